What follows belongs to an exercise in optimizing a design on an open flow for small area, a short achievable clock period and few clock cycles per item; a production flow would make more cautious choices. At most, simulation tests tie the RTL to the original design; equivalence was not proved. Runs are listed by start time; runs that overlapped did not see each other's results, and the first one shown may already differ from the original design. Some runs may be left out. An edit can pass the tests and still lose a function that they never use. The RTL of runs 1 to 9 was laid out without a check of its function. Power figures rest on the tool's default switching activity, not on a simulated workload.

`flow/config.mk`:
```
export PLATFORM = sky130hd
export DESIGN_NAME = rc5_encryption
export DESIGN_NICKNAME = rc5_encryption
export VERILOG_FILES = /design/flow/design.v
export SDC_FILE = /design/flow/constraint.sdc
export NUM_CORES = 4
export LEC_CHECK = 0
export CAP_MARGIN = 20
export CORE_MARGIN = 2
export CORE_UTILIZATION = 40
export SLEW_MARGIN = 20
```
`flow/constraint.sdc`:
```
create_clock -name core_clock -period 10.0 [get_ports {clk}]
set_input_delay 2.0000 -clock core_clock [delete_from_list [all_inputs] [get_ports {clk}]]
set_output_delay 2.0000 -clock core_clock [all_outputs]
set_load 0.01 [all_outputs]
```
`flow/run.sh`:
```
#!/bin/bash
# synth_recipe.tcl (not shown) runs the flow's synth.tcl, then flattens the netlist and writes it again
# the make line also repeats each setting of config.mk as NAME=value (left out here)
make -C /OpenROAD-flow-scripts/flow DESIGN_CONFIG=/design/flow/config.mk WORK_HOME=/design/flow/orfs CLKGATE_MAP_FILE= SYNTH_SCRIPT=/design/flow/synth_recipe.tcl finish
```
`flow/design.v`:
```
module rc5_encryption (
    input clk,
    input rst,
    input start,
    input [63:0] d_in,
    output ready,
    output reg done,
    output reg [63:0] d_out
);
    parameter WORD_SIZE  = 32;
    parameter NUM_ROUNDS = 12;
    function [WORD_SIZE-1:0] rol;
        input [WORD_SIZE-1:0] value;
        input [4:0] shift;
        begin
            rol = (value << shift) | (value >> (WORD_SIZE-shift));
        end
    endfunction
    localparam IDLE    = 2'b00,
               INIT    = 2'b01,
               ENCRYPT = 2'b10,
               DONE    = 2'b11;
    reg [1:0] state;
    reg [31:0] A, B;
    reg [3:0] round_counter;
    reg [WORD_SIZE-1:0] key_a, key_b;
    always @(*) begin
        case (round_counter)
            4'd0: begin key_a = 32'h0; key_b = 32'h0; end
            4'd1: begin key_a = 32'h46F8E8C5; key_b = 32'h460C6085; end
            4'd2: begin key_a = 32'h70F83B8A; key_b = 32'h284B8303; end
            4'd3: begin key_a = 32'h513E1454; key_b = 32'hF621ED22; end
            4'd4: begin key_a = 32'h3125065D; key_b = 32'h11A83A5D; end
            4'd5: begin key_a = 32'hD427686B; key_b = 32'h713AD82D; end
            4'd6: begin key_a = 32'h4B792F99; key_b = 32'h2799A4DD; end
            4'd7: begin key_a = 32'hA7901C49; key_b = 32'hDEDE871A; end
            4'd8: begin key_a = 32'h36C03196; key_b = 32'hA7EFC249; end
            4'd9: begin key_a = 32'h61A78BB8; key_b = 32'h3B0A1D2B; end
            4'd10: begin key_a = 32'h4DBFCA76; key_b = 32'hAE162167; end
            4'd11: begin key_a = 32'h30D76B0A; key_b = 32'h43192304; end
            4'd12: begin key_a = 32'hF6CC1431; key_b = 32'h65046380; end
            default: begin key_a = 32'h0; key_b = 32'h0; end
        endcase
    end
    wire [31:0] nextA = rol((A ^ B), B[4:0]) + key_a;
    wire [31:0] nextB = rol((B ^ nextA), nextA[4:0]) + key_b;
    assign ready = (state == IDLE);
    always @(posedge clk) begin
        if (rst) begin
            state <= IDLE;
            done  <= 1'b0;
        end else begin
            done <= 1'b0;
            case (state)
                IDLE: begin
                    if (start) begin
                        A <= d_in[63:32];
                        B <= d_in[31:0];
                        state <= INIT;
                    end
                end
                INIT: begin
                    A <= A + 32'h0;
                    B <= B + 32'h0;
                    round_counter <= 1;
                    state <= ENCRYPT;
                end
                ENCRYPT: begin
                    if (round_counter < NUM_ROUNDS+1) begin
                        A <= nextA;
                        B <= nextB;
                        round_counter <= round_counter + 1;
                    end else begin
                        state <= DONE;
                    end
                end
                DONE: begin
                    d_out <= {A, B};
                    done  <= 1'b1;
                    state <= IDLE;
                end
                default: state <= IDLE;
            endcase
        end
    end
endmodule
```
==> metrics.yaml, run 1 <==
clocking:
  clock_path_buffers: 2
  clk_pin_slew_worst_paths_ps: 90
  cts_hold_buf: 0
  cts_buffers: 17
  clockRootBuffer: "clkbuf_16"
  insertion_delay_ps: 510
  cts_tree: "yes"
  cts_sinks: 199
  htreeDepth: 4
routing:
  drt_iter0_markers: 2143
  dr.pass1.iters: 6
  ant_nets: 0
  remaining_drc_errors: 0
  wl_per_cell_um: 28.93
  vias: 18380
  viasPerCell: 6.300
  drt_wl_total_um: 84410
timing:
  hold_slack_ps: 463.2
  hold_viol: 0
  max_slew.worst_pin.slew_ps: 1167
  min_period_ps: 9463
  clock_skew_ps: 20.45
  min_period_over_period_pct: 94.63
  layout_setup_ws_ps: 537.3
  maxSlewHeadroom_pct: 22.18
  slew_violations: 0
  setup_viol: 0
  max_freq_ghz: 0.1057
synth:
  synth_nets: 2343
  synth_enable_flop_cells: 132
  syn_avg_cell_area_um2: 8.469
  synth_warnings: 1
  synth-adder-area-share_pct: 5.813
  yosysUniqueCellTypes: 94
  synth_top_family_by_area: "compound AO/OA/AOI/OAI gates"
  netlist_area_um2: 18560
  synthFlopType: "edfxtp_1"
  synth-async-reset-ratio_pct: 0
  synthCells: 2191
  synth_commonest_cells: "nand2_1 (276), nor2_1 (214), a21oi_1 (195)"
  synth_most_common_cell: "nand2_1"
  synth.largest_area_cell: "edfxtp_1"
  synth-compound-area-share_pct: 24.54
  yosys.area_share.xor_xnor_pct: 8.780
  synth-simple-area-share_pct: 15.45
  yosysSeqAreaShare_pct: 28.59
  ys_ff_latch: 199
  synth_area_leaders: "edfxtp_1 (21%), dfxtp_1 (7.2%), ha_1 (5.6%), nand2_1 (5.6%), a21oi_1 (5.3%)"
  synthMuxAreaShare_pct: 12.87
  synth_top_area_share_pct: 21.36
finish:
  multi_input_area_um2: 12720
  final_util_pct: 47.64
  seq_area_um2: 5305
  drive_gt1_share_pct: 13.86
  fillCellCount: 4443
  final_cells: 2918
  syn2layout_area_growth_pct: 17.01
  nNetsFinal: 2455
setup_path:
  reg2reg_slack_ps: 540
  path_class: "flip-flop to flip-flop"
  slowest_delay_ps: 600
  r2r_start: "B[11]"
  cp.arrival_ps: 9710
  crit_start: "B[11]"
  crit_path_start_kind: "flip-flop"
  cp.required_ps: 10240
  timing.critical_path.mode_cell: "nand2_1"
  cp_max_fo: 8
  critical_path.slowest_cell: "xnor2_1"
  worst_setup_path_end_kind: "flip-flop"
die:
  dieHeight_um: 219.4
  boundaryPins: 133
  core_um2: 45580
  dieArea_um2: 48130
  rows: 78
  die_x_um: 219.4
  start_util_pct: 40.71
status:
  status: "finished clean"
flow_run:
  drv_cap: 0
place:
  hpwlAfterDp_um: 67250
  dp.cells: 2884
  pre_cts_slack_ps: 92.17
  io_buffers: 132
  routabilityCongestion: 0.9945
global_routing:
  grt_max_degree: 79
  grt_pass1_wl_um: 120400
  grt.total_usage_pct: 34.91
  gr-total-overflow: 0
  grt_antenna_before_repair: 2
  grt_pass1_vias: 17220
hold_path:
  hp-start: "A[26]"
  hp-class: "flip-flop to flip-flop"
layout by cell type (no fill, tap or decap), types with 10 or more instances in the layout:
master	n
nand2_1	276
nor2_1	214
a21oi_1	194
o21ai_0	189
edfxtp_1	132
clkdlybuf4s50_1	132
buf_4	108
mux2i_1	89
xnor2_1	82
ha_1	80
mux2_2	68
dfxtp_1	67
a21o_1	50
xor2_1	47
nand3_1	41
o211ai_1	40
o22ai_1	32
mux4_2	31
inv_1	29
nor3_1	24
a211oi_1	22
a31oi_1	21
clkbuf_16	17
and2_1	16
nand2b_1	16
o221ai_1	13
o21a_1	12
o21ai_1	11
and3_1	11
o21bai_1	11
xnor2_2	10
a211o_1	10
a22oi_1	10
stage by stage:
step / cell area (um2) / setup TNS, ps
floorplan: 18560 / 0
global placement: 20980 / -6.348
detailed placement: 20980 / 0
CTS: 21590 / 0
global route: 21710 / -2.176
finish: 21710 / 0
routing by layer:
layer / share of wire (%) / up-vias / GRT usage [%]
li1: - / 8323 / -
met1: 43 / 8929 / 47.52
met2: 45 / 991 / 55.53
met3: 8.6 / 141 / 6.376
met4: 3.7 / 0 / 11.98
met5: 0 / - / 0
flip-flops by register name (all words and copies together), names as in the netlist:
| name | flops |
|---|---|
| A | 32 |
| done | 1 |
| round_counter | 4 |
| state | 2 |
| B | 32 |
| key_a | 32 |
| d_out | 64 |
| key_b | 32 |
cell type report:
cell class                      instances  area share [%]
Clock buffer                           17           1.959
Timing Repair Buffer                  244           10.11
Antenna cell                            2         0.02305
Inverter                               34          0.5993
Multi-Input combinational cell       1807           58.58
Sequential cell                       199           24.43
Clock inverter                         15          0.8356
Tap cell                              600           3.458
path summary, 6_finish.rpt:
path | cells after the start | endpoint
worst max-delay path | 37 | B[25]
worst min-delay path | 0 | d_out[58]
worst max register to register | 37 | B[25]
worst min register to register | 0 | d_out[58]
critical path, delay by kind of cell, from the launching register on:
kind / cells / cell delay, ps
AO/OA/AOI/OAI: 15 / 3300
flip-flops: 1 / 510
XOR/XNOR: 4 / 1250
adder cells (fa/ha/maj): 2 / 830
AND/OR/NAND/NOR: 12 / 2150
buffers and inverters: 1 / 160
multiplexers: 3 / 970
logic make-up after synthesis:
group / count (synthesis)
AOI/OAI and AO/OA: 716
and+or+nand+nor: 656
DFF: 199
muxes: 191
buffers and inverters: 185
xor gates and xnor gates: 159
adders and majority gates: 85
timing repair:
item / CTS / global route
endpoints found under the setup margin: 0 / 14
setup buffers: 0 / 0
hold endpoints to repair: 0 / 0
resized for setup: 0 / 28
Power of run 1 is not shown: default switching activity piles up to over one toggle a cycle in this logic, so the estimate is an artifact.
==> inputs of run 2 (changes only) <==
==> flow/design.v (replaced) <==
module rc5_encryption (
    input clk,
    input rst,
    input start,
    input [63:0] d_in,
    output ready,
    output done,
    output [63:0] d_out
);
    function [31:0] key;
        input [4:0] c;
        begin
            case (c)
                5'd1:  key = 32'h46F8E8C5;
                5'd2:  key = 32'h460C6085;
                5'd3:  key = 32'h70F83B8A;
                5'd4:  key = 32'h284B8303;
                5'd5:  key = 32'h513E1454;
                5'd6:  key = 32'hF621ED22;
                5'd7:  key = 32'h3125065D;
                5'd8:  key = 32'h11A83A5D;
                5'd9:  key = 32'hD427686B;
                5'd10: key = 32'h713AD82D;
                5'd11: key = 32'h4B792F99;
                5'd12: key = 32'h2799A4DD;
                5'd13: key = 32'hA7901C49;
                5'd14: key = 32'hDEDE871A;
                5'd15: key = 32'h36C03196;
                5'd16: key = 32'hA7EFC249;
                5'd17: key = 32'h61A78BB8;
                5'd18: key = 32'h3B0A1D2B;
                5'd19: key = 32'h4DBFCA76;
                5'd20: key = 32'hAE162167;
                5'd21: key = 32'h30D76B0A;
                5'd22: key = 32'h43192304;
                5'd23: key = 32'hF6CC1431;
                5'd24: key = 32'h65046380;
                default: key = 32'h0;
            endcase
        end
    endfunction
    function [31:0] rol;
        input [31:0] v;
        input [4:0] s;
        reg [31:0] t;
        begin
            t = v;
            if (s[0]) t = {t[30:0], t[31]};
            if (s[1]) t = {t[29:0], t[31:30]};
            if (s[2]) t = {t[27:0], t[31:28]};
            if (s[3]) t = {t[23:0], t[31:24]};
            if (s[4]) t = {t[15:0], t[31:16]};
            rol = t;
        end
    endfunction
    reg [31:0] xp, yp;
    reg [4:0]  cp;
    reg        vp;
    reg [31:0] rq, yq;
    reg [4:0]  cq;
    reg        vq;
    reg        ready_r, done_r;
    wire [31:0] rot = rol(xp ^ yp, yp[4:0]);
    wire [31:0] sum = rq + key(cq);
    assign ready = ready_r;
    assign done  = done_r;
    assign d_out = {xp, yp};
    always @(posedge clk) begin
        xp <= yq;
        yp <= sum;
        cp <= cq + 5'd1;
        if (ready_r) begin
            rq <= d_in[31:0];
            yq <= d_in[63:32];
            cq <= 5'd0;
        end else begin
            rq <= rot;
            yq <= yp;
            cq <= cp;
        end
        if (rst) begin
            vp      <= 1'b0;
            vq      <= 1'b0;
            done_r  <= 1'b0;
            ready_r <= 1'b1;
        end else begin
            vp      <= vq;
            vq      <= ready_r ? start : vp;
            done_r  <= vq && (cq == 5'd24);
            ready_r <= !vq || (cq == 5'd24);
        end
    end
endmodule
==> run 2 against run 1 <==
  * Still clean on timing, DRC and antenna
  * Sequential share of layout area grew 5.8 points
  * First-iteration DRC count shrank 67%
  * Register-to-register slack gained 5600 ps
  * Routed wire length shrank 65%
  * Highest routed layer unchanged
==> metrics.yaml, run 2 <==
die:
  dieArea_um2: 24940
  rows: 56
  start_util_pct: 40.62
  boundaryPins: 133
  die_x_um: 157.9
  dieHeight_um: 157.9
  core_um2: 23330
synth:
  synth-async-reset-ratio_pct: 0
  synth_nets: 1097
  synth_enable_flop_cells: 0
  synth_top_area_share_pct: 36.76
  syn_avg_cell_area_um2: 9.601
  synth_area_leaders: "dfxtp_1 (37%), mux4_2 (6.7%), mux2_2 (6.4%), ha_1 (5.5%), xnor2_1 (4.8%)"
  synth-simple-area-share_pct: 10.51
  synth_top_family_by_area: "compound AO/OA/AOI/OAI gates"
  netlist_area_um2: 9477
  synth_most_common_cell: "dfxtp_1"
  yosysSeqAreaShare_pct: 36.76
  yosysUniqueCellTypes: 66
  synth-compound-area-share_pct: 19.98
  synthFlopType: "dfxtp_1"
  synth.largest_area_cell: "dfxtp_1"
  synthCells: 987
  synth_commonest_cells: "dfxtp_1 (174), a21oi_1 (82), nand2_1 (81)"
  ys_ff_latch: 174
  yosys.area_share.xor_xnor_pct: 5.823
  synthMuxAreaShare_pct: 17.08
  synth-adder-area-share_pct: 5.757
  synth_warnings: 1
routing:
  drt_iter0_markers: 705
  vias: 8078
  drt_wl_total_um: 29860
  ant_nets: 0
  wl_per_cell_um: 21.21
  viasPerCell: 5.737
  remaining_drc_errors: 0
  dr.pass1.iters: 5
timing:
  min_period_over_period_pct: 43.42
  maxSlewHeadroom_pct: 31.72
  max_slew.worst_pin.slew_ps: 1023
  max_freq_ghz: 0.2303
  min_period_ps: 4342
  clock_skew_ps: 14.46
  hold_viol: 0
  slew_violations: 0
  setup_viol: 0
  layout_setup_ws_ps: 5658
  rsz0062_at_grt: "no"
  fin_tns_setup_ps: 0
finish:
  antenna_cells: 0
  syn2layout_area_growth_pct: 21.80
  final_cells: 1408
  nNetsFinal: 1187
  final_util_pct: 49.47
  drive_gt1_share_pct: 14.97
  fillCellCount: 2201
  final_common_cell: "dfxtp_1"
  layout_common_cells: "dfxtp_1 (171), clkdlybuf4s50_1 (132), a21oi_1 (82), nand2_1 (81)"
setup_path:
  path_cells: "buf_4 > clkdlybuf4s50_1"
  worst_setup_path_end_kind: "output port"
  crit_path_start_kind: "flip-flop"
  cp_max_fo: 56
  critical_path.slowest_cell: "clkdlybuf4s50_1"
  cp.required_ps: 8000
  slowest_delay_ps: 660
  cp.arrival_ps: 2340
  path_class: "flip-flop to output port"
pwr:
  power_density_nw_per_um2: 193.6
  leakage_nw: 4.694
  ir_drop_uv: 97.41
place:
  pre_cts_slack_ps: 6100
  hpwlAfterDp_um: 22790
  routabilityCongestion: 0.9164
  dp.cells: 1376
  io_buffers: 132
flow_run:
  drv_cap: 0
clocking:
  clockRootBuffer: "clkbuf_16"
  htreeDepth: 4
  cts_hold_buf: 0
  cts_sinks: 174
  clk_pin_slew_worst_paths_ps: 70
  insertion_delay_ps: 440
  cts_buffers: 17
  clock_path_buffers: 2
  cts_tree: "yes"
  post_cts_resized: 0
  postCtsSetupRepairBufs: 0
global_routing:
  grt_antenna_before_repair: 0
  gr-total-overflow: 0
  grt.total_usage_pct: 24.24
  grt_max_degree: 57
  grt_pass1_vias: 7586
  grt_pass1_wl_um: 45040
hold_path:
  hp-class: "flip-flop to flip-flop"
status:
  status: "finished clean"
-- run 2: final timing paths --
kind / from / to / slack, ps / cells after the start
worst max-delay path: ready_r / ready / 5660 / 2
worst min-delay path: yq[14] / xp[14] / 320 / 0
worst max register to register: ready_r / key$func$/design/flow/design.v:64$5471.$result[26] / 6170 / 7
worst min register to register: yq[14] / xp[14] / 320 / 0
-- run 2: through the flow --
| stage | cell area [um2] | hold slack [ps] | power [W] |
|---|---|---|---|
| after detailed placement | 10970 | 312.1 | 0.001598 |
| after floorplan | 9477 | 309.6 | 0.001317 |
| after global placement | 10970 | 310.2 | 0.001602 |
| after global routing | 11540 | 327.8 | 0.002337 |
| final | 11540 | 323.3 | 0.002234 |
| after CTS | 11510 | 323.5 | 0.002233 |
-- run 2: cell type report --
cell class / instances / area, um2 / area share [%]
multi-input cells: 716 / 5605 / 48.56
clock buffers: 17 / 425.4 / 3.686
clock inverters: 14 / 120.1 / 1.041
repair buffers: 139 / 1394 / 12.08
well taps: 319 / 399.1 / 3.458
inverters: 29 / 108.9 / 0.9431
flip-flops and latches: 174 / 3490 / 30.23
-- run 2: metal layers --
layer	part of all wire, %	vias to the layer above	track usage [%]	routed length [um]
met5	0	-	0	0
met4	3.4	0	10.13	1003
met3	8.3	53	6.269	2466
met2	43	377	36.05	12970
met1	45	3872	33.28	13420
li1	-	3776	-	-
-- run 2: worst max-delay path, delay by kind of cell, from the launching register on --
kind | cells | cell delay, ps
buffers and inverters | 2 | 1260
flip-flops | 1 | 630
-- run 2: kinds of logic after synthesis --
kind of cell / count (synthesis)
compound gates: 275
simple gates: 215
flops: 174
mux: 120
buf+inv: 97
xor+xnor: 63
fa+ha+maj: 43
-- run 2: where the power goes --
group          switching (W)  leakage [nW]  internal, W
logic               0.000414          2.97     0.000366
clock network       0.000304         0.267     0.000325
registers          0.0000626          1.45     0.000763
total               0.000781          4.69      0.00145
==> inputs of run 3 (changes only) <==
--- a/flow/config.mk
+++ b/flow/config.mk
@@ -6,6 +6,9 @@
 export NUM_CORES = 4
 export LEC_CHECK = 0
+export ABC_CLOCK_PERIOD_IN_PS = 2500
 export CAP_MARGIN = 20
 export CORE_MARGIN = 2
 export CORE_UTILIZATION = 40
+export SETUP_SLACK_MARGIN = 5
 export SLEW_MARGIN = 20
+export TNS_END_PERCENT = 100
==> run 3 against run 2 <==
  * Count of clock-buffer cells in the layout is the same
  * Combinational power is essentially flat
  * Sequential share of layout area is the same
  * Design area is the same
  * Critical endpoint unchanged
  * Utilization is the same
  * Setup slack is the same
  * Largest cell class unchanged
  * Via count is the same
  * Sequential cell count is the same
  * Final cell count is the same
  * Synthesized area is the same
  * Total power is the same
  * Largest power group unchanged
  * Sequential power is essentially flat
==> metrics.yaml, run 3 <==
finish:
  final_cells: 1408
  layout_common_cells: "dfxtp_1 (171), clkdlybuf4s50_1 (132), a21oi_1 (82), nand2_1 (81)"
  antenna_cells: 0
  syn2layout_area_growth_pct: 21.80
  drive_gt1_share_pct: 14.97
  nNetsFinal: 1187
  final_common_cell: "dfxtp_1"
  fin_area_um2: 11540
routing:
  wl_per_cell_um: 21.21
  viasPerCell: 5.737
  remaining_drc_errors: 0
  dr.pass1.iters: 5
  ant_nets: 0
  vias: 8078
  drt_wl_total_um: 29860
  drt_iter0_markers: 705
synth:
  synth-async-reset-ratio_pct: 0
  synth_area_leaders: "dfxtp_1 (37%), mux4_2 (6.7%), mux2_2 (6.4%), ha_1 (5.5%), xnor2_1 (4.8%)"
  synth_top_family_by_area: "compound AO/OA/AOI/OAI gates"
  synthFlopType: "dfxtp_1"
  ys_ff_latch: 174
  yosysSeqAreaShare_pct: 36.76
  synthCells: 987
  netlist_area_um2: 9477
  synth_top_area_share_pct: 36.76
  synth_commonest_cells: "dfxtp_1 (174), a21oi_1 (82), nand2_1 (81)"
  synth_warnings: 1
  synth.largest_area_cell: "dfxtp_1"
  synth-adder-area-share_pct: 5.757
  synth_enable_flop_cells: 0
  synth-compound-area-share_pct: 19.98
  synth-simple-area-share_pct: 10.51
  synth_most_common_cell: "dfxtp_1"
  synthMuxAreaShare_pct: 17.08
  syn_avg_cell_area_um2: 9.601
  yosys.area_share.xor_xnor_pct: 5.823
  yosysUniqueCellTypes: 66
  synth_nets: 1097
clocking:
  cts_tree: "yes"
  postCtsSetupRepairBufs: 0
  htreeDepth: 4
  cts_hold_buf: 0
  clk_pin_slew_worst_paths_ps: 70
  cts_sinks: 174
  post_cts_resized: 0
  clockRootBuffer: "clkbuf_16"
  clock_path_buffers: 2
  insertion_delay_ps: 440
  cts_buffers: 17
hold_path:
  hp-class: "flip-flop to flip-flop"
die:
  boundaryPins: 133
  rows: 56
  dieArea_um2: 24940
  dieHeight_um: 157.9
  core_um2: 23330
  start_util_pct: 40.62
  die_x_um: 157.9
setup_path:
  cp_max_fo: 56
  path_cells: "buf_4 > clkdlybuf4s50_1"
  slowest_delay_ps: 660
  path_class: "flip-flop to output port"
  cp.required_ps: 8000
  critical_path.slowest_cell: "clkdlybuf4s50_1"
  worst_setup_path_end_kind: "output port"
  crit_path_start_kind: "flip-flop"
  cp.arrival_ps: 2340
pwr:
  p_total_w: 0.002234
  ir_drop_uv: 97.41
  power_density_nw_per_um2: 193.6
  leakage_nw: 4.694
global_routing:
  grt_antenna_before_repair: 0
  grt_pass1_vias: 7586
  grt.total_usage_pct: 24.24
  gr-total-overflow: 0
  grt_max_degree: 57
  grt_pass1_wl_um: 45040
flow_run:
  drv_cap: 0
timing:
  min_period_ps: 4342
  min_period_over_period_pct: 43.42
  hold_slack_ps: 323.3
  hold_viol: 0
  max_slew.worst_pin.slew_ps: 1023
  clock_skew_ps: 14.46
  max_freq_ghz: 0.2303
  fin_tns_setup_ps: 0
  maxSlewHeadroom_pct: 31.72
  setup_viol: 0
  rsz0062_at_grt: "no"
  slew_violations: 0
status:
  status: "finished clean"
place:
  hpwlAfterDp_um: 22790
  dp.cells: 1376
  routabilityCongestion: 0.9164
  postPlaceCellArea_um2: 10970
  io_buffers: 132
-- run 3: cell counts in the layout (fill, tap and decap cells not counted) --
Identical to the previous run, type by type.
-- run 3: final timing paths --
kind,cells after the start,slack [ps],to,start
setup reg to reg,7,6170,key$func$/design/flow/design.v:64$5471.$result[26],ready_r
setup / recovery,2,5660,ready,ready_r
hold / removal,0,320,xp[14],yq[14]
hold reg to reg,0,320,xp[14],yq[14]
-- run 3: cell families (layout without fill, tap and decap cells) --
family	count (synthesis)	in the layout
flops	174	174
mux	120	120
buf+inv	97	199
fa+ha+maj	43	43
xor+xnor	63	63
simple gates	215	215
compound gates	275	275
-- run 3: where the power goes --
| group | total [W] | switching (W) | internal, W | leakage (nW) |
|---|---|---|---|---|
| sequential | 0.000826 | 0.0000626 | 0.000763 | 1.45 |
| clock | 0.000629 | 0.000304 | 0.000325 | 0.267 |
| combinational | 0.000780 | 0.000414 | 0.000366 | 2.97 |
-- run 3: layout make-up --
type	count	area, um2
clock buffer	17	425.4
clock inverter	14	120.1
fill	2201	11790
inverter	29	108.9
multi-input combinational	716	5605
sequential	174	3490
tap	319	399.1
timing repair buffer	139	1394
-- run 3: through the flow --
stage	utilization, %	setup WS, ps
floorplan	-	7546
global placement	47.01	6094
CTS	49.35	5609
detailed placement	47.01	6100
global route	49.47	5489
finish	49.47	5658
-- run 3: layer usage --
layer	track usage [%]	share of wire, %	up-vias
li1	-	-	3776
met3	6.269	8.3	53
met5	0	0	-
met1	33.28	45	3872
met2	36.05	43	377
met4	10.13	3.4	0
-- run 3: critical path: cells and delay by family (launching register included) --
family | cells | cell delay [ps]
buffers and inverters | 2 | 1260
DFF | 1 | 630
==> inputs of run 4 (changes only) <==
==> flow/flow/run.sh (new file) <==
#!/bin/bash
export SETUP_SLACK_MARGIN=7.0
bash standard.sh > standard.log 2>&1
==> flow/standard.sh (new file) <==
#!/bin/bash
# synth_recipe.tcl (not shown) runs the flow's synth.tcl, then flattens the netlist and writes it again
# the make line also repeats each setting of config.mk as NAME=value (left out here)
make -C /OpenROAD-flow-scripts/flow DESIGN_CONFIG=/design/flow/config.mk WORK_HOME=/design/flow/orfs CLKGATE_MAP_FILE= SYNTH_SCRIPT=/design/flow/synth_recipe.tcl "${@:-finish}"
--- a/flow/config.mk
+++ b/flow/config.mk
@@ -10,5 +10,4 @@
 export CORE_MARGIN = 2
 export CORE_UTILIZATION = 40
-export SETUP_SLACK_MARGIN = 5
 export SLEW_MARGIN = 20
 export TNS_END_PERCENT = 100
removed: flow/run.sh
==> run 4 against run 3 <==
  * Synthesized cell count unchanged
  * Clock power about the same
  * Utilization rose by 2.2 points
  * Global-route usage up 1.9 points
  * Synthesized area is the same
  * Count of clock-buffer cells in the layout is the same
  * Largest power group is now combinational logic
  * Non-clock buffer count increased by 58
  * Critical path depth unchanged
  * Sequential power decreased by 1%
  * Hold slack about the same
  * Highest routed layer unchanged
  * Combinational power up 11%
  * Sequential share of layout area fell by 0.43 points
==> metrics.yaml, run 4 <==
routing:
  drt_wl_total_um: 32250
  dr.pass1.iters: 5
  drt_iter0_markers: 798
  remaining_drc_errors: 0
  wl_per_cell_um: 22.00
  vias: 8449
  ant_nets: 0
  viasPerCell: 5.763
synth:
  synthFlopType: "dfxtp_1"
  synth_most_common_cell: "dfxtp_1"
  synth-async-reset-ratio_pct: 0
  netlist_area_um2: 9477
  synth_nets: 1097
  synth_commonest_cells: "dfxtp_1 (174), a21oi_1 (82), nand2_1 (81)"
  synth_enable_flop_cells: 0
  ys_ff_latch: 174
  synth_area_leaders: "dfxtp_1 (37%), mux4_2 (6.7%), mux2_2 (6.4%), ha_1 (5.5%), xnor2_1 (4.8%)"
  synth.largest_area_cell: "dfxtp_1"
  synth_warnings: 1
  synth_top_area_share_pct: 36.76
  yosysSeqAreaShare_pct: 36.76
  yosysUniqueCellTypes: 66
  syn_avg_cell_area_um2: 9.601
  synthCells: 987
timing:
  setup_viol: 0
  max_freq_ghz: 0.3286
  slew_violations: 0
  min_period_ps: 3043
  hold_viol: 0
  rsz0062_at_grt: "yes"
  maxSlewHeadroom_pct: 52.34
  fin_tns_setup_ps: 0
  clock_skew_ps: 15.34
  layout_setup_ws_ps: 6957
  min_period_over_period_pct: 30.43
  max_slew.worst_pin.slew_ps: 709.7
global_routing:
  grt_pass1_wl_um: 48230
  grt_max_degree: 41
  gr-total-overflow: 0
  grt_pass1_vias: 8034
  grt_antenna_before_repair: 0
  grt.total_usage_pct: 26.16
clocking:
  insertion_delay_ps: 440
  clk_pin_slew_worst_paths_ps: 70
  cts_buffers: 17
  cts_hold_buf: 0
  cts_tree: "yes"
  clock_path_buffers: 2
  cts_sinks: 174
  clockRootBuffer: "clkbuf_16"
  htreeDepth: 4
finish:
  layout_common_cells: "dfxtp_1 (110), a21oi_1 (82), nand2_1 (79), clkdlybuf4s50_1 (66), buf_2 (62)"
  multi_input_area_um2: 5630
  syn2layout_area_growth_pct: 27.13
  nNetsFinal: 1245
  drive_gt1_share_pct: 30.86
  antenna_cells: 0
  fillCellCount: 2197
  seq_area_um2: 3591
  final_common_cell: "dfxtp_1"
place:
  pre_cts_slack_ps: 6100
  routabilityCongestion: 0.9164
  io_buffers: 132
  hpwlAfterDp_um: 22790
pwr:
  switchingPower_w: 0.0008101
  leakage_nw: 5.127
  ir_drop_uv: 97.53
  p_int_w: 0.001502
  p_sw_share_pct: 35.04
  clkPwrFrac_pct: 27.3
  p_total_w: 0.002312
  p_comb_share_pct: 37.5
  seq_power_share_pct: 35.2
  power_density_nw_per_um2: 191.9
die:
  boundaryPins: 133
  rows: 56
  start_util_pct: 40.62
  die_x_um: 157.9
  dieArea_um2: 24940
  core_um2: 23330
  dieHeight_um: 157.9
hold_path:
  hp-class: "flip-flop to flip-flop"
  whs_path_depth: 0
setup_path:
  crit_path_start_kind: "flip-flop"
  cp.arrival_ps: 1040
  cp_max_fo: 2
  worst_setup_path_end_kind: "output port"
  cp.required_ps: 8000
  path_class: "flip-flop to output port"
  reg2reg_depth: 9
flow_run:
  drv_cap: 0
status:
  status: "finished clean"
==> run 4: cell counts after synthesis <==
Identical to the previous run, type by type.
==> run 4: what timing repair did <==
item,in CTS,in global routing
cloned,7,0
pin swaps,0,0
endpoints found under the setup margin,97,37
resized for setup,332,28
setup buffers,51,0
==> run 4: layer usage <==
metal | vias to the layer above | part of all wire (%) | track usage [%]
li1 | 3899 | - | -
met1 | 4049 | 43 | 34.71
met2 | 433 | 44 | 39.34
met3 | 68 | 9.9 | 8.130
met4 | 0 | 3.7 | 10.91
met5 | - | 0 | 0
==> run 4: worst paths after layout <==
kind	end	slack (ps)	start
min reg2reg	xp[14]	320	yq[14]
max	ready	6960	ready_r
max reg2reg	key$func$/design/flow/design.v:64$5471.$result[24]	7190	ready_r
min	xp[14]	320	yq[14]
==> run 4: kinds of logic after synthesis <==
logic type	share of synthesized area [%]
buffers and inverters	4.093
XOR/XNOR	5.823
AND/OR/NAND/NOR	10.51
adder cells (fa/ha/maj)	5.757
AO/OA/AOI/OAI	19.98
flip-flops	36.76
multiplexers	17.08
==> run 4: worst max-delay path, cell delays in order (launching register included) <==
cell,delay (ps)
dfxtp_4,370
buf_16,120
buf_6,110
==> run 4: through the flow <==
step                      instances  hold slack (ps)  area, um2  utilization (%)
after CTS                      1465            322.0      12120            51.95
final                          1466            323.1      12050            51.64
after global placement         1376            310.2      10970            47.01
after global routing           1466            324.7      12050            51.64
after floorplan                 987            309.6       9477                -
after detailed placement       1376            312.1      10970            47.01
==> run 4: power groups by stage <==
stage,registers [W],clock network [W],logic [W]
CTS,0.000814,0.000643,0.000849
global placement,0.000841,0,0.000761
detailed placement,0.000842,0,0.000756
global route,0.000820,0.000675,0.000915
floorplan,0.000831,0,0.000486
finish,0.000814,0.000631,0.000867
==> run 4: final cells by class <==
class,instances,share of cell area [%]
multi-input cells,716,46.73
flip-flops and latches,174,29.81
repair buffers,197,14.71
clock buffers,17,3.531
well taps,319,3.313
clock inverters,14,0.9970
inverters,29,0.9139
==> inputs of run 5 (changes only) <==
--- a/flow/design.v
+++ b/flow/design.v
@@ -11,31 +11,28 @@
         input [4:0] c;
         begin
-            case (c)
-                5'd1:  key = 32'h46F8E8C5;
-                5'd2:  key = 32'h460C6085;
-                5'd3:  key = 32'h70F83B8A;
-                5'd4:  key = 32'h284B8303;
-                5'd5:  key = 32'h513E1454;
-                5'd6:  key = 32'hF621ED22;
-                5'd7:  key = 32'h3125065D;
-                5'd8:  key = 32'h11A83A5D;
-                5'd9:  key = 32'hD427686B;
-                5'd10: key = 32'h713AD82D;
-                5'd11: key = 32'h4B792F99;
-                5'd12: key = 32'h2799A4DD;
-                5'd13: key = 32'hA7901C49;
-                5'd14: key = 32'hDEDE871A;
-                5'd15: key = 32'h36C03196;
-                5'd16: key = 32'hA7EFC249;
-                5'd17: key = 32'h61A78BB8;
-                5'd18: key = 32'h3B0A1D2B;
-                5'd19: key = 32'h4DBFCA76;
-                5'd20: key = 32'hAE162167;
-                5'd21: key = 32'h30D76B0A;
-                5'd22: key = 32'h43192304;
-                5'd23: key = 32'hF6CC1431;
-                5'd24: key = 32'h65046380;
-                default: key = 32'h0;
-            endcase
+            key = ({32{c == 5'd1}} & 32'h46F8E8C5)
+                | ({32{c == 5'd2}} & 32'h460C6085)
+                | ({32{c == 5'd3}} & 32'h70F83B8A)
+                | ({32{c == 5'd4}} & 32'h284B8303)
+                | ({32{c == 5'd5}} & 32'h513E1454)
+                | ({32{c == 5'd6}} & 32'hF621ED22)
+                | ({32{c == 5'd7}} & 32'h3125065D)
+                | ({32{c == 5'd8}} & 32'h11A83A5D)
+                | ({32{c == 5'd9}} & 32'hD427686B)
+                | ({32{c == 5'd10}} & 32'h713AD82D)
+                | ({32{c == 5'd11}} & 32'h4B792F99)
+                | ({32{c == 5'd12}} & 32'h2799A4DD)
+                | ({32{c == 5'd13}} & 32'hA7901C49)
+                | ({32{c == 5'd14}} & 32'hDEDE871A)
+                | ({32{c == 5'd15}} & 32'h36C03196)
+                | ({32{c == 5'd16}} & 32'hA7EFC249)
+                | ({32{c == 5'd17}} & 32'h61A78BB8)
+                | ({32{c == 5'd18}} & 32'h3B0A1D2B)
+                | ({32{c == 5'd19}} & 32'h4DBFCA76)
+                | ({32{c == 5'd20}} & 32'hAE162167)
+                | ({32{c == 5'd21}} & 32'h30D76B0A)
+                | ({32{c == 5'd22}} & 32'h43192304)
+                | ({32{c == 5'd23}} & 32'hF6CC1431)
+                | ({32{c == 5'd24}} & 32'h65046380);
         end
     endfunction
==> run 5 against run 4 <==
  * Critical endpoint is now yp[24]
  * Still clean
  * Global-route usage rose by 1.6 points
  * Via count is 8.3% higher
  * Utilization rose by 6.3 points
==> metrics.yaml, run 5 <==
die:
  rows: 54
  boundaryPins: 133
  die_x_um: 152.7
  dieArea_um2: 23310
  dieHeight_um: 152.7
  core_um2: 21760
  start_util_pct: 40.64
timing:
  hold_viol: 0
  slew_violations: 0
  max_slew.worst_pin.slew_ps: 912.2
  clock_skew_ps: 16.28
  max_freq_ghz: 0.2788
  min_period_over_period_pct: 35.86
  min_period_ps: 3586
  setup_viol: 0
  fin_tns_setup_ps: 0
  maxSlewHeadroom_pct: 39.19
  rsz0062_at_grt: "yes"
routing:
  vias: 9148
  dr.pass1.iters: 6
  ant_nets: 0
  wl_per_cell_um: 21.60
  viasPerCell: 5.868
  remaining_drc_errors: 0
  drt_iter0_markers: 1053
  drt_wl_total_um: 33680
setup_path:
  rr_endpoint: "yp[24]"
  crit_path_start_kind: "flip-flop"
  r2r_start: "cq[0]"
  cp.required_ps: 10350
  cp.arrival_ps: 3940
  reg2reg_slack_ps: 6410
  reg2reg_depth: 19
  path_class: "flip-flop to flip-flop"
  cp_max_fo: 5
  worst_setup_path_end_kind: "flip-flop"
place:
  postPlaceCellArea_um2: 10390
  io_buffers: 132
  hpwlAfterDp_um: 22850
  routabilityCongestion: 0.9759
finish:
  layout_common_cells: "nand2_1 (149), buf_4 (107), nor2_1 (83), dfxtp_1 (80), clkdlybuf4s50_1 (66)"
  final_util_pct: 57.96
  fillCellCount: 1942
  syn2layout_area_growth_pct: 42.61
  drive_gt1_share_pct: 37.56
  final_common_cell: "nand2_1"
  nNetsFinal: 1369
  fin_area_um2: 12610
pwr:
  p_sw_share_pct: 36.31
  power_density_nw_per_um2: 171.2
  p_total_w: 0.002159
  seq_power_share_pct: 31.3
  p_comb_share_pct: 37.0
  ir_drop_uv: 101.4
  clkPwrFrac_pct: 31.7
  leakage_nw: 5.532
  switchingPower_w: 0.0007839
  p_int_w: 0.001375
synth:
  synth_commonest_cells: "nand2_1 (155), dfxtp_1 (142), nor2_1 (95)"
  synth_most_common_cell: "nand2_1"
  synth_area_leaders: "dfxtp_1 (32%), mux4_2 (6.6%), nand2_1 (6.6%), ha_1 (5.1%), mux2_2 (4.5%)"
  synth.largest_area_cell: "dfxtp_1"
  synth_warnings: 1
  synthCells: 1049
  syn_avg_cell_area_um2: 8.429
  netlist_area_um2: 8842
  yosysUniqueCellTypes: 75
  synthFlopType: "dfxtp_1"
  ys_ff_latch: 142
  synth_enable_flop_cells: 0
  synth_nets: 1153
  yosysSeqAreaShare_pct: 32.15
  synth_top_area_share_pct: 32.15
  synth-async-reset-ratio_pct: 0
flow_run:
  drv_cap: 0
clocking:
  clockRootBuffer: "clkbuf_16"
  clock_path_buffers: 2
  cts_buffers: 17
  cts_tree: "yes"
  htreeDepth: 4
  insertion_delay_ps: 450
  clk_pin_slew_worst_paths_ps: 80
  cts_sinks: 142
global_routing:
  grt_pass1_vias: 8638
  grt.total_usage_pct: 27.78
  grt_max_degree: 79
  grt_antenna_before_repair: 1
  gr-total-overflow: 0
  grt_pass1_wl_um: 50230
hold_path:
  hp-class: "flip-flop to flip-flop"
  whs_path_depth: 0
  hold_path_end: "xp[14]"
  hp-start: "yq[14]"
status:
  status: "finished clean"
[run 5: layout make-up]
type / count / area [um2] / area share, %
Clock buffer: 17 / 425.4 / 3.374
Multi-Input combinational cell: 814 / 6148 / 48.76
Clock inverter: 15 / 197.7 / 1.568
Tap cell: 280 / 350.3 / 2.778
Timing Repair Buffer: 268 / 2396 / 19.00
Antenna cell: 1 / 2.502 / 0.01985
Sequential cell: 142 / 2983 / 23.66
Inverter: 22 / 106.4 / 0.8434
[run 5: power by group through the flow]
stage               clock (W)  combinational (W)  sequential, W
global route         0.000717           0.000856       0.000680
floorplan                   0           0.000444       0.000685
global placement            0           0.000702       0.000689
detailed placement          0           0.000699       0.000689
CTS                  0.000693           0.000775       0.000674
finish               0.000685           0.000799       0.000675
[run 5: repair_timing]
action                     CTS  global route
hold buffers                 0             0
cloned                       7             2
buffers inserted            91            25
gates resized for setup    412            85
pin swaps                   39            30
setup endpoints to repair   93            54
[run 5: worst max-delay path, stage by stage, from the launching register on]
cell,delay [ps]
dfxtp_4,370
inv_4,50
ha_4,170
buf_12,130
and2_4,150
o21ai_2,140
a21oi_2,60
or3_4,420
ha_4,180
fa_2,350
a21oi_2,170
nand3b_1,170
a31o_1,240
nor3b_2,90
nor2_2,130
o21ai_2,90
buf_4,140
buf_4,140
a31oi_4,140
xnor2_1,150
[run 5: through the flow]
step,worst slack [ps],hold slack [ps],std cells
floorplan,6645,309.6,1049
global placement,5772,309.5,1401
detailed placement,5883,312.1,1401
CTS,6426,324.9,1531
global route,6324,329.5,1558
finish,6414,325.4,1559
[run 5: logic make-up (layout without fill, tap and decap cells)]
group / after synthesis / in the layout / share of synthesized area (%)
other: 0 / 1 / 0
AO/OA/AOI/OAI: 292 / 292 / 21.28
buffers and inverters: 93 / 322 / 4.486
flip-flops: 142 / 142 / 32.15
XOR/XNOR: 61 / 61 / 6.042
AND/OR/NAND/NOR: 334 / 334 / 16.36
multiplexers: 90 / 90 / 14.36
adder cells (fa/ha/maj): 37 / 37 / 5.320
[run 5: how the worst max path moves through the flow]
stage,end,start,slack [ps],cells after the start
final,yp[24],cq[0],6410,19
after global routing,yp[30],cq[1],6320,16
after CTS,yp[30],cq[0],6430,17
after detailed placement,yp[30],cq[4],5880,15
after global placement,yp[31],cq[4],5770,15
after floorplan,yp[31],cq[0],6650,17
[run 5: routing by layer]
metal	track usage, %	wire (um)
met5	0	91
met4	12.52	1786
met3	5.034	2435
met2	46.76	15900
met1	34.70	13460
==> inputs of run 6 (changes only) <==
==> flow/design.v: back to that of run 2 <==
==> flow/flow/run.sh (replaced) <==
#!/bin/bash
export SETUP_SLACK_MARGIN=7.0
export BUFFER_PORTS_ARGS="-buffer_cell sky130_fd_sc_hd__buf_1"
bash standard.sh > standard.log 2>&1
--- a/flow/config.mk
+++ b/flow/config.mk
@@ -9,5 +9,7 @@
 export CAP_MARGIN = 20
 export CORE_MARGIN = 2
-export CORE_UTILIZATION = 40
+export CORE_UTILIZATION = 60
+export CTS_BUF_LIST = sky130_fd_sc_hd__clkbuf_8
+export CTS_CLUSTER_SIZE = 30
 export SLEW_MARGIN = 20
 export TNS_END_PERCENT = 100
==> run 6 against run 5 <==
  * Utilization up 15 points
  * Critical path depth down 17
  * Synthesized cell count down 5.9%
  * Final cell count down 14%
  * Design area down 12%
  * Global-route usage up 5.9 points
  * Sequential share of layout area up 8.6 points
  * Critical path type is now flip-flop to output port
==> metrics.yaml, run 6 <==
status:
  status: "finished clean"
pwr:
  ir_drop_uv: 102.7
  p_total_w: 0.002113
  switchingPower_w: 0.0007611
  seq_power_share_pct: 38.7
  power_density_nw_per_um2: 189.9
  clkPwrFrac_pct: 23.3
  p_int_w: 0.001352
  p_sw_share_pct: 36.02
  leakage_nw: 4.739
  p_comb_share_pct: 37.9
routing:
  drt_iter0_markers: 950
  dr.pass1.iters: 7
  drt_wl_total_um: 29100
  viasPerCell: 6.246
  ant_nets: 0
  remaining_drc_errors: 0
  wl_per_cell_um: 21.62
  vias: 8407
synth:
  yosys.area_share.xor_xnor_pct: 5.823
  yosysSeqAreaShare_pct: 36.76
  ys_ff_latch: 174
  synthMuxAreaShare_pct: 17.08
  syn_avg_cell_area_um2: 9.601
  synth_top_family_by_area: "compound AO/OA/AOI/OAI gates"
  synthFlopType: "dfxtp_1"
  synth_enable_flop_cells: 0
  synth-simple-area-share_pct: 10.51
  synth_nets: 1097
  synth_area_leaders: "dfxtp_1 (37%), mux4_2 (6.7%), mux2_2 (6.4%), ha_1 (5.5%), xnor2_1 (4.8%)"
  synthCells: 987
  synth_top_area_share_pct: 36.76
  synth_commonest_cells: "dfxtp_1 (174), a21oi_1 (82), nand2_1 (81)"
  synth_warnings: 1
  synth-async-reset-ratio_pct: 0
  synth-compound-area-share_pct: 19.98
  yosysUniqueCellTypes: 66
  synth-adder-area-share_pct: 5.757
  synth.largest_area_cell: "dfxtp_1"
  synth_most_common_cell: "dfxtp_1"
  netlist_area_um2: 9477
timing:
  rsz0062_at_grt: "yes"
  setup_viol: 0
  clock_skew_ps: 15.52
  maxSlewHeadroom_pct: 29.68
  fin_tns_setup_ps: 0
  max_freq_ghz: 0.3269
  hold_viol: 0
  min_period_over_period_pct: 30.59
  min_period_ps: 3059
  slew_violations: 0
  max_slew.worst_pin.slew_ps: 1052
global_routing:
  grt.total_usage_pct: 33.66
  grt_max_degree: 63
  grt_pass1_wl_um: 42480
  grt_pass1_vias: 7582
  grt_antenna_before_repair: 1
  gr-total-overflow: 0
finish:
  layout_common_cells: "dfxtp_1 (109), a21oi_1 (82), nand2_1 (80), buf_1 (67), dfxtp_2 (57)"
  fillCellCount: 1146
  drive_gt1_share_pct: 29.69
  syn2layout_area_growth_pct: 17.44
  nNetsFinal: 1232
  final_common_cell: "dfxtp_1"
  final_cells: 1346
  antenna_cells: 0
setup_path:
  path_class: "flip-flop to output port"
  cp_max_fo: 2
  crit_path_start_kind: "flip-flop"
  cp.arrival_ps: 1060
  r2r_start: "rq[0]"
  cp.required_ps: 8000
  worst_setup_path_end_kind: "output port"
  crit_start: "yp[0]"
hold_path:
  hp-start: "yq[12]"
  hp-class: "flip-flop to flip-flop"
clocking:
  cts_sinks: 174
  cts_tree: "yes"
  insertion_delay_ps: 480
  clk_pin_slew_worst_paths_ps: 100
  cts_buffers: 17
  htreeDepth: 4
  clockRootBuffer: "clkbuf_8"
  clock_path_buffers: 2
die:
  start_util_pct: 61.88
  boundaryPins: 133
  die_x_um: 129.7
  rows: 45
  dieHeight_um: 129.7
  dieArea_um2: 16820
  core_um2: 15310
flow_run:
  drv_cap: 0
place:
  io_buffers: 132
  routabilityCongestion: 0.9650
  hpwlAfterDp_um: 20250
  dp.cells: 1268
==> run 6: cell count changes after synthesis, sizes merged, moves of 19 or more <==
cell    change
a21oi      +23
dfxtp      +32
mux2       +19
nand2      -74
nand2b     +29
nor2       -47
o21ai      -52
o221a      +28
xnor2      +30
xor2       -28
==> run 6: through the flow <==
stage	hold WS [ps]	utilization, %	instance area (um2)	worst slack [ps]
2_1_floorplan	309.6	-	9477	7546
3_3_place_gp	309.7	65.35	10010	6848
3_5_place_dp	312.1	65.35	10010	6838
4_1_cts	323.8	70.34	10770	6841
5_1_grt	316.3	72.67	11130	6913
6_report	318.6	72.67	11130	6941
==> run 6: worst max-delay path, stage by stage, from the launching register on <==
cell and delay [ps]:
dfxtp_4 360, buf_12 120, buf_6 110
==> run 6: area by class of cell <==
type,instances,area (um2),share of cell area (%)
Sequential cell,174,3585,32.21
Clock inverter,15,157.7,1.417
Multi-Input combinational cell,716,5610,50.41
Clock buffer,17,234.0,2.102
Tap cell,211,264.0,2.372
Timing Repair Buffer,184,1166,10.48
Inverter,29,112.6,1.012
==> run 6: power by group through the flow <==
stage | Combinational [W] | Clock (W) | Sequential, W
2_1_floorplan | 0.000486 | 0 | 0.000831
3_3_place_gp | 0.000662 | 0 | 0.000838
3_5_place_dp | 0.000665 | 0 | 0.000840
4_1_cts | 0.000724 | 0.000498 | 0.000820
5_1_grt | 0.000843 | 0.000526 | 0.000824
6_report | 0.000802 | 0.000493 | 0.000819
==> run 6: logic make-up (layout without fill, tap and decap cells) <==
kind of cell             Yosys count  in the layout
flip-flops                       174            174
adder cells (fa/ha/maj)           43             43
AO/OA/AOI/OAI                    275            275
buffers and inverters             97            245
multiplexers                     120            120
AND/OR/NAND/NOR                  215            215
XOR/XNOR                          63             63
==> run 6: timing repair <==
action	4_1_cts	5_1_grt
hold buffers	0	0
cloned	3	0
gates resized for setup	104	56
setup endpoints to repair	63	68
setup buffers	13	30
==> run 6: routing by layer <==
layer | up-vias | GRT usage, % | wire length, um
met2 | 513 | 53.03 | 13480
met1 | 3931 | 45.71 | 11790
met4 | 0 | 13.41 | 1091
met3 | 84 | 6.606 | 2745
met5 | - | 0 | 0
li1 | 3879 | - | -
==> run 6: path summary, 6_finish.rpt <==
kind | to | slack, ps | cells after the start
max | d_out[0] | 6940 | 2
min | xp[12] | 320 | 0
max reg2reg | yp[30] | 7150 | 9
min reg2reg | xp[12] | 320 | 0
==> inputs of run 7 (changes only) <==
--- a/flow/config.mk
+++ b/flow/config.mk
@@ -9,7 +9,5 @@
 export CAP_MARGIN = 20
 export CORE_MARGIN = 2
-export CORE_UTILIZATION = 60
-export CTS_BUF_LIST = sky130_fd_sc_hd__clkbuf_8
-export CTS_CLUSTER_SIZE = 30
+export CORE_UTILIZATION = 40
 export SLEW_MARGIN = 20
 export TNS_END_PERCENT = 100
==> run 7 against run 6 <==
  * Clock skew down 3.2 ps
  * Sequential power about the same
  * Via count down 2.5%
  * Synthesized area unchanged
  * Clock power up 35%
  * Utilization down 24 points
  * Highest routed layer unchanged
==> metrics.yaml, run 7 <==
status:
  status: "finished clean"
synth:
  netlist_area_um2: 9477
  yosysUniqueCellTypes: 66
  yosysSeqAreaShare_pct: 36.76
  synth_top_area_share_pct: 36.76
  synth_warnings: 1
  synth_enable_flop_cells: 0
  synth_commonest_cells: "dfxtp_1 (174), a21oi_1 (82), nand2_1 (81)"
  synth_nets: 1097
  synthFlopType: "dfxtp_1"
  syn_avg_cell_area_um2: 9.601
  synth-async-reset-ratio_pct: 0
  synth.largest_area_cell: "dfxtp_1"
  ys_ff_latch: 174
  synth_most_common_cell: "dfxtp_1"
  synthCells: 987
  synth_area_leaders: "dfxtp_1 (37%), mux4_2 (6.7%), mux2_2 (6.4%), ha_1 (5.5%), xnor2_1 (4.8%)"
global_routing:
  grt_antenna_before_repair: 0
  grt_pass1_wl_um: 45920
  grt_max_degree: 41
  grt.total_usage_pct: 25.14
  gr-total-overflow: 0
  grt_pass1_vias: 7705
timing:
  fin_tns_setup_ps: 0
  hold_slack_ps: 320.0
  min_period_ps: 3098
  layout_setup_ws_ps: 6902
  setup_viol: 0
  hold_viol: 0
  rsz0062_at_grt: "yes"
  min_period_over_period_pct: 30.98
  max_slew.worst_pin.slew_ps: 834.0
  maxSlewHeadroom_pct: 44.32
  slew_violations: 0
  max_freq_ghz: 0.3227
  clock_skew_ps: 12.30
place:
  postPlaceCellArea_um2: 10150
  routabilityCongestion: 0.9100
  pre_cts_slack_ps: 6503
  hpwlAfterDp_um: 22330
  io_buffers: 132
pwr:
  p_total_w: 0.002288
  power_density_nw_per_um2: 202.3
  ir_drop_uv: 115.2
  leakage_nw: 4.748
finish:
  nNetsFinal: 1209
  layout_common_cells: "dfxtp_1 (139), a21oi_1 (82), buf_1 (81), nand2_1 (79)"
  fin_area_um2: 11310
  syn2layout_area_growth_pct: 19.34
  final_common_cell: "dfxtp_1"
  drive_gt1_share_pct: 24.46
  antenna_cells: 0
routing:
  viasPerCell: 5.728
  wl_per_cell_um: 21.67
  remaining_drc_errors: 0
  dr.pass1.iters: 6
  ant_nets: 0
  drt_wl_total_um: 31010
  drt_iter0_markers: 966
  vias: 8197
die:
  dieArea_um2: 24940
  rows: 56
  boundaryPins: 133
  core_um2: 23330
  die_x_um: 157.9
  dieHeight_um: 157.9
  start_util_pct: 40.62
setup_path:
  worst_setup_path_end_kind: "output port"
  cp.arrival_ps: 1100
  crit_path_start_kind: "flip-flop"
  reg2reg_depth: 9
  cp.required_ps: 8000
  cp_max_fo: 3
  path_class: "flip-flop to output port"
clocking:
  htreeDepth: 4
  cts_buffers: 17
  clockRootBuffer: "clkbuf_16"
  insertion_delay_ps: 440
  cts_tree: "yes"
  clock_path_buffers: 2
  cts_sinks: 174
  cts_hold_buf: 0
  clk_pin_slew_worst_paths_ps: 70
hold_path:
  hp-class: "flip-flop to flip-flop"
  whs_path_depth: 0
flow_run:
  drv_cap: 0
==> run 7: metal layers <==
| metal | wire length, um | up-vias | GRT usage [%] |
|---|---|---|---|
| met4 | 816 | 0 | 9.481 |
| met5 | 0 | - | 0 |
| met1 | 13580 | 3927 | 32.58 |
| met3 | 2733 | 42 | 7.802 |
| li1 | - | 3833 | - |
| met2 | 13880 | 395 | 39.21 |
==> run 7: final timing paths <==
path,startpoint,endpoint,slack [ps]
min,yq[16],xp[16],320
max reg2reg,key$func$/design/flow/design.v:64$5471.$result[0],yp[30],7180
min reg2reg,yq[16],xp[16],320
max,ready_r,ready,6900
==> run 7: repair_timing <==
action	CTS	global route
pin swaps	0	0
endpoints found under the setup margin	40	59
cloned	7	0
gates resized for setup	61	52
setup buffers	14	1
==> run 7: area by class of cell <==
class,count,area (um2)
well taps,319,399.1
repair buffers,161,1050
flip-flops and latches,174,3550
clock buffers,20,456.7
fillers,2207,12020
multi-input cells,716,5618
clock inverters,12,126.4
inverters,29,110.1
==> run 7: stage by stage <==
step / utilization, % / std cells
final: 48.47 / 1431
after global routing: 48.47 / 1431
after CTS: 48.11 / 1430
after detailed placement: 43.51 / 1377
after global placement: 43.51 / 1377
after floorplan: - / 987
==> run 7: cells by family after synthesis <==
group	Yosys count	share of synthesized area (%)
AO/OA/AOI/OAI	275	19.98
XOR/XNOR	63	5.823
adder cells (fa/ha/maj)	43	5.757
buffers and inverters	97	4.093
flip-flops	174	36.76
multiplexers	120	17.08
AND/OR/NAND/NOR	215	10.51
==> run 7: worst max-delay path, cell delays in order, from the launching register on <==
cell and delay, ps:
dfxtp_4 390, buf_16 150, buf_6 110
==> run 7: where the power goes <==
| part | internal [W] | switching (W) | leakage [nW] |
|---|---|---|---|
| combinational | 0.000362 | 0.000441 | 3.01 |
| sequential | 0.000769 | 0.0000516 | 1.46 |
| clock | 0.000364 | 0.000300 | 0.286 |
| total | 0.00150 | 0.000793 | 4.75 |
==> inputs of run 8 (changes only) <==
--- a/flow/design.v
+++ b/flow/design.v
@@ -55,4 +55,5 @@
     endfunction
     reg [31:0] xp, yp;
+    reg [4:0]  ys_n;
     reg [4:0]  cp;
     reg        vp;
@@ -60,8 +61,9 @@
     reg [4:0]  cq;
     reg        vq;
-    reg        ready_r, done_r;
-    wire [31:0] rot = rol(xp ^ yp, yp[4:0]);
-    wire [31:0] sum = rq + key(cq);
-    assign ready = ready_r;
+    reg        ready_r, ready_o, done_r;   
+    wire [31:0] rot = rol(xp ^ yp, ~ys_n);
+    wire [31:0] kq  = key(cq);
+    wire [31:0] sum = rq + kq;
+    assign ready = ready_o;
     assign done  = done_r;
     assign d_out = {xp, yp};
@@ -69,4 +71,5 @@
         xp <= yq;
         yp <= sum;
+        ys_n <= ~sum[4:0];
         cp <= cq + 5'd1;
         if (ready_r) begin
@@ -84,4 +87,5 @@
             done_r  <= 1'b0;
             ready_r <= 1'b1;
+            ready_o <= 1'b1;
         end else begin
             vp      <= vq;
@@ -89,4 +93,5 @@
             done_r  <= vq && (cq == 5'd24);
             ready_r <= !vq || (cq == 5'd24);
+            ready_o <= !vq || ((cq + 5'd1) == 5'd25);
         end
     end
--- a/flow/config.mk
+++ b/flow/config.mk
@@ -9,5 +9,7 @@
 export CAP_MARGIN = 20
 export CORE_MARGIN = 2
-export CORE_UTILIZATION = 40
+export CORE_UTILIZATION = 60
+export CTS_BUF_LIST = sky130_fd_sc_hd__clkbuf_16
+export CTS_CLUSTER_SIZE = 60
 export SLEW_MARGIN = 20
 export TNS_END_PERCENT = 100
==> run 8 against run 7 <==
  * Final cell count down 13%
  * Register-to-register slack better by 40 ps
  * First-iteration DRC count down 14%
  * Critical path depth down 1
  * Combinational power up 33%
  * Maximum frequency up 3.8%
  * Design area down 1.1%
  * Sequential cell count up 6
  * Global-route usage up 7.4 points
  * Setup slack better by 110 ps
  * Clock skew about the same
==> metrics.yaml, run 8 <==
status:
  status: "finished clean"
global_routing:
  grt_pass1_wl_um: 44020
  grt_antenna_before_repair: 2
  gr-total-overflow: 0
  grt.total_usage_pct: 32.50
  grt_max_degree: 65
  grt_pass1_vias: 7741
timing:
  max_freq_ghz: 0.3351
  hold_slack_ps: 325.9
  max_slew.worst_pin.slew_ps: 935.6
  fin_tns_setup_ps: 0
  rsz0062_at_grt: "no"
  setup_viol: 0
  min_period_ps: 2984
  maxSlewHeadroom_pct: 37.63
  min_period_over_period_pct: 29.84
  layout_setup_ws_ps: 7016
  clock_skew_ps: 12.27
  hold_viol: 0
  slew_violations: 0
place:
  routabilityCongestion: 0.9279
  pre_cts_slack_ps: 6591
  io_buffers: 132
  dp.cells: 1216
  hpwlAfterDp_um: 21680
die:
  dieArea_um2: 17860
  rows: 47
  core_um2: 16520
  die_x_um: 133.6
  start_util_pct: 61.03
  dieHeight_um: 133.6
  boundaryPins: 133
hold_path:
  hp-class: "flip-flop to flip-flop"
finish:
  nNetsFinal: 1126
  syn2layout_area_growth_pct: 10.91
  final_common_cell: "dfxtp_1"
  final_cells: 1250
  drive_gt1_share_pct: 17.59
  layout_common_cells: "dfxtp_1 (164), buf_1 (98), mux2_2 (68), a21oi_1 (66), nand2_1 (60)"
pwr:
  seq_power_share_pct: 34.6
  ir_drop_uv: 142.1
  power_density_nw_per_um2: 234.2
  clkPwrFrac_pct: 24.7
  p_sw_share_pct: 37.01
  p_int_w: 0.001650
  p_total_w: 0.002620
  switchingPower_w: 0.0009695
  leakage_nw: 4.698
  p_comb_share_pct: 40.7
clocking:
  cts_hold_buf: 0
  clk_pin_slew_worst_paths_ps: 70
  cts_sinks: 180
  clock_path_buffers: 2
  htreeDepth: 4
  cts_tree: "yes"
  cts_buffers: 17
  insertion_delay_ps: 440
  clockRootBuffer: "clkbuf_16"
routing:
  dr.pass1.iters: 6
  ant_nets: 0
  drt_iter0_markers: 833
  vias: 7975
  drt_wl_total_um: 29100
  viasPerCell: 6.380
  wl_per_cell_um: 23.28
  remaining_drc_errors: 0
setup_path:
  critical_path.top_delay_family: "flip-flops"
  cp.arrival_ps: 980
  path_cells: "clkbuf_2"
  cp.required_ps: 8000
  path_class: "flip-flop to output port"
  cp_max_fo: 3
  crit_path_start_kind: "flip-flop"
  crit_buf_inv: 1
  slowest_delay_ps: 390
  critical_path.slowest_cell: "dfxtp_1"
  worst_setup_path_end_kind: "output port"
synth:
  synth_commonest_cells: "dfxtp_1 (180), mux2_2 (68), a21oi_1 (66)"
  yosysSeqAreaShare_pct: 35.73
  synth_area_leaders: "dfxtp_1 (36%), mux4_1 (15%), mux2_2 (7.6%), ha_1 (5.2%), xnor2_1 (4.5%)"
  synth-async-reset-ratio_pct: 0
  synthFlopType: "dfxtp_1"
  synth_warnings: 1
  netlist_area_um2: 10080
  yosysUniqueCellTypes: 68
  synth.largest_area_cell: "dfxtp_1"
  syn_avg_cell_area_um2: 10.87
  ys_ff_latch: 180
  synth_enable_flop_cells: 0
  synthCells: 928
  synth_nets: 1038
  synth_most_common_cell: "dfxtp_1"
  synth_top_area_share_pct: 35.73
flow_run:
  drv_cap: 0
run 8: changes by cell type in the layout (fill, tap and decap cells not counted), moves of 11 or more:
| cell | delta |
|---|---|
| mux4_1 | +56 |
| o221a_2 | -29 |
| nand2b_1 | -27 |
| dfxtp_1 | +25 |
| mux4_2 | -20 |
| nand2_1 | -19 |
| buf_1 | +17 |
| a21oi_1 | -16 |
| buf_2 | -16 |
| mux2_2 | +14 |
| dfxtp_2 | -11 |
run 8: cells by family after synthesis:
family / share of synthesized area, %
AO/OA/AOI/OAI: 13.41
flip-flops: 35.73
multiplexers: 27.74
AND/OR/NAND/NOR: 7.543
buffers and inverters: 4.777
XOR/XNOR: 5.385
adder cells (fa/ha/maj): 5.409
run 8: power groups by stage:
stage / Clock, W / Sequential, W / Combinational (W)
floorplan: 0 / 0.000895 / 0.000741
global placement: 0 / 0.000912 / 0.00101
detailed placement: 0 / 0.000917 / 0.00102
CTS: 0.000652 / 0.000902 / 0.00104
global route: 0.000677 / 0.000915 / 0.00112
finish: 0.000647 / 0.000906 / 0.00107
run 8: stage by stage:
stage                     utilization (%)  area (um2)
final                               67.68       11180
after global routing                67.67       11180
after CTS                           67.25       11110
after detailed placement            63.70       10530
after global placement              63.69       10530
after floorplan                         -       10080
run 8: metal layers:
| layer | track usage, % | share of wire, % |
|---|---|---|
| met1 | 42.42 | 42 |
| met2 | 54.21 | 48 |
| met3 | 6.773 | 6.8 |
| met4 | 10.82 | 3.4 |
| met5 | 0 | 0 |
run 8: timing repair:
action | CTS | global route
setup buffers | 0 | 1
resized for setup | 13 | 42
setup endpoints to repair | 34 | 41
run 8: area by class of cell:
cell class	instances	area, um2
antenna	1	2.502
clock buffer	17	425.4
clock inverter	15	133.9
fill	1292	5340
inverter	27	101.3
multi-input combinational	651	6010
sequential	180	3626
tap	220	275.3
timing repair buffer	139	610.6
run 8: worst paths after layout:
check | slack [ps] | cells after the start | end | start
hold / removal | 330 | 0 | xp[31] | yq[31]
setup reg to reg | 7220 | 7 | kq[12] | ready_r
hold reg to reg | 330 | 0 | xp[31] | yq[31]
setup / recovery | 7020 | 1 | d_out[19] | yp[19]
==> inputs of run 9 (changes only) <==
--- a/flow/config.mk
+++ b/flow/config.mk
@@ -10,6 +10,6 @@
 export CORE_MARGIN = 2
 export CORE_UTILIZATION = 60
-export CTS_BUF_LIST = sky130_fd_sc_hd__clkbuf_16
-export CTS_CLUSTER_SIZE = 60
+export CTS_BUF_LIST = sky130_fd_sc_hd__clkbuf_8
+export CTS_CLUSTER_SIZE = 30
 export SLEW_MARGIN = 20
 export TNS_END_PERCENT = 100
==> run 9 against run 8 <==
  * Sequential share of layout area up 0.21 points
  * Sequential cell count unchanged
  * Via count up 2.0%
  * Non-clock buffer count up 19
  * First-iteration DRC count up 5.8%
  * Routed wire length up 1.6%
  * Largest cell class unchanged
==> metrics.yaml, run 9 <==
timing:
  min_period_over_period_pct: 29.89
  setup_viol: 0
  clock_skew_ps: 21.28
  rsz0062_at_grt: "no"
  hold_viol: 0
  max_slew.worst_pin.slew_ps: 938.7
  fin_tns_setup_ps: 0
  min_period_ps: 2989
  max_freq_ghz: 0.3345
  slew_violations: 0
  maxSlewHeadroom_pct: 37.42
setup_path:
  r2r_start: "ready_r"
  crit_start: "yp[20]"
  path_class: "flip-flop to output port"
  worst_setup_path_end_kind: "output port"
  critical_path.top_delay_family: "flip-flops"
  critical_path.slowest_cell: "dfxtp_2"
  slowest_delay_ps: 350
  cp.required_ps: 8000
  crit_buf_inv: 1
  crit_path_start_kind: "flip-flop"
  cp.arrival_ps: 990
  reg2reg_depth: 7
  path_cells: "buf_2"
  cp_max_fo: 2
  rr_endpoint: "kq[12]"
  reg2reg_slack_ps: 7230
finish:
  drive_gt1_share_pct: 26.62
  layout_common_cells: "dfxtp_1 (117), mux2_2 (68), buf_1 (68), a21oi_1 (66)"
  syn2layout_area_growth_pct: 12.12
  final_cells: 1269
  fillCellCount: 1277
  final_common_cell: "dfxtp_1"
  nNetsFinal: 1145
pwr:
  leakage_nw: 4.810
  p_total_w: 0.002522
  power_density_nw_per_um2: 223.1
  ir_drop_uv: 129.0
synth:
  synth_nets: 1038
  syn_avg_cell_area_um2: 10.87
  synth_area_leaders: "dfxtp_1 (36%), mux4_1 (15%), mux2_2 (7.6%), ha_1 (5.2%), xnor2_1 (4.5%)"
  synthFlopType: "dfxtp_1"
  synth_commonest_cells: "dfxtp_1 (180), mux2_2 (68), a21oi_1 (66)"
  yosysUniqueCellTypes: 68
  netlist_area_um2: 10080
  synth_warnings: 1
  synth_most_common_cell: "dfxtp_1"
  ys_ff_latch: 180
  synthCells: 928
  yosysSeqAreaShare_pct: 35.73
  synth-async-reset-ratio_pct: 0
  synth_top_area_share_pct: 35.73
  synth.largest_area_cell: "dfxtp_1"
  synth_enable_flop_cells: 0
routing:
  ant_nets: 0
  wl_met2_um: 14280
  dr.pass1.iters: 5
  vias: 8135
  drt_iter0_markers: 881
  route.met3.wl_um: 2140
  viasPerCell: 6.411
  wl_per_cell_um: 23.29
  drt_wl_total_um: 29550
  met1Wirelength_um: 12240
  top_layer_used: "met4"
  remaining_drc_errors: 0
global_routing:
  grt_max_degree: 65
  grt.total_usage_pct: 32.37
  grt_antenna_before_repair: 1
  grt_pass1_wl_um: 43790
  gr-total-overflow: 0
  grt_pass1_vias: 7732
flow_run:
  drv_cap: 0
clocking:
  clk_pin_slew_worst_paths_ps: 110
  clock_path_buffers: 2
  cts_hold_buf: 0
  cts_sinks: 180
  cts_buffers: 17
  clockRootBuffer: "clkbuf_8"
  insertion_delay_ps: 490
  cts_tree: "yes"
  htreeDepth: 4
place:
  routabilityCongestion: 0.9279
  io_buffers: 132
  hpwlAfterDp_um: 21680
  dp.cells: 1216
hold_path:
  hp-class: "flip-flop to flip-flop"
  hold_path_end: "xp[13]"
  whs_path_depth: 0
  hp-start: "yq[13]"
die:
  start_util_pct: 61.03
  boundaryPins: 133
  die_x_um: 133.6
  dieHeight_um: 133.6
  dieArea_um2: 17860
  rows: 47
  core_um2: 16520
status:
  status: "finished clean"
run 9: cell counts after synthesis:
Identical to the previous run, type by type.
run 9: through the flow:
step           cell area, um2  setup WS, ps  hold slack (ps)  utilization [%]
2_1_floorplan           10080          7627            309.6                -
3_3_place_gp            10530          6650            310.1            63.69
3_5_place_dp            10530          6591            312.1            63.70
4_1_cts                 11050          7000            329.5            66.87
5_1_grt                 11300          6976            339.4            68.41
6_report                11310          7011            332.5            68.43
run 9: where the power goes:
group	internal, W	leakage [nW]	switching [W]	total (W)
registers	0.000822	1.51	0.0000881	0.000910
logic	0.000541	3.10	0.000572	0.00111
clock network	0.000199	0.203	0.000301	0.000499
total	0.00156	4.81	0.000961	0.00252
run 9: cells by family (layout without fill, tap and decap cells):
kind of cell / count (synthesis) / after routing / synth area share [%]
xor gates and xnor gates: 62 / 62 / 5.385
DFF: 180 / 180 / 35.73
AOI/OAI and AO/OA: 209 / 209 / 13.41
other: 0 / 1 / 0
adders and majority gates: 43 / 43 / 5.409
and+or+nand+nor: 167 / 167 / 7.543
muxes: 170 / 170 / 27.74
buffers and inverters: 97 / 217 / 4.777
run 9: worst max path at each step:
| stage | cells after the start | slack (ps) | end |
|---|---|---|---|
| floorplan | 0 | 7630 | d_out[0] |
| global placement | 6 | 6650 | kq[26] |
| detailed placement | 8 | 6590 | kq[26] |
| CTS | 1 | 7000 | d_out[46] |
| global route | 1 | 6980 | d_out[20] |
| finish | 1 | 7010 | d_out[20] |
run 9: cell type report:
| type | instances | area [um2] | share of cell area, % |
|---|---|---|---|
| Timing Repair Buffer | 158 | 840.8 | 7.436 |
| Antenna cell | 1 | 2.502 | 0.02213 |
| Tap cell | 220 | 275.3 | 2.434 |
| Clock inverter | 13 | 126.4 | 1.118 |
| Inverter | 27 | 101.3 | 0.8963 |
| Sequential cell | 180 | 3690 | 32.63 |
| Multi-Input combinational cell | 651 | 6010 | 53.15 |
| Clock buffer | 19 | 261.5 | 2.313 |
run 9: worst register-to-register path, delay by kind of cell, from the launching register on:
kind                   cells  cell delay (ps)
AOI/OAI and AO/OA          2              250
buffers and inverters      2              710
DFF                        1              530
and+or+nand+nor            3             1130
run 9: timing repair:
action,4_1_cts,5_1_grt
hold endpoints to repair,0,0
buffers inserted,0,20
pin swaps,0,0
cloned,0,0
setup endpoints to repair,86,65
gates resized for setup,96,46
run 9: per-layer routing:
| metal | track usage (%) | vias up |
|---|---|---|
| met5 | 0 | - |
| met4 | 10.70 | 0 |
| met3 | 6.355 | 63 |
| met2 | 54.12 | 403 |
| met1 | 42.42 | 3986 |
| li1 | - | 3683 |
==> inputs of run 10 (changes only) <==
--- a/flow/design.v
+++ b/flow/design.v
@@ -61,7 +61,7 @@
     reg [4:0]  cq;
     reg        vq;
+    reg [31:0] kq;       
     reg        ready_r, ready_o, done_r;   
     wire [31:0] rot = rol(xp ^ yp, ~ys_n);
-    wire [31:0] kq  = key(cq);
     wire [31:0] sum = rq + kq;
     assign ready = ready_o;
@@ -73,4 +73,5 @@
         ys_n <= ~sum[4:0];
         cp <= cq + 5'd1;
+        kq <= key(ready_r ? 5'd0 : cp);
         if (ready_r) begin
             rq <= d_in[31:0];
--- a/flow/config.mk
+++ b/flow/config.mk
@@ -10,6 +10,6 @@
 export CORE_MARGIN = 2
 export CORE_UTILIZATION = 60
-export CTS_BUF_LIST = sky130_fd_sc_hd__clkbuf_8
-export CTS_CLUSTER_SIZE = 30
+export CTS_BUF_LIST = sky130_fd_sc_hd__clkbuf_16
+export CTS_CLUSTER_SIZE = 60
 export SLEW_MARGIN = 20
 export TNS_END_PERCENT = 100
==> run 10 against run 9 <==
  * Still clean on timing, DRC and antenna
  * Setup slack improved by 16 ps
  * Clock skew fell by 11 ps
  * Sequential cell count did not move
  * Global-route usage rose by 0.76 points
  * Non-clock buffer count fell by 17
==> metrics.yaml, run 10 <==
die:
  start_util_pct: 61.75
  core_um2: 16000
  dieHeight_um: 132.3
  boundaryPins: 133
  rows: 46
  dieArea_um2: 17510
  die_x_um: 132.3
synth:
  synthFlopType: "dfxtp_1"
  ys_ff_latch: 180
  synth_most_common_cell: "dfxtp_1"
  yosysUniqueCellTypes: 63
  synth_top_area_share_pct: 36.47
  syn_avg_cell_area_um2: 10.97
  synth_area_leaders: "dfxtp_1 (36%), mux4_1 (15%), mux2_2 (7.3%), ha_1 (5.3%), xnor2_1 (4.5%)"
  synth_warnings: 1
  synth_enable_flop_cells: 0
  synth_nets: 1011
  synth_commonest_cells: "dfxtp_1 (180), a21oi_1 (75), mux2_2 (64)"
  synthCells: 901
  yosysSeqAreaShare_pct: 36.47
  netlist_area_um2: 9879
  synth.largest_area_cell: "dfxtp_1"
  synth-async-reset-ratio_pct: 0
timing:
  min_period_ps: 2974
  clock_skew_ps: 9.859
  maxSlewHeadroom_pct: 36.97
  hold_viol: 0
  setup_viol: 0
  slew_violations: 0
  min_period_over_period_pct: 29.74
  max_freq_ghz: 0.3363
  max_slew.worst_pin.slew_ps: 945.4
  rsz0062_at_grt: "no"
  fin_tns_setup_ps: 0
global_routing:
  grt_max_degree: 61
  gr-total-overflow: 0
  grt_antenna_before_repair: 1
  grt_pass1_wl_um: 44410
  grt.total_usage_pct: 33.14
  grt_pass1_vias: 7613
setup_path:
  path_cells: "buf_1"
  cp_max_fo: 2
  cp.arrival_ps: 970
  critical_path.slowest_cell: "dfxtp_1"
  reg2reg_depth: 5
  reg2reg_slack_ps: 7160
  r2r_start: "xp[28]"
  rr_endpoint: "rq[23]"
  slowest_delay_ps: 370
  crit_buf_inv: 1
  critical_path.top_delay_family: "flip-flops"
  cp.required_ps: 8000
  crit_path_start_kind: "flip-flop"
  worst_setup_path_end_kind: "output port"
  path_class: "flip-flop to output port"
hold_path:
  hold_path_end: "xp[31]"
  hp-start: "yq[31]"
  whs_path_depth: 0
  hp-class: "flip-flop to flip-flop"
pwr:
  leakage_nw: 4.619
  power_density_nw_per_um2: 228.5
  ir_drop_uv: 141.7
routing:
  dr.pass1.iters: 7
  remaining_drc_errors: 0
  drt_iter0_markers: 971
  viasPerCell: 6.501
  drt_wl_total_um: 29250
  wl_per_cell_um: 23.69
  ant_nets: 0
  vias: 8029
finish:
  drive_gt1_share_pct: 17.27
  nNetsFinal: 1116
  final_util_pct: 69.28
  fillCellCount: 1209
  final_common_cell: "dfxtp_1"
  antenna_cells: 0
  layout_common_cells: "dfxtp_1 (162), buf_1 (95), a21oi_1 (75), mux2_2 (64), mux4_1 (56)"
  syn2layout_area_growth_pct: 12.21
clocking:
  cts_sinks: 180
  cts_tree: "yes"
  clockRootBuffer: "clkbuf_16"
  insertion_delay_ps: 440
  clk_pin_slew_worst_paths_ps: 80
  htreeDepth: 4
  cts_buffers: 17
  clock_path_buffers: 2
place:
  hpwlAfterDp_um: 21260
  routabilityCongestion: 0.9958
  io_buffers: 132
status:
  status: "finished clean"
flow_run:
  drv_cap: 0
## run 10: cell types whose count changed after synthesis, moves of 5 or more
cell	before	now
o21ai_0	45	51
nand2b_1	10	3
a21oi_1	66	75
nor2_1	44	50
o22ai_1	9	4
buf_1	9	4
## run 10: logic make-up (layout without fill, tap and decap cells)
family                   Yosys count  in the layout  synth area share, %
AO/OA/AOI/OAI                    207            207                12.88
flip-flops                       180            180                36.47
multiplexers                     165            165                27.89
AND/OR/NAND/NOR                  159            159                7.244
buffers and inverters             82            200                4.230
XOR/XNOR                          65             65                5.762
adder cells (fa/ha/maj)           43             43                5.522
## run 10: metrics by stage
step	instances	area, um2	hold slack (ps)	power (W)	worst slack [ps]
floorplan	901	9879	309.6	0.001525	7627
global placement	1203	10400	309.9	0.001781	7172
detailed placement	1203	10400	312.8	0.001798	7047
CTS	1235	11020	330.0	0.002498	6992
global route	1235	11090	332.1	0.002612	6992
finish	1235	11090	329.1	0.002533	7026
## run 10: repair_timing
item                       CTS  global route
setup endpoints to repair   10            43
buffers inserted             0             0
gates resized for setup     12            46
hold buffers                 0             0
## run 10: power breakdown
| group | leakage (nW) | internal [W] | switching [W] |
|---|---|---|---|
| logic | 2.82 | 0.000446 | 0.000527 |
| clock network | 0.294 | 0.000340 | 0.000340 |
| registers | 1.50 | 0.000810 | 0.0000700 |
## run 10: how the worst max path moves through the flow
stage / startpoint / end / cells after the start
2_1_floorplan: yp[0] / d_out[0] / 0
3_3_place_gp: ready_r / kq[2] / 9
3_5_place_dp: ready_r / kq[2] / 9
4_1_cts: yp[30] / d_out[30] / 1
5_1_grt: xp[8] / d_out[40] / 1
6_report: xp[12] / d_out[44] / 1
## run 10: area by class of cell
type | count | area (um2) | area share (%)
well taps | 216 | 270.3 | 2.438
multi-input cells | 639 | 5863 | 52.89
repair buffers | 141 | 609.3 | 5.497
clock inverters | 15 | 181.4 | 1.637
inverters | 27 | 105.1 | 0.9481
flip-flops and latches | 180 | 3631 | 32.75
clock buffers | 17 | 425.4 | 3.837
## run 10: routing by layer
layer  share of wire [%]  GRT usage (%)  vias to the layer above  wire [um]
met4                 3.4          10.39                        0        999
met1                  40          43.34                     3881      11610
met3                 9.5          8.651                       73       2786
met5                   0              0                        -          0
li1                    -              -                     3601          -
met2                  47          54.03                      474      13850
Testbench counts for the RTL of run 10, summed over its fixed seeds: cycles 19,206, blocks 768.
==> inputs of run 11 (changes only) <==
--- a/flow/config.mk
+++ b/flow/config.mk
@@ -6,5 +6,5 @@
 export NUM_CORES = 4
 export LEC_CHECK = 0
-export ABC_CLOCK_PERIOD_IN_PS = 2500
+export ABC_AREA = 1
 export CAP_MARGIN = 20
 export CORE_MARGIN = 2
==> run 11 against run 10 <==
  * Sequential power fell by 5.0%
  * Total power fell by 19%
  * Synthesized cell count grew 58%
  * Critical path depth unchanged
  * Via count increased by 32%
  * Largest power group is now sequential cells
  * Maximum frequency decreased by 0.83%
  * Still clean on timing, DRC and antenna
  * Final cell count rose by 41%
  * Routed wire length grew 17%
==> metrics.yaml, run 11 <==
clocking:
  clock_path_buffers: 2
  postCtsSetupRepairBufs: 0
  cts_tree: "yes"
  insertion_delay_ps: 450
  cts_buffers: 17
  cts_sinks: 180
  clockRootBuffer: "clkbuf_16"
  clk_pin_slew_worst_paths_ps: 70
  htreeDepth: 4
die:
  die_x_um: 131.4
  dieHeight_um: 131.4
  boundaryPins: 133
  core_um2: 15890
  dieArea_um2: 17250
  start_util_pct: 61.26
  rows: 46
global_routing:
  gr-total-overflow: 0
  grt_pass1_wl_um: 52780
  grt_pass1_vias: 9820
  grt.total_usage_pct: 39.10
  grt_max_degree: 95
  grt_antenna_before_repair: 1
finish:
  fillCellCount: 1347
  nNetsFinal: 1627
  syn2layout_area_growth_pct: 11.90
  final_cells: 1746
  multi_input_area_um2: 5310
  layout_common_cells: "nand3_1 (390), nand2_1 (305), dfxtp_1 (160), inv_1 (137), buf_1 (102)"
  antenna_cells: 0
  seq_area_um2: 3631
  drive_gt1_share_pct: 6.863
  final_common_cell: "nand3_1"
synth:
  synth-simple-area-share_pct: 36.72
  yosys.area_share.xor_xnor_pct: 2.250
  synth_top_area_share_pct: 37.03
  ys_ff_latch: 180
  synth_most_common_cell: "nand3_1"
  synth_warnings: 1
  synth-async-reset-ratio_pct: 0
  synth_top_family_by_area: "simple AND/OR/NAND/NOR gates"
  netlist_area_um2: 9732
  synth_enable_flop_cells: 0
  synth-compound-area-share_pct: 9.990
  synth-adder-area-share_pct: 5.606
  synthMuxAreaShare_pct: 0
  yosysUniqueCellTypes: 38
  yosysSeqAreaShare_pct: 37.03
  synth_area_leaders: "dfxtp_1 (37%), nand3_1 (20%), nand2_1 (12%), ha_1 (5.4%), inv_1 (5.2%)"
  syn_avg_cell_area_um2: 6.853
  synth_commonest_cells: "nand3_1 (390), nand2_1 (305), dfxtp_1 (180)"
  synthCells: 1420
  synth_nets: 1530
  synthFlopType: "dfxtp_1"
  synth.largest_area_cell: "dfxtp_1"
pwr:
  leakage_nw: 5.211
  ir_drop_uv: 144.3
  power_density_nw_per_um2: 187.7
timing:
  slew_violations: 0
  hold_slack_ps: 317.6
  min_period_over_period_pct: 29.99
  fin_tns_setup_ps: 0
  hold_viol: 0
  max_freq_ghz: 0.3335
  clock_skew_ps: 15.59
  min_period_ps: 2999
  rsz0062_at_grt: "no"
  max_slew.worst_pin.slew_ps: 1047
  setup_viol: 0
  maxSlewHeadroom_pct: 30.12
setup_path:
  crit_start: "yp[7]"
  path_class: "flip-flop to output port"
  crit_end: "d_out[7]"
  cp_max_fo: 3
  crit_path_start_kind: "flip-flop"
  rr_endpoint: "kq[0]"
  path_cells: "buf_2"
  critical_path.slowest_cell: "dfxtp_1"
  cp.arrival_ps: 1000
  critical_path.top_delay_family: "flip-flops"
  cp.required_ps: 8000
  r2r_start: "ready_r"
  crit_buf_inv: 1
  reg2reg_depth: 5
  reg2reg_slack_ps: 7110
  path_depth: 1
  slowest_delay_ps: 390
  worst_setup_path_end_kind: "output port"
routing:
  drt_wl_total_um: 34260
  viasPerCell: 6.050
  ant_nets: 0
  drt_iter0_markers: 1449
  vias: 10560
  wl_per_cell_um: 19.62
  remaining_drc_errors: 0
  dr.pass1.iters: 7
hold_path:
  hp-class: "flip-flop to flip-flop"
  hp-start: "yq[18]"
status:
  status: "finished clean"
place:
  dp.cells: 1714
  io_buffers: 132
  hpwlAfterDp_um: 26680
  routabilityCongestion: 1.056
flow_run:
  drv_cap: 0
==> run 11: logic make-up after synthesis <==
family / after synthesis
buf+inv: 200
flops: 180
xor+xnor: 25
simple gates: 794
compound gates: 178
fa+ha+maj: 43
==> run 11: repair_timing <==
item	CTS	global route
hold buffers	0	0
endpoints found under the setup margin	14	32
resized for setup	10	39
==> run 11: metrics by stage <==
step | worst slack (ps) | instance area [um2] | utilization (%) | power, W
4_1_cts | 7000 | 10840 | 68.25 | 0.002017
6_report | 7001 | 10890 | 68.56 | 0.002045
3_3_place_gp | 6952 | 10250 | 64.55 | 0.001360
5_1_grt | 6995 | 10890 | 68.56 | 0.002125
3_5_place_dp | 6923 | 10250 | 64.55 | 0.001366
2_1_floorplan | 7638 | 9732 | - | 0.001202
==> run 11: layout make-up <==
| cell class | instances | share of cell area, % |
|---|---|---|
| inverters | 140 | 4.825 |
| repair buffers | 138 | 5.308 |
| clock buffers | 17 | 3.906 |
| flip-flops and latches | 180 | 33.34 |
| well taps | 216 | 2.482 |
| clock inverters | 15 | 1.379 |
| multi-input cells | 1040 | 48.76 |
==> run 11: worst min-delay path by stage <==
stage,cells after the start,slack (ps),end
after global routing,0,330,xp[19]
after CTS,0,320,xp[18]
after floorplan,0,310,xp[0]
after detailed placement,0,310,xp[24]
final,0,320,xp[18]
after global placement,0,310,xp[22]
==> run 11: where the power goes <==
part,total (W),internal (W),switching [W]
Clock,0.000664,0.000351,0.000313
Sequential,0.000836,0.000783,0.0000534
Combinational,0.000544,0.000168,0.000376
==> run 11: metal layers <==
metal	routed length, um	track usage [%]
met4	1657	17.93
met5	0	0
met2	16000	64.94
met3	3315	8.256
met1	13280	48.87

-- what the ideal ports hide --
No port has a modelled driver above. Below, the same layouts with a new extraction and two added sets of constraints.
Step 1: set_driving_cell puts a clkbuf_16 on clk and a buf_2 on each other input, an assumption about the parent block.
Step 2, shift: input delay + t, output delay - t, t = (earliest + latest rising clock arrival at the registers) / 2. This alone moves slack from input paths to output paths.
Three values: ideal, step 1, step 2; two values: the first two.
run | t, ns | setup slack, ns | hold slack, ns
run 1 | 0.552 | 0.537 / 0.537 / 0.537 | 0.463 / 0.463 / 0.463
run 2 | 0.479 | 5.658 / 5.613 / 6.092 | 0.323 / 0.323 / 0.323
run 3 | 0.479 | 5.658 / 5.613 / 6.092 | 0.323 / 0.323 / 0.323
run 4 | 0.481 | 6.957 / 6.911 / 7.025 | 0.323 / 0.323 / 0.323
run 5 | 0.488 | 6.414 / 6.414 / 6.414 | 0.325 / 0.325 / 0.325
run 6 | 0.516 | 6.941 / 6.900 / 7.153 | 0.319 / 0.319 / 0.319
run 7 | 0.481 | 6.902 / 6.855 / 7.181 | 0.320 / 0.320 / 0.320
run 8 | 0.478 | 7.016 / 6.970 / 7.215 | 0.326 / 0.326 / 0.326
run 9 | 0.516 | 7.011 / 6.969 / 7.227 | 0.332 / 0.332 / 0.332
run 10 | 0.479 | 7.026 / 6.982 / 7.164 | 0.329 / 0.329 / 0.329
run 11 | 0.485 | 7.001 / 6.956 / 7.106 | 0.318 / 0.318 / 0.318
After both steps setup and hold are still met in every run listed.
